Context: an optimization exercise on an open-source flow, tuned for small area, a short achievable clock period and few clock cycles. The choices shown serve that exercise and are no tape-out recipe.
Where RTL was checked, it was by simulation tests only, not by an equivalence proof against the original.
Runs are listed by start time; runs that overlapped did not see each other's results, and the first one shown may already differ from the original design.
Not every run is shown, and edits may drop behaviour that the tests do not exercise.
The RTL of runs 5, 7 and 8 was laid out without a check of its function.
Power and IR drop assume default switching activity.

==> flow/design.v <==
module ellipse_generator
#(
parameter  int  BITS_RES            = 12,             
parameter  int  BITS_RAD            = BITS_RES - 1,   
parameter  bit  USE_ALTERA_IP       = 0               
)
(
  input logic                        clk,               
  input logic                        reset,             
  input logic                        enable,            
  input logic                        run,               
  input logic         [1:0]          quadrant,          
  input logic                        ellipse_filled,    
  input logic  signed [BITS_RES-1:0] Xc,                
  input logic  signed [BITS_RES-1:0] Yc,                
  input logic  signed [BITS_RES-1:0] Xr,                
  input logic  signed [BITS_RES-1:0] Yr,                
  input logic                        ena_pause,         
  output logic                       busy,              
  output logic signed [BITS_RES:0]   X_coord,           
  output logic signed [BITS_RES:0]   Y_coord,           
  output logic                       pixel_data_rdy,    
  output logic                       ellipse_complete   
);
logic               draw_line ;
logic        [1:0]  quadrant_latch ;     
logic        [3:0]  sub_function ;     
logic               inv ;     
logic               draw_flat ;     
logic               filled ;     
logic signed   [BITS_RES-1:0]   x ;     
logic signed   [BITS_RES-1:0]   y ;     
logic signed   [BITS_RES-1:0]   xcr ;     
logic signed   [BITS_RES-1:0]   ycr ;     
logic signed   [BITS_RES-1:0]   xrr ;     
logic signed   [BITS_RES-1:0]   yrr ;     
logic signed   [BITS_RAD*3+1:0] p ;     
logic signed   [BITS_RAD*3+1:0] px ;     
logic signed   [BITS_RAD*3+1:0] py ;     
logic unsigned [BITS_RAD*2-1:0] rx2 ;     
logic unsigned [BITS_RAD*2-1:0] ry2 ;     
logic unsigned [BITS_RAD*1-1:0] alu_mult_a ;  
logic unsigned [BITS_RAD*2-1:0] alu_mult_b ;  
logic unsigned [BITS_RAD*3-1:0] alu_mult_y     ;  
logic               pixel_data_rdy_int ;     
logic               busy_int ;     
logic               ena_process ;     
logic               freeze ;     
     always_ff @(posedge clk) if (ena_process) alu_mult_y <= alu_mult_a * alu_mult_b ;
always_comb begin
   pixel_data_rdy = pixel_data_rdy_int && !ena_pause ;  
   busy           = busy_int || run ;                   
   ena_process    = enable && !(ena_pause && pixel_data_rdy_int);
end
always_ff @( posedge clk or posedge reset ) begin
   if ( reset ) begin
      draw_line          <= 1'b0  ;
      pixel_data_rdy_int <= 1'b0  ;
      busy_int           <= 1'b0  ;
      ellipse_complete   <= 1'b0  ;
      quadrant_latch     <= 2'b0  ;
      sub_function       <= 4'd0  ;  
      x                  <= 0 ;
      y                  <= 0 ;
      xcr                <= 0 ;
      ycr                <= 0 ;
      xrr                <= 0 ;
      yrr                <= 0 ;
      p                  <= 0 ;
      rx2                <= 0 ;
      ry2                <= 0 ;
      px                 <= 0 ;
      py                 <= 0 ;
      inv                <= 1'b0 ;       
      draw_flat          <= 1'b0 ;
      filled             <= 1'b0 ;
      freeze             <= 1'b0 ;
      X_coord            <= (BITS_RES)'(0);
      Y_coord            <= (BITS_RES)'(0);
      alu_mult_a         <= (BITS_RAD*1)'(0);
      alu_mult_b         <= (BITS_RAD*2)'(0);
   end
   else if ( ena_process  ) begin 
if (!freeze) begin
  if (inv==0) begin
    case ( quadrant_latch )
      4'd0 : begin
             X_coord    <=  xcr + x;
             Y_coord    <=  ycr + y;
             end
      4'd1 : begin
             X_coord    <=  xcr - x;
             Y_coord    <=  ycr + y;
             end
      4'd2 : begin
             X_coord    <=  xcr + x;
             Y_coord    <=  ycr - y;
             end
      4'd3 : begin
             X_coord    <=  xcr - x;
             Y_coord    <=  ycr - y;
             end
      endcase
  end else begin
  case ( quadrant_latch )
      4'd0 : begin
             Y_coord    <=  xcr + x;
             X_coord    <=  ycr + y;
             end
      4'd1 : begin
             Y_coord    <=  xcr + x;
             X_coord    <=  ycr - y;
             end
      4'd2 : begin
             Y_coord    <=  xcr - x;
             X_coord    <=  ycr + y;
             end
      4'd3 : begin
             Y_coord    <=  xcr - x;
             X_coord    <=  ycr - y;
             end
      endcase
  end
end else begin   
  if (((X_coord==xcr)&& !inv) || ((X_coord==ycr)&& inv) )  freeze     <= 1'b0;            
  if (((X_coord>xcr)&& !inv)  || ((X_coord>ycr)&& inv)  )  X_coord    <= X_coord - 1'b1;  
  if (((X_coord<xcr)&& !inv)  || ((X_coord<ycr)&& inv)  )  X_coord    <= X_coord + 1'b1;  
end
casez ( sub_function )
    4'd0 : begin  
      if ( run ) begin   
         quadrant_latch <= quadrant ;  
         if ( ( Xr == 0 ) && ( Yr == 0 ) ) begin  
            x                  <= 0    ;  
            y                  <= 0    ;  
            pixel_data_rdy_int <= 1'b0  ;  
            ellipse_complete   <= 1'b0  ;  
            sub_function       <= 4'd9  ;  
            draw_line          <= 1'b1  ;  
            busy_int           <= 1'b1  ;  
            xcr       <= Xc ;  
            ycr       <= Yc ;
            xrr       <= 0 ;
            yrr       <= 0 ;
            inv       <= 1'b0 ;
            draw_flat <= 1'b0 ;
            freeze    <= 1'b0 ;
         end
         else begin  
            sub_function       <= sub_function + 1'd1  ;  
            draw_line          <= 1'b1  ;  
            busy_int           <= 1'b1  ;  
            pixel_data_rdy_int <= 1'b0  ;  
            ellipse_complete   <= 1'b0  ;  
            xcr       <= Xc ;  
            ycr       <= Yc ;
            xrr       <= Xr ;
            yrr       <= Yr ;
            inv       <= 1'b0 ;
            draw_flat <= 1'b0 ;
            filled    <= ellipse_filled ;
            freeze    <= 1'b0 ;
         end  
      end  
    end  
    4'd1 : begin  
     alu_mult_a[BITS_RAD*1-1:0]          <= xrr[BITS_RAD-1:0] ;
     alu_mult_b[BITS_RAD*1-1:0]          <= xrr[BITS_RAD-1:0] ;
     alu_mult_b[BITS_RAD*2-1:BITS_RAD*1] <= 0     ;
     x                                   <= 0     ;
     y                                   <= yrr   ;
     draw_flat                           <= 1'b0  ;
     p                                   <= 0     ;
     sub_function                        <= sub_function + 1'd1  ;  
    end
    4'd2 : begin  
     alu_mult_a[BITS_RAD*1-1:0]          <= yrr[BITS_RAD-1:0] ;
     alu_mult_b[BITS_RAD*1-1:0]          <= yrr[BITS_RAD-1:0] ;
     alu_mult_b[BITS_RAD*2-1:BITS_RAD*1] <= 0     ;
     sub_function                        <= sub_function + 1'd1  ;  
    end
    4'd3 : begin  
     rx2[BITS_RAD*2-1:0]                <= alu_mult_y[BITS_RAD*2-1:0] ;  
     alu_mult_a[BITS_RAD*1-1:0]          <= yrr[BITS_RAD-1:0] ;
     alu_mult_b[BITS_RAD*2-1:0]          <= alu_mult_y[BITS_RAD*2-1:0] ;
     ry2                                 <= (BITS_RAD*2)'((alu_mult_y[BITS_RAD*2-1:0] + 2) >> 2) ;  
     px                                  <= 0     ;                                  
     sub_function                        <= sub_function + 1'd1  ;                   
    end
    4'd4 : begin  
     px                                 <= px + ry2 ;  
     ry2[BITS_RAD*2-1:0]                <= alu_mult_y[BITS_RAD*2-1:0] ;  
     sub_function                       <= sub_function + 1'd1  ;  
    end
    4'd5 : begin  
     px                                 <= px + ry2 - alu_mult_y[BITS_RAD*3-1:0] ;  
     py                                 <= (alu_mult_y[((BITS_RAD)*3-1):0]) << 1 ;  
     sub_function                       <= sub_function + 1'd1  ;  
    end
    4'd6 : begin  
     p                                  <= px  ;  
     px                                 <= 0;
              if (xrr<2) sub_function   <= sub_function + 2'd2  ;  
              else       sub_function   <= sub_function + 1'd1  ;  
    end
    4'd7 : begin  
  if (!freeze) begin
       if (px <= py) begin   
                     pixel_data_rdy_int <= 1'b1  ;  
		             x                  <= x + 1'd1 ;
		             px                 <= px + (ry2<<1);
                     if (inv && filled) freeze <= 1'b1;    
		             if (p <= 0) begin
	                             p  <= p + ry2 + (px + (ry2<<1)) ;
		                         end else begin
		                         if (!inv && filled)  freeze <= 1'b1;      
                                 y  <= y - 1'd1;
                                 py <= py - (rx2<<1);
                                 p  <= p + ry2 + (px + (ry2<<1)) - (py - (rx2<<1)) ;
                                 end
       end else begin  
          pixel_data_rdy_int <= 1'b0  ;                 
          sub_function       <= sub_function + 1'd1  ;  
       end
   end  
    end  
    4'd8 : begin  
if (!freeze) begin
if (((y<2) || draw_flat) && x <= xrr ) begin  
    draw_flat          <= 1'b1 ;       
    y                  <= 0        ;   
              if (draw_flat) begin               
              pixel_data_rdy_int <= 1'b1  ;      
              x                  <= x + 1'd1 ;   
              end
    end else begin
          if (inv) begin
                   pixel_data_rdy_int <= 1'b0  ;  
                   sub_function       <= 4'd0  ;  
                   inv                <= 1'b0  ;  
                   draw_line          <= 1'b0  ;  
                   ellipse_complete   <= 1'b1  ;
                   busy_int           <= 1'b0  ;  
          end else begin
                   pixel_data_rdy_int <= 1'b0  ;  
                   sub_function       <= 4'd1  ;  
                   inv                <= 1'b1  ;  
                   xcr                <= ycr   ;  
                   ycr                <= xcr   ;
                   xrr                <= yrr   ;  
                   yrr                <= xrr   ;
          end
     end  
    end  
    end  
    4'd9 : begin  
            pixel_data_rdy_int <= 1'b1                 ;  
            sub_function       <= sub_function + 1'd1  ;  
    end
    default : begin                 
    sub_function       <= 4'd0  ;   
    draw_line          <= 1'b0  ;   
    pixel_data_rdy_int <= 1'b0  ;  
    sub_function       <= 4'd0  ;  
    ellipse_complete   <= 1'b1  ;
    busy_int           <= 1'b0  ;  
    end
  endcase  
      if (!draw_line && !run ) begin
         pixel_data_rdy_int <= 1'b0 ;  
         ellipse_complete   <= 1'b0 ;  
         busy_int           <= 1'b0 ;  
      end
   end  
end
endmodule
==> flow/run.sh <==
#!/bin/bash
# synth_recipe.tcl (not shown) runs the flow's synth.tcl, then flattens the netlist and writes it again
# the make line also repeats each setting of config.mk as NAME=value (left out here)
make -C /OpenROAD-flow-scripts/flow DESIGN_CONFIG=/design/flow/config.mk WORK_HOME=/design/flow/orfs CLKGATE_MAP_FILE= SYNTH_SCRIPT=/design/flow/synth_recipe.tcl finish
==> flow/config.mk <==
export PLATFORM = sky130hd
export DESIGN_NAME = ellipse_generator
export DESIGN_NICKNAME = ellipse_generator
export VERILOG_FILES = /design/flow/design.v
export SDC_FILE = /design/flow/constraint.sdc
export NUM_CORES = 4
export LEC_CHECK = 0
export CAP_MARGIN = 20
export CORE_MARGIN = 2
export CORE_UTILIZATION = 40
export SLEW_MARGIN = 20
==> flow/constraint.sdc <==
create_clock -name core_clock -period 7.5 [get_ports {clk}]
set_input_delay 1.5000 -clock core_clock [delete_from_list [all_inputs] [get_ports {clk}]]
set_output_delay 1.5000 -clock core_clock [all_outputs]
set_load 0.01 [all_outputs]
==> results.cfg, run 1 <==
[timing]
max_clock_freq_mhz = 140
timing.setup.tns_ns = 0
rsz_0062_raised_after_global_routing = no
skew_ns = 0.0527
worstMarginPinSlew_ns = 1.00
finalSetupViolations = 0
timing.max_slew.rel_slack = 0.327
min_period_over_period = 0.955
finalCriticalPeriod_ns = 7.17
slew_violations = 0
final-hold-violation-count = 0

[synth]
seq_area_frac_synth = 0.226
simple_gate_share_of_the_synthesized_area = 0.171
post_synth_xor_area_fraction = 0.0640
number_of_enable_flip_flop_cells_after_synthesis = 33
syn-mean-instance-area_sq_um = 8.27
ys_warn_count = 1
postSynth.asyncResetShare = 0.899
yosys-mux-area-fraction = 0.0151
synth_compound_area_frac = 0.214
synth_area_sq_um = 36900
synth.ff_latch_count = 326
postSynthCellCount = 4462
ys_dominant_reg_cell = dfrtp_1
synth_cell_types = 109
synth_top_family_by_area = adder cells
fraction_of_the_mapped_netlist_area_in_adder_cells = 0.246
mappedNetlistNets = 5117

[cts]
cts_tree = done
numClockSinks = 326
cts-htree-levels = 2
cts_root_buf = clkbuf_16
clkSlewWorstSetupHoldPaths_ns = 0.06
worstSkewPairLatency_ns = 0.64
cts_inserted_buffers = 44
clock_path_buffers = 3

[final_layout]
post_layout_net_count = 5089
area_overhead_of_the_layout_relative_to_synthesis_pct = 9.67
drive_above_1_share = 0.0524
count_of_placed_standard_cells_in_the_final_layout_fillers_left_out = 5656
final_core_utilization = 0.442

[global_routing]
grt_first_pass_wirelength_mm = 176
antenna_found_initial = 0
grt_start_max_net_pins = 161
first_global_vias = 30800
grt_usage = 0.234
globalRoute.totalOverflow = 0

[floorplanning]
placement_rows = 111
floorplan.die.height_um = 308
die-width_um = 308
floorplan.initialDensity = 0.403
ioPinCount = 85
design.core.area_sq_um = 91500
dieArea_sq_um = 94700

[setup_path]
max_fanout_on_critical_path = 6
required_ns = 7.99
type_of_the_setup_path_with_the_least_slack = register to register
critical_path.slowest_cell = fa_1
cp-start-kind = register
r2r_setup_slack_ns = 0.33
crit_arrival_ns = 7.66
worst-path-buf-inv = 1
cpPeakStageDelay_ns = 0.48
critPathCaptureType = register
critical_path_s_top_delay_family = compound AO/OA/AOI/OAI gates

[routing]
routed-via-count = 31900
initial_drc_count = 2501
drt_wl_total_mm = 111
antenna_left = 0
drt_pre_antenna_iters = 6
post_drt_wl_per_cell_um = 19.6
drc = 0
route.detailed.vias_per_inst = 5.63

[min_path]
min-delay-path-class = register to register

[place]
placedCellCount = 5572
globalplace.congestion = 0.932
dpl.hpwl_mm = 86.8
port_buffers = 84

[flow_run]
drv.max_cap_violation_count = 0

[status]
status = finished clean
layer usage:
metal  vias up  global-route usage  wire, um
met4         0              0.0469      1780
met3       110              0.0308      6940
li1      15400                   -         -
met2       874               0.360     48200
met5         -                   0         0
met1     15500               0.351     54100
cells in the mapped netlist (33+ instances only):
cell / count / area (sq um)
a211oi_1: 34 / 255
a21o_1: 105 / 788
a21oi_1: 303 / 1520
a22oi_1: 38 / 285
a31oi_1: 85 / 532
and2_1: 113 / 707
clkbuf_1: 184 / 691
dfrtp_1: 293 / 7330
edfxtp_1: 33 / 991
fa_1: 211 / 4220
ha_1: 388 / 4850
inv_1: 413 / 1550
nand2_1: 603 / 2260
nand2b_1: 51 / 319
nand3_1: 66 / 330
nand4_1: 41 / 257
nor2_1: 314 / 1180
nor2b_1: 40 / 250
nor3_1: 49 / 245
o21a_1: 48 / 360
o21ai_0: 331 / 1660
xnor2_1: 181 / 1590
xor2_1: 86 / 753
final timing paths:
kind                                               end  cells after the start                    from
worst max-delay path                 p[31]$_DFFE_PP0P_                     30       px[4]$_DFFE_PP0P_
worst min-delay path            Y_coord[7]$_DFFE_PP0P_                      2  Y_coord[7]$_DFFE_PP0P_
worst max register to register       p[31]$_DFFE_PP0P_                     30       px[4]$_DFFE_PP0P_
worst min register to register  Y_coord[7]$_DFFE_PP0P_                      2  Y_coord[7]$_DFFE_PP0P_
max in group asynchronous            p[34]$_DFFE_PP0P_                      3                   reset
min in group asynchronous            px[0]$_DFFE_PP0P_                      2                   reset
flip-flops by register name (all words and copies together), names as in the netlist, 13 cells and up:
register	flops
ry2	22
px	35
Y_coord	13
py	34
p	35
alu_mult_b	22
alu_mult_y	33
X_coord	13
rx2	22
cells by family (layout without fill, tap and decap cells):
family,after synthesis,in the layout
multiplexers,38,38
buffers and inverters,626,633
XOR/XNOR,268,268
AO/OA/AOI/OAI,1224,1224
adder cells (fa/ha/maj),599,599
flip-flops,326,326
AND/OR/NAND/NOR,1381,1381
other,0,1
through the flow:
stage	hold slack, ns	instance area [sq um]	setup slack [ns]
4_1_cts	0.488	40300	0.136
3_3_place_gp	0.463	38800	0.252
3_5_place_dp	0.474	38800	0.224
6_report	0.481	40500	0.335
5_1_grt	0.521	40500	0.00796
2_1_floorplan	0.448	36900	0.900
layout make-up:
cell class / instances / area, sq um
antenna: 1 / 2.50
clock buffer: 58 / 1190
clock inverter: 23 / 307
fill: 8971 / 51100
inverter: 415 / 1560
multi-input combinational: 3510 / 26300
sequential: 326 / 8320
tap: 1186 / 1480
timing repair buffer: 137 / 1270
cells in the final DEF (no fill, tap or decap), types with 33 or more instances in the layout:
cell,instances
inv_1,412
clkdlybuf4s50_1,84
nand4_1,41
xor2_1,84
o21a_1,47
fa_1,211
nor3_1,49
clkbuf_16,45
a22oi_1,38
nand3_1,66
and2_1,110
nand2b_1,51
edfxtp_1,33
buf_4,51
dfrtp_1,292
xnor2_1,179
a31oi_1,84
a21o_1,105
ha_1,386
o21ai_0,328
nor2_1,313
nand2_1,601
a21oi_1,299
nor2b_1,40
a211oi_1,34
timing repair:
item | CTS | global route
hold buffers | 0 | 0
resized for setup | 0 | 21
buffers inserted | 0 | 1
setup endpoints to repair | 0 | 8
worst reg2reg max path, delay by kind of cell (launching register included):
family,cells,cell delay [ns]
xor gates and xnor gates,3,0.48
AOI/OAI and AO/OA,19,3.79
adders and majority gates,4,1.44
DFF,1,0.46
and+or+nand+nor,3,0.70
buffers and inverters,1,0.16
Testbench counts, summed over its fixed seeds: cycles 332,522.
Power of run 1 is left out: the tool's default activity adds up to more than one toggle a clock period on the data nets, which glitch-free logic cannot reach.
==> inputs of run 2 (changes only) <==
==> flow/design.v (replaced) <==
module ellipse_generator
#(
parameter  int  BITS_RES            = 12,
parameter  int  BITS_RAD            = BITS_RES - 1,
parameter  bit  USE_ALTERA_IP       = 0
)
(
  input logic                        clk,
  input logic                        reset,
  input logic                        enable,
  input logic                        run,
  input logic         [1:0]          quadrant,
  input logic                        ellipse_filled,
  input logic  signed [BITS_RES-1:0] Xc,
  input logic  signed [BITS_RES-1:0] Yc,
  input logic  signed [BITS_RES-1:0] Xr,
  input logic  signed [BITS_RES-1:0] Yr,
  input logic                        ena_pause,
  output logic                       busy,
  output logic signed [BITS_RES:0]   X_coord,
  output logic signed [BITS_RES:0]   Y_coord,
  output logic                       pixel_data_rdy,
  output logic                       ellipse_complete
);
localparam logic [2:0] S_IDLE  = 3'd0,
                       S_SQ    = 3'd1,    
                       S_L1    = 3'd2,    
                       S_L2    = 3'd3,    
                       S_MUL   = 3'd4,    
                       S_INIT  = 3'd5,    
                       S_ARC   = 3'd6,    
                       S_FLAT  = 3'd7;    
logic [2:0]         st;
logic               inv, filled, fill, point;
logic [1:0]         q;
logic [3:0]         cnt;
logic signed [11:0] x, y, w;
logic signed [11:0] xc, yc;
logic [10:0]        a, b;
logic [32:0]        qx;
logic signed [33:0] d;
logic signed [34:0] pm;
logic [21:0]        ry2;
logic [22:0]        s2;
logic step, arc_go, arc_end, flat_ok, flat_last, half_end, last_pix, rdy_int, ena, accept;
logic do_step, fill_start, fill_end, start_cmd, start_half2;
assign step      = !pm[34];                    
assign arc_go    = !d[33];                     
logic signed [11:0] a_s, b_s;
assign a_s = {1'b0, a};
assign b_s = {1'b0, b};
assign flat_ok   = (y < 2) && (a_s >= x);
assign flat_last = (x[10:0] == a);
assign arc_end   = (st == S_ARC && !fill && !arc_go) || (st == S_INIT && a < 2);
assign half_end  = (arc_end && !flat_ok) || (st == S_FLAT && flat_last);
assign rdy_int = point || (st == S_ARC && (fill || arc_go)) || (st == S_FLAT);
assign pixel_data_rdy = rdy_int && !ena_pause;
assign ena = enable && !(ena_pause && rdy_int);
assign last_pix = point || (st == S_FLAT && inv && flat_last);
assign ellipse_complete = (last_pix && enable && !ena_pause) ||
                          (arc_end && inv && !flat_ok);
assign accept = (st == S_IDLE && !point) || ellipse_complete;
assign busy   = !accept || run;
assign start_cmd   = accept && run;
assign start_half2 = half_end && !inv;
assign do_step     = st == S_ARC && !fill && arc_go;
assign fill_start  = do_step && filled && (inv || step);
assign fill_end    = st == S_ARC && fill && w[11];
logic signed [11:0] dx, dy;
always_comb begin
  dx = fill ? (w[11] ? 12'sd0 : w) : (inv ? y : x);
  dy = inv ? x : y;
  X_coord = 13'(xc) + 13'(q[0] ? ~dx : dx) + 13'(q[0]);
  Y_coord = 13'(yc) + 13'(q[1] ? ~dy : dy) + 13'(q[1]);
end
logic ak, bk;
assign ak = a[cnt];
assign bk = b[cnt];
logic [32:0] qx_a, qx_b, qx_n;
always_comb begin
  qx_a = 33'd0; qx_b = 33'd0;
  case (st)
    S_SQ:  begin qx_a = {qx[31:0], 1'b0}; qx_b = ak ? 33'(a) : 33'd0; end
    S_MUL, S_L1, S_L2: qx_a = qx;
    S_ARC: begin qx_a = qx; qx_b = do_step ? 33'(ry2) : 33'd0; end
    default: ;
  endcase
  qx_n = qx_a + qx_b;
end
logic [33:0] d_a, d_b, d_n;
logic        d_c;
always_comb begin
  d_a = 34'd0; d_b = 34'd0; d_c = 1'b0;
  case (st)
    S_SQ:  begin d_a = {d[32:0], 1'b0}; d_b = bk ? 34'(b) : 34'd0; end
    S_L1:  begin d_a = d; d_b = 34'(qx); end
    S_MUL: begin d_a = {d[32:0], 1'b0}; d_b = bk ? 34'(qx) : 34'd0; end
    S_INIT: d_a = d;
    S_ARC: begin
      d_a = d;
      if (do_step) begin d_b = ~(34'(step ? s2 : {1'b0, ry2})); d_c = 1'b1; end
    end
    default: ;
  endcase
  d_n = d_a + d_b + 34'(d_c);
end
logic [34:0] p_a, p_b, p_c, p_d, p_n;
logic        p_cin;
always_comb begin
  p_a = pm; p_b = 35'd0; p_c = 35'd0; p_d = 35'd0; p_cin = 1'b0;
  case (st)
    S_MUL: begin
      p_a = {pm[33:0], 1'b1};
      p_b = bk ? ~(35'(qx)) : ~(35'd0);
      p_cin = 1'b1;
    end
    S_INIT: begin
      p_b = 35'(ry2);
      p_c = 35'(qx[32:2]);
      p_cin = qx[1];
    end
    S_ARC: if (do_step) begin
      p_b = 35'(ry2);
      p_c = 35'({(step ? s2 : {1'b0, ry2}), 1'b0});
      p_d = step ? {~d, 1'b1} : 35'({qx, 1'b0});
      p_cin = step;
    end
    default: ;
  endcase
  p_n = p_a + p_b + p_c + p_d + 35'(p_cin);
end
logic signed [11:0] x_n, y_n, w_n;
logic x_inc, y_dec;
assign x_inc = (do_step && !(fill_start && inv)) || (fill_end && inv) ||
               (st == S_FLAT);
assign y_dec = (do_step && step && !(fill_start && !inv)) || (fill_end && !inv);
assign x_n = x + 12'(x_inc);
assign y_n = y - 12'(y_dec);
assign w_n = (fill ? w : (inv ? y : x)) - 1'd1;
always_ff @(posedge clk or posedge reset) begin
  if (reset) begin
    st    <= S_IDLE;
    point <= 1'b0;
    fill  <= 1'b0;
  end else if (ena) begin
    if (accept) begin
      point <= 1'b0;
      st    <= S_IDLE;
      fill  <= 1'b0;
      if (run) begin
        if (Xr == 0 && Yr == 0) point <= 1'b1;
        else                    st    <= S_SQ;
      end
    end else begin
      case (st)
        S_SQ:   if (cnt == 0) st <= S_L1;
        S_L1:   st <= S_L2;
        S_L2:   st <= S_MUL;
        S_MUL:  if (cnt == 0) st <= S_INIT;
        S_INIT: if (a >= 2) st <= S_ARC;
        default: ;
      endcase
      if (fill_start) fill <= 1'b1;
      if (fill_end)   fill <= 1'b0;
      if (arc_end && flat_ok) st <= S_FLAT;
      if (half_end) st <= inv ? S_IDLE : S_SQ;
    end
  end
end
always_ff @(posedge clk) begin
  if (ena) begin
    if (start_cmd) begin
      xc     <= Xc;
      yc     <= Yc;
      q      <= quadrant;
      a      <= Xr[10:0];
      b      <= Yr[10:0];
      filled <= ellipse_filled;
    end
    if (start_half2) begin
      a <= b;
      b <= a;
    end
    if (start_cmd || start_half2)
      inv <= start_half2;
    if (start_cmd || start_half2 || st == S_L2) cnt <= 4'd10;
    else if (st == S_SQ || st == S_MUL)         cnt <= cnt - 1'd1;
    if (start_cmd || start_half2 || st == S_INIT) qx <= 0;
    else                                          qx <= qx_n;
    if (start_cmd || start_half2 || st == S_L2) d <= 0;
    else                                        d <= d_n;
    if (st == S_L2) pm <= -35'sd1;
    else            pm <= p_n;
    if (st == S_L1) ry2 <= d[21:0];
    if (st == S_L2) s2  <= d[22:0];
    if (start_cmd || st == S_L2) x <= 0;
    else                         x <= x_n;
    if (start_cmd)                            y <= 0;
    else if (st == S_L2)                      y <= b_s;
    else if (arc_end && flat_ok)              y <= 0;
    else                                      y <= y_n;
    if (fill_start || fill) w <= w_n;
  end
end
endmodule
==> run 2 against run 1 <==
Compared with the run above:
- first-iteration DRC count decreased by 38%
- cell area decreased by 43%
- clock skew decreased by 0.020 ns
- non-clock buffer count decreased by 25
- largest cell class unchanged
- critical endpoint is now X_coord[12]
- flip-flop and latch count decreased by 84
- synthesized area decreased by 44%
- worst hold slack improved by 0.048 ns
==> results.cfg, run 2 <==
[synth]
syn-mean-instance-area_sq_um = 9.14
synth.ff_latch_count = 242
synth_largest_type_area_fraction = 0.346
seq_area_frac_synth = 0.352
yosys.area.top_type = edfxtp_1
synth_area_sq_um = 20600
mappedNetlistNets = 2508
synth_cell_types = 75
synthMostInstantiatedCell = nand2_1
synth.top_cells.by_area = edfxtp_1 (35%), ha_1 (8.0%), fa_1 (6.8%)
number_of_enable_flip_flop_cells_after_synthesis = 237
ys_dominant_reg_cell = edfxtp_1
postSynthCellCount = 2251
postSynth.asyncResetShare = 0.0207
ys_warn_count = 1
netlist_top_cells_count = nand2_1 (355), edfxtp_1 (237), nor2_1 (180)

[timing]
timing.setup.tns_ns = 0
rsz_0062_raised_after_global_routing = no
finalSetupViolations = 0
skew_ns = 0.0328
slew_violations = 0
timing.max_slew.rel_slack = 0.254
max_clock_freq_mhz = 152
finalCriticalPeriod_ns = 6.57
min_period_over_period = 0.877
worstMarginPinSlew_ns = 1.12
final-hold-violation-count = 0

[final_layout]
mostFrequentLayoutCells = nand2_1 (354), edfxtp_1 (237), nor2_1 (176), a21oi_1 (151), inv_1 (132)
drive_above_1_share = 0.0522
count_of_placed_standard_cells_in_the_final_layout_fillers_left_out = 3000
post_layout_net_count = 2552
top_regs = pm (35), d (34), qx (33)
largest_register_ff_count = 35
regMostFlops = pm
antenna_cells_inserted = 0
area_overhead_of_the_layout_relative_to_synthesis_pct = 12.8
final_common_cell = nand2_1
filler_cells = 4903

[cts]
numClockSinks = 242
worstSkewPairLatency_ns = 0.61
cts-htree-levels = 1
cts_root_buf = clkbuf_16
post_cts.repair.setup_buffers = 0
cts_hold_repair.buffers = 0
cts_inserted_buffers = 31
clkSlewWorstSetupHoldPaths_ns = 0.07
post_cts.resized_instances = 0
clock_path_buffers = 3
cts_tree = done

[floorplanning]
placement_rows = 83
dieArea_sq_um = 53300
floorplan.die.height_um = 231
ioPinCount = 85
die-width_um = 231
floorplan.initialDensity = 0.403
design.core.area_sq_um = 51100

[setup_path]
required_ns = 6.00
cp-start-kind = register
critPathCaptureType = output port
max_fanout_on_critical_path = 16
crit_arrival_ns = 5.07
type_of_the_setup_path_with_the_least_slack = register to output port

[global_routing]
first_global_vias = 17100
grt_start_max_net_pins = 60
grt_usage = 0.228
grt_first_pass_wirelength_mm = 96.3
antenna_found_initial = 2
globalRoute.totalOverflow = 0

[place]
port_buffers = 84
globalplace.congestion = 0.921
placedCellCount = 2941
dpl.hpwl_mm = 44.8

[routing]
drt_pre_antenna_iters = 7
antenna_left = 0
route.detailed.vias_per_inst = 5.76
initial_drc_count = 1552
drt_wl_total_mm = 61.2
drc = 0
post_drt_wl_per_cell_um = 20.4
routed-via-count = 17300

[pwr]
leakagePower_uw = 0.0100
ir_worst_vdd_mv = 0.166
totalPowerFinal_uw = 8850
cell_pwr_density_nw_per_um2 = 381

[status]
status = finished clean

[min_path]
min-delay-path-class = register to register

[flow_run]
drv.max_cap_violation_count = 0
run 2: cell count changes in the layout (fill, tap and decap cells not counted), moves of 72 or more:
cell,previous run,this run
a22o_1,2,77
nand2_1,601,354
ha_1,386,131
dfrtp_1,292,5
a31oi_1,84,12
a21oi_1,299,151
edfxtp_1,33,237
nor2_1,313,176
fa_1,211,70
and2_1,110,26
inv_1,412,132
o21ai_0,328,122
xnor2_1,179,102
run 2: cell type report:
cell class                 instances  area, sq um  area share
multi-input combinational       1772        12500       0.536
sequential                       242         7240       0.312
timing repair buffer             112         1050      0.0454
tap                              680          851      0.0366
clock buffer                      38          802      0.0345
inverter                         136          513      0.0221
clock inverter                    20          300      0.0129
run 2: path summary, 6_finish.rpt:
kind	startpoint	to	slack, ns	depth (start not counted)
max	fill$_DFFE_PP0P_	X_coord[12]	0.93	14
min in group asynchronous	reset	fill$_DFFE_PP0P_	1.17	2
max reg2reg	st[0]$_DFFE_PP0P_	pm[31]$_SDFFCE_PP1P_	1.15	21
min reg2reg	d[22]$_SDFFCE_PP0P_	s2[22]$_DFFE_PP_	0.53	0
min	d[22]$_SDFFCE_PP0P_	s2[22]$_DFFE_PP_	0.53	0
max in group asynchronous	reset	st[1]$_DFFE_PP0P_	6.08	2
run 2: per-stage QoR:
step | util | hold slack (ns) | area [sq um] | setup WS [ns]
floorplan | - | 0.476 | 20600 | 1.90
finish | 0.454 | 0.529 | 23200 | 0.925
CTS | 0.454 | 0.530 | 23200 | 0.891
global placement | 0.433 | 0.518 | 22100 | 1.35
detailed placement | 0.433 | 0.510 | 22100 | 1.22
global route | 0.454 | 0.558 | 23200 | 0.583
run 2: worst max-delay path: stages (launching register included):
cell,delay [ns]
dfrtp_1,0.65
nor2b_1,0.60
a2bb2oi_1,0.28
mux2_2,0.35
fa_1,0.42
a21o_1,0.17
a21oi_1,0.22
o21bai_1,0.09
a21oi_1,0.22
nor2b_1,0.08
o21a_1,0.19
o31a_1,0.26
o21ai_0,0.22
a31o_2,0.19
clkdlybuf4s50_1,0.52
run 2: kinds of logic after synthesis:
kind of cell | after synthesis | share of synthesized area
buffers and inverters | 237 | 0.0446
adders and majority gates | 202 | 0.148
DFF | 242 | 0.352
xor gates and xnor gates | 154 | 0.0655
and+or+nand+nor | 767 | 0.167
AOI/OAI and AO/OA | 584 | 0.189
muxes | 65 | 0.0331
run 2: layer usage:
layer | part of all wire | vias up | global-route usage
met5 | 0.00021 | - | 0
met4 | 0.039 | 2 | 0.0843
met3 | 0.067 | 126 | 0.0317
met2 | 0.46 | 632 | 0.376
met1 | 0.43 | 8373 | 0.306
li1 | - | 8150 | -
run 2: report_power, final:
| group | leakage (uW) | switching, uW | total (uW) | internal, uW |
|---|---|---|---|---|
| clock | 0.000533 | 644 | 1650 | 1000 |
| sequential | 0.00235 | 503 | 2590 | 2090 |
| combinational | 0.00712 | 2660 | 4610 | 1950 |
Testbench counts for the RTL of run 2, summed over its fixed seeds: cycles 341,438.
==> inputs of run 3 (changes only) <==
--- a/flow/design.v
+++ b/flow/design.v
@@ -81,7 +81,8 @@
   qx_a = 33'd0; qx_b = 33'd0;
   case (st)
     S_SQ:  begin qx_a = {qx[31:0], 1'b0}; qx_b = ak ? 33'(a) : 33'd0; end
-    S_MUL, S_L1, S_L2: qx_a = qx;
+    S_L1:  if (inv) qx_b = 33'(ry2); else qx_a = qx;
+    S_MUL, S_L2: qx_a = qx;
     S_ARC: begin qx_a = qx; qx_b = do_step ? 33'(ry2) : 33'd0; end
     default: ;
   endcase
@@ -93,7 +94,8 @@
   d_a = 34'd0; d_b = 34'd0; d_c = 1'b0;
   case (st)
     S_SQ:  begin d_a = {d[32:0], 1'b0}; d_b = bk ? 34'(b) : 34'd0; end
-    S_L1:  begin d_a = d; d_b = 34'(qx); end
+    S_L1:  if (inv) begin d_a = 34'(s2); d_b = ~(34'(ry2)); d_c = 1'b1; end
+           else     begin d_a = d; d_b = 34'(qx); end
     S_MUL: begin d_a = {d[32:0], 1'b0}; d_b = bk ? 34'(qx) : 34'd0; end
     S_INIT: d_a = d;
     S_ARC: begin
@@ -109,14 +111,11 @@
 always_comb begin
   p_a = pm; p_b = 35'd0; p_c = 35'd0; p_d = 35'd0; p_cin = 1'b0;
   case (st)
-    S_MUL: begin
-      p_a = {pm[33:0], 1'b1};
-      p_b = bk ? ~(35'(qx)) : ~(35'd0);
-      p_cin = 1'b1;
-    end
     S_INIT: begin
+      p_a = 35'd0;
       p_b = 35'(ry2);
       p_c = 35'(qx[32:2]);
+      p_d = ~(35'(d));
       p_cin = qx[1];
     end
     S_ARC: if (do_step) begin
@@ -163,7 +162,7 @@
       if (fill_start) fill <= 1'b1;
       if (fill_end)   fill <= 1'b0;
       if (arc_end && flat_ok) st <= S_FLAT;
-      if (half_end) st <= inv ? S_IDLE : S_SQ;
+      if (half_end) st <= inv ? S_IDLE : S_L1;
     end
   end
 end
@@ -183,16 +182,15 @@
     end
     if (start_cmd || start_half2)
       inv <= start_half2;
-    if (start_cmd || start_half2 || st == S_L2) cnt <= 4'd10;
+    if (start_cmd || st == S_L2) cnt <= 4'd10;
     else if (st == S_SQ || st == S_MUL)         cnt <= cnt - 1'd1;
-    if (start_cmd || start_half2 || st == S_INIT) qx <= 0;
+    if (start_cmd || st == S_INIT) qx <= 0;
     else                                          qx <= qx_n;
-    if (start_cmd || start_half2 || st == S_L2) d <= 0;
+    if (start_cmd || st == S_L2) d <= 0;
     else                                        d <= d_n;
-    if (st == S_L2) pm <= -35'sd1;
-    else            pm <= p_n;
-    if (st == S_L1) ry2 <= d[21:0];
-    if (st == S_L2) s2  <= d[22:0];
+    pm <= p_n;
+    if ((st == S_L1 && !inv) || (st == S_L2 && inv)) ry2 <= d[21:0];
+    if (st == S_L2 && !inv)                          s2  <= d[22:0];
     if (start_cmd || st == S_L2) x <= 0;
     else                         x <= x_n;
     if (start_cmd)                            y <= 0;
==> run 3 against run 2 <==
Compared with the run above:
- combinational power down 15%
- sequential power down 3%
- sequential share of layout area up 0.31 points
- clock skew up 0.013 ns
- synthesized area down 0.75%
- global-route usage down 0.90 points
- first-iteration DRC count down 7.0%
- critical endpoint is now X_coord[10]
==> results.cfg, run 3 <==
[synth]
seq_area_frac_synth = 0.355
synthMostInstantiatedCell = edfxtp_1
synth.ff_latch_count = 242
yosys.area.top_type = edfxtp_1
postSynthCellCount = 2161
mappedNetlistNets = 2418
synth_area_sq_um = 20400
synth_cell_types = 94
synth_largest_type_area_fraction = 0.348
number_of_enable_flip_flop_cells_after_synthesis = 237
ys_warn_count = 1
ys_dominant_reg_cell = edfxtp_1
netlist_top_cells_count = edfxtp_1 (237), nor2_1 (194), nand2_1 (172)
synth.top_cells.by_area = edfxtp_1 (35%), ha_1 (8.7%), fa_1 (5.8%)
postSynth.asyncResetShare = 0.0207
syn-mean-instance-area_sq_um = 9.45

[setup_path]
required_ns = 6.00
worst-path-buf-inv = 2
cell_with_the_most_instances_on_the_worst_path = a21oi_1
cp-start-kind = register
path_cells = nor2b_1 > o2bb2ai_1 > mux2i_1 > inv_1 > fa_1 > a21o_1 > a21oi_1 > o21bai_1 > a21oi_1 > o21bai_1 > a21oi_1 > o21bai_1 > a21oi_1 > xnor2_1 > clkdlybuf4s50_1
crit_arrival_ns = 5.10
max_fanout_on_critical_path = 18
type_of_the_setup_path_with_the_least_slack = register to output port
critical_path_s_top_delay_family = compound AO/OA/AOI/OAI gates
rr_startpoint = st[1]$_DFFE_PP0P_
critical_path.startpoint = fill$_DFFE_PP0P_
critPathCaptureType = output port
critical_path.slowest_cell = dfrtp_1
cpPeakStageDelay_ns = 0.76

[global_routing]
globalRoute.totalOverflow = 0
grt_usage = 0.219
global_route.usage.met2 = 0.359
global_route.peak_usage_layer = met2
grt_first_pass_wirelength_mm = 92.8
first_global_vias = 16600
grt_use_met1 = 0.301
antenna_found_initial = 0
grt_start_max_net_pins = 108
grt_util_met3 = 0.0316

[timing]
skew_ns = 0.0460
worstMarginPinSlew_ns = 1.04
timing.max_slew.rel_slack = 0.306
rsz_0062_raised_after_global_routing = no
max_clock_freq_mhz = 151
finalSetupViolations = 0
timing.setup.tns_ns = 0
min_period_over_period = 0.880
setup_slack_ns = 0.898
finalCriticalPeriod_ns = 6.60
slew_violations = 0
final-hold-violation-count = 0

[routing]
antenna_left = 0
drt_pre_antenna_iters = 8
route.detailed.vias_per_inst = 5.73
routed-via-count = 16600
drt_wl_total_mm = 58.9
initial_drc_count = 1444
drc = 0
post_drt_wl_per_cell_um = 20.3

[pwr]
seq_power_share = 0.317
ir_worst_vdd_mv = 0.178
leakagePower_uw = 0.00948
power_frac_clock = 0.188
netSwitchingFraction = 0.416
cell_internal_pwr_uw = 4600
cell_pwr_density_nw_per_um2 = 343
switching_power_uw = 3280
comb_power_share = 0.495

[cts]
cts_root_buf = clkbuf_16
numClockSinks = 242
cts_tree = done
worstSkewPairLatency_ns = 0.61
clkSlewWorstSetupHoldPaths_ns = 0.06
cts-htree-levels = 1
clock_path_buffers = 3
post_cts.repair.setup_buffers = 0
cts_inserted_buffers = 30
cts_hold_repair.buffers = 0
post_cts.resized_instances = 0

[floorplanning]
die-width_um = 230
dieArea_sq_um = 52900
floorplan.die.height_um = 230
design.core.area_sq_um = 50300
floorplan.initialDensity = 0.406
ioPinCount = 85
placement_rows = 82

[final_layout]
drive_above_1_share = 0.0651
largest_register_ff_count = 35
area_overhead_of_the_layout_relative_to_synthesis_pct = 12.5
finalInstanceArea_sq_um = 23000
top_regs = pm (35), d (34), qx (33)
post_layout_net_count = 2464
final_common_cell = edfxtp_1
regMostFlops = pm
mostFrequentLayoutCells = edfxtp_1 (237), nor2_1 (192), nand2_1 (171), inv_1 (154), a21oi_1 (148)

[status]
status = finished clean

[place]
port_buffers = 84
dpl_cell_area_sq_um = 22000
preCtsSetupSlack_ns = 1.12
dpl.hpwl_mm = 43.5
globalplace.congestion = 0.927

[flow_run]
drv.max_cap_violation_count = 0

[min_path]
min-delay-path-class = register to register
worst_hold_startpoint = point$_DFFE_PP0P_
==> run 3: logic make-up (layout without fill, tap and decap cells) <==
logic type	count (synthesis)	after routing	synth area share
and+or+nand+nor	651	651	0.154
AOI/OAI and AO/OA	585	585	0.192
buffers and inverters	256	323	0.0488
DFF	242	242	0.355
adders and majority gates	201	201	0.145
xor gates and xnor gates	149	149	0.0639
muxes	77	77	0.0417
other	0	1	0
==> run 3: power groups by stage <==
stage                     Clock (uW)  Combinational (uW)  Sequential [uW]
after floorplan                    0                2880             2260
after global placement             0                3800             2500
after detailed placement           0                3870             2500
after CTS                       1510                3890             2480
after global routing            1560                4320             2540
final                           1480                3900             2500
==> run 3: metrics by stage <==
step           utilization  hold WS, ns  std cells  total power (uW)
6_report             0.457        0.546       2901              7880
5_1_grt              0.457        0.574       2900              8420
4_1_cts              0.457        0.545       2900              7890
3_5_place_dp         0.437        0.521       2847              6370
3_3_place_gp         0.437        0.526       2847              6300
2_1_floorplan            -        0.489       2161              5140
==> run 3: final cells by class <==
class                      instances  area [sq um]
tap                              672           841
multi-input combinational       1663         12300
antenna                            1          2.50
fill                            4821         27300
timing repair buffer             113          1070
sequential                       242          7240
clock inverter                    11           134
clock buffer                      42           846
inverter                         157           592
==> run 3: worst paths after layout <==
check	to	slack, ns	depth (start not counted)
worst max-delay path	X_coord[10]	0.90	15
worst min-delay path	point$_DFFE_PP0P_	0.55	1
worst max register to register	pm[33]$_DFFE_PP_	1.26	18
worst min register to register	point$_DFFE_PP0P_	0.55	1
max in group asynchronous	st[2]$_DFFE_PP0P_	6.09	2
min in group asynchronous	point$_DFFE_PP0P_	1.18	2
==> run 3: worst register-to-register path: cells and delay by family (launching register included) <==
| kind | cells | cell delay, ns |
|---|---|---|
| adder cells (fa/ha/maj) | 4 | 1.58 |
| AO/OA/AOI/OAI | 7 | 1.70 |
| XOR/XNOR | 1 | 0.16 |
| buffers and inverters | 1 | 0.05 |
| AND/OR/NAND/NOR | 5 | 1.76 |
| flip-flops | 1 | 0.73 |
==> run 3: metal layers <==
| metal | wire length (um) | part of all wire |
|---|---|---|
| met1 | 26400 | 0.45 |
| met2 | 27000 | 0.46 |
| met3 | 3980 | 0.068 |
| met4 | 1570 | 0.027 |
| met5 | 0 | 0 |
Testbench counts for the RTL of run 3, summed over its fixed seeds: cycles 338,622.
==> inputs of run 4 (changes only) <==
--- a/flow/config.mk
+++ b/flow/config.mk
@@ -5,7 +5,9 @@
 export SDC_FILE = /design/flow/constraint.sdc
 export NUM_CORES = 4
 export LEC_CHECK = 0
+export ABC_CLOCK_PERIOD_IN_PS = 4500
 export CAP_MARGIN = 20
 export CORE_MARGIN = 2
 export CORE_UTILIZATION = 40
+export SETUP_SLACK_MARGIN = 2.5
 export SLEW_MARGIN = 20
==> run 4 against run 3 <==
Compared with the run above:
- final cell count grew 3.4%
- cell area grew 7.5%
- clock-buffer cell count shrank 8
- synthesized cell count is the same
- still clean on timing, DRC and antenna
- setup slack gained 1.3 ns
==> results.cfg, run 4 <==
[status]
status = finished clean

[timing]
rsz_0062_raised_after_global_routing = yes
worstMarginPinSlew_ns = 0.950
finalSetupViolations = 0
min_period_over_period = 0.701
setup_slack_ns = 2.24
timing.setup.tns_ns = 0
timing.max_slew.rel_slack = 0.365
max_clock_freq_mhz = 190
slew_violations = 0
skew_ns = 0.0343
final-hold-violation-count = 0
finalCriticalPeriod_ns = 5.26

[synth]
number_of_enable_flip_flop_cells_after_synthesis = 237
synth.ff_latch_count = 242
yosys.area.top_type = edfxtp_1
seq_area_frac_synth = 0.355
synth.top_cells.by_area = edfxtp_1 (35%), ha_1 (8.7%), fa_1 (5.8%)
postSynthCellCount = 2161
synth_area_sq_um = 20400
ys_dominant_reg_cell = edfxtp_1
syn-mean-instance-area_sq_um = 9.45
synth_cell_types = 94
netlist_top_cells_count = edfxtp_1 (237), nor2_1 (194), nand2_1 (172)
ys_warn_count = 1
synth_largest_type_area_fraction = 0.348
synthMostInstantiatedCell = edfxtp_1
mappedNetlistNets = 2418
postSynth.asyncResetShare = 0.0207

[setup_path]
worst-path-buf-inv = 3
critical_path_s_top_delay_family = compound AO/OA/AOI/OAI gates
cell_with_the_most_instances_on_the_worst_path = a21oi_2
crit_arrival_ns = 3.76
rr_startpoint = st[0]$_DFFE_PP0P_
critical_path.startpoint = inv$_DFFE_PP_
path_cells = buf_6 > buf_12 > mux2i_4 > mux2_4 > fa_2 > a21o_1 > a21oi_2 > o21bai_1 > a21oi_2 > o21bai_1 > a21oi_2 > o21ai_2 > o21a_1 > o41ai_2 > buf_2
cp-start-kind = register
required_ns = 6.00
critPathCaptureType = output port
cpPeakStageDelay_ns = 0.42
type_of_the_setup_path_with_the_least_slack = register to output port
critical_path.slowest_cell = edfxtp_1
max_fanout_on_critical_path = 3

[routing]
drt_wl_total_mm = 62.7
routed-via-count = 17500
antenna_left = 0
initial_drc_count = 1766
route.detailed.vias_per_inst = 5.84
post_drt_wl_per_cell_um = 20.9
drc = 0
drt_pre_antenna_iters = 7

[pwr]
totalPowerFinal_uw = 8350
leakagePower_uw = 0.0103
ir_worst_vdd_mv = 0.209
cell_pwr_density_nw_per_um2 = 338

[final_layout]
regMostFlops = pm
top_regs = pm (35), d (34), qx (33)
area_overhead_of_the_layout_relative_to_synthesis_pct = 21.0
antenna_cells_inserted = 0
largest_register_ff_count = 35
mostFrequentLayoutCells = edfxtp_1 (237), nor2_1 (188), nand2_1 (170), inv_1 (147), a21oi_1 (130)
post_layout_net_count = 2561
final_common_cell = edfxtp_1
filler_cells = 4598
drive_above_1_share = 0.166

[cts]
cts_inserted_buffers = 31
worstSkewPairLatency_ns = 0.61
clock_path_buffers = 3
cts_tree = done
cts-htree-levels = 1
cts_root_buf = clkbuf_16
cts_hold_repair.buffers = 0
clkSlewWorstSetupHoldPaths_ns = 0.06
numClockSinks = 242

[floorplanning]
dieArea_sq_um = 52900
floorplan.initialDensity = 0.406
floorplan.die.height_um = 230
die-width_um = 230
ioPinCount = 85
placement_rows = 82
design.core.area_sq_um = 50300

[global_routing]
grt_usage = 0.228
antenna_found_initial = 0
grt_start_max_net_pins = 131
globalRoute.totalOverflow = 0
first_global_vias = 17100
grt_first_pass_wirelength_mm = 96.3

[place]
port_buffers = 84
globalplace.congestion = 0.868
preCtsSetupSlack_ns = 1.49
dpl.hpwl_mm = 43.4

[min_path]
min-delay-path-class = register to register
worst_hold_startpoint = point$_DFFE_PP0P_

[flow_run]
drv.max_cap_violation_count = 0
run 4: cell counts after synthesis:
No cell type changed its count.
run 4: metal layers:
layer,up-vias,routed length (um),global-route usage
li1,8157,-,-
met1,8548,26800,0.305
met2,691,29700,0.387
met3,121,4280,0.0288
met4,0,1910,0.0629
met5,-,0,0
run 4: logic make-up after synthesis:
logic type      Yosys count  share of synthesized area
mux                      77                     0.0417
flops                   242                      0.355
fa+ha+maj               201                      0.145
buf+inv                 256                     0.0488
xor+xnor                149                     0.0639
simple gates            651                      0.154
compound gates          585                      0.192
run 4: repair_timing:
item / 4_1_cts / 5_1_grt
resized for setup: 121 / 154
setup buffers: 52 / 42
cloned: 2 / 1
endpoints found under the setup margin: 84 / 58
pin swaps: 28 / 64
run 4: layout make-up:
| cell class | instances | area [sq um] | area share |
|---|---|---|---|
| clock inverter | 23 | 221 | 0.00896 |
| clock buffer | 34 | 787 | 0.0318 |
| sequential | 242 | 7250 | 0.293 |
| multi-input combinational | 1663 | 13000 | 0.528 |
| timing repair buffer | 209 | 1970 | 0.0797 |
| inverter | 157 | 602 | 0.0243 |
| tap | 672 | 841 | 0.0340 |
run 4: power breakdown:
| group | switching, uW | internal (uW) |
|---|---|---|
| combinational | 2430 | 1910 |
| sequential | 478 | 2020 |
| clock | 621 | 890 |
| total | 3530 | 4830 |
run 4: final timing paths:
| kind | to | slack [ns] | cells past startpoint |
|---|---|---|---|
| min | point$_DFFE_PP0P_ | 0.54 | 1 |
| max reg2reg | pm[32]$_DFFE_PP_ | 2.52 | 21 |
| max in group asynchronous | st[1]$_DFFE_PP0P_ | 6.16 | 2 |
| min in group asynchronous | st[0]$_DFFE_PP0P_ | 1.12 | 2 |
| min reg2reg | point$_DFFE_PP0P_ | 0.54 | 1 |
| max | Y_coord[12] | 2.24 | 15 |
run 4: metrics by stage:
step	cells	util	cell area [sq um]	hold WS (ns)
after floorplan	2161	-	20500	0.489
after global routing	3000	0.492	24700	0.546
after global placement	2846	0.438	22000	0.524
after CTS	2957	0.473	23800	0.532
after detailed placement	2846	0.438	22000	0.515
final	3000	0.492	24700	0.543
==> inputs of run 5 (changes only) <==
==> flow/design.v (replaced) <==
module ellipse_generator
#(
parameter  int  BITS_RES            = 12,
parameter  int  BITS_RAD            = BITS_RES - 1,
parameter  bit  USE_ALTERA_IP       = 0
)
(
  input logic                        clk,
  input logic                        reset,
  input logic                        enable,
  input logic                        run,
  input logic         [1:0]          quadrant,
  input logic                        ellipse_filled,
  input logic  signed [BITS_RES-1:0] Xc,
  input logic  signed [BITS_RES-1:0] Yc,
  input logic  signed [BITS_RES-1:0] Xr,
  input logic  signed [BITS_RES-1:0] Yr,
  input logic                        ena_pause,
  output logic                       busy,
  output logic signed [BITS_RES:0]   X_coord,
  output logic signed [BITS_RES:0]   Y_coord,
  output logic                       pixel_data_rdy,
  output logic                       ellipse_complete
);
localparam logic [3:0] S_IDLE  = 4'd0,
                       S_SQ    = 4'd1,    
                       S_S1    = 4'd2,    
                       S_S2    = 4'd3,    
                       S_MUL   = 4'd4,    
                       S_T1    = 4'd5,    
                       S_T2    = 4'd6,    
                       S_T3    = 4'd7,    
                       S_ARC   = 4'd8,    
                       S_FLAT  = 4'd9,    
                       S_POINT = 4'd10,   
                       S_END   = 4'd11;   
logic [3:0]         st;
logic               inv, filled, freeze, rdy, busy_int;
logic [1:0]         q;
logic [3:0]         cnt;
logic signed [11:0] x, y;
logic signed [11:0] xc, yc;
logic [10:0]        a, b;
logic [34:0]        A;
logic [34:0]        C;
logic [34:0]        pm;
logic [21:0]        ry2;
logic [22:0]        s2;
logic ena, step, go, ak, bk;
assign pixel_data_rdy = rdy && !ena_pause;
assign busy           = busy_int || run;
assign ena            = enable && !(ena_pause && rdy);
assign step = !pm[34];                  
assign ak   = a[cnt];
assign bk   = b[cnt];
logic [35:0] g1, g2, g3, gs;
always_comb begin
  g1 = {13'd0, ry2};
  g2 = {12'd0, s2, 1'b0};
  g3 = ~{C[34], C};
  gs = (g1 ^ g2 ^ g3) + {((g1 & g2) | (g1 & g3) | (g2 & g3)), 1'b1};
end
assign go = !gs[35];
logic signed [11:0] a_s;
assign a_s = {1'b0, a};
logic flat_ok, flat_last, arc_exit, half_end, draw;
assign draw      = (st == S_ARC) && !freeze;
assign flat_ok   = (y < 2) && (a_s >= x);
assign flat_last = (x[10:0] == a);
assign arc_exit  = (draw && !go) || (st == S_T3 && a < 2);
assign half_end  = (arc_exit && !flat_ok) || (st == S_FLAT && flat_last);
logic do_step, emit;
assign do_step = draw && go;
assign emit    = do_step || (st == S_FLAT);
logic [34:0] a_in, a_op, a_n;
logic        a_c;
always_comb begin
  a_in = A; a_op = 35'd0; a_c = 1'b0;
  case (st)
    S_SQ:  begin a_in = {A[33:0], 1'b0}; a_op = ak ? 35'(a) : 35'd0; end
    S_T1:  begin a_in = {2'b00, A[34:2]}; a_op = 35'(ry2); a_c = A[1]; end
    S_T2:  begin a_in = 35'd0; a_op = 35'(ry2); end
    S_T3:  a_op = {12'd0, ry2, 1'b0};
    S_ARC: if (do_step) a_op = {12'd0, ry2, 1'b0};
    default: ;
  endcase
  a_n = a_in + a_op + 35'(a_c);
end
logic [34:0] c_in, c_op, c_n;
logic        c_c;
always_comb begin
  c_in = C; c_op = 35'd0; c_c = 1'b0;
  case (st)
    S_SQ:  begin c_in = {C[33:0], 1'b0}; c_op = bk ? 35'(b) : 35'd0; end
    S_S1:  c_op = A;
    S_MUL: begin c_in = {C[33:0], 1'b1}; c_op = bk ? ~A : 35'd0; c_c = bk; end
    S_T1:  begin c_in = {C[33:0], 1'b1}; c_op = {11'd0, s2, 1'b0}; end
    S_T2:  begin c_op = 35'(ry2); c_c = 1'b1; end
    S_ARC: if (do_step) c_op = step ? {11'd0, s2, 1'b0} : {12'd0, ry2, 1'b0};
    default: ;
  endcase
  c_n = c_in + c_op + 35'(c_c);
end
logic [34:0] p_in, p_op, p_n;
always_comb begin
  p_in = pm; p_op = 35'd0;
  case (st)
    S_T1:  begin p_in = 35'd0; p_op = C; end
    S_T2:  p_op = A;
    S_ARC: if (do_step) p_op = step ? C : A;
    default: ;
  endcase
  p_n = p_in + p_op;
end
logic signed [11:0] dx, dy;
logic signed [12:0] xc13, mx, my;
always_comb begin
  dx = inv ? y : x;
  dy = inv ? x : y;
  mx = 13'(xc) + 13'(q[0] ? ~dx : dx) + 13'(q[0]);
  my = 13'(yc) + 13'(q[1] ? ~dy : dy) + 13'(q[1]);
  xc13 = 13'(xc);
end
always_ff @(posedge clk or posedge reset) begin
  if (reset) begin
    st               <= S_IDLE;
    rdy              <= 1'b0;
    busy_int         <= 1'b0;
    ellipse_complete <= 1'b0;
    freeze           <= 1'b0;
  end else if (ena) begin
    case (st)
      S_IDLE: begin
        ellipse_complete <= 1'b0;
        busy_int         <= run;
        if (run) st <= (Xr == 0 && Yr == 0) ? S_POINT : S_SQ;
      end
      S_SQ:    if (cnt == 0) st <= S_S1;
      S_S1:    st <= S_S2;
      S_S2:    st <= S_MUL;
      S_MUL:   if (cnt == 0) st <= S_T1;
      S_T1:    st <= S_T2;
      S_T2:    st <= S_T3;
      S_T3:    if (a >= 2) st <= S_ARC;
      S_POINT: st <= S_END;
      S_END: begin
        ellipse_complete <= 1'b1;
        busy_int         <= 1'b0;
        st               <= S_IDLE;
      end
      default: ;
    endcase
    if (st == S_ARC) begin
      if (freeze) begin
        if (X_coord == xc13) freeze <= 1'b0;
      end else if (go) begin
        if (filled && (inv || step)) freeze <= 1'b1;
      end
    end
    rdy <= emit || (st == S_POINT) || (st == S_ARC && freeze);
    if (arc_exit && flat_ok) st <= S_FLAT;
    if (half_end) begin
      if (!inv) st <= S_SQ;
      else begin
        ellipse_complete <= !(st == S_FLAT);
        st               <= (st == S_FLAT) ? S_END : S_IDLE;
        busy_int         <= (st == S_FLAT);
      end
    end
  end
end
always_ff @(posedge clk) begin
  if (ena) begin
    if (st == S_IDLE && run) begin
      xc     <= Xc;
      yc     <= Yc;
      q      <= quadrant;
      a      <= Xr[10:0];
      b      <= Yr[10:0];
      filled <= ellipse_filled;
      inv    <= 1'b0;
    end
    if (half_end && !inv) begin
      inv <= 1'b1;
      a   <= b;
      b   <= a;
    end
    if ((st == S_IDLE) || (half_end && !inv) || st == S_S2) cnt <= 4'd10;
    else if (st == S_SQ || st == S_MUL)                     cnt <= cnt - 1'd1;
    if ((st == S_IDLE) || (half_end && !inv)) A <= 35'd0;
    else                                      A <= a_n;
    if ((st == S_IDLE) || (half_end && !inv)) C <= 35'd0;
    else if (st == S_S2)                      C <= '1;
    else                                      C <= c_n;
    pm <= p_n;
    if (st == S_S1) ry2 <= C[21:0];
    if (st == S_S2) s2  <= C[22:0];
    if (st == S_S2) begin
      x <= 0;
      y <= {1'b0, b};
    end else begin
      if (do_step || st == S_FLAT) x <= x + 1'd1;
      if (do_step && step)         y <= y - 1'd1;
      if (arc_exit && flat_ok)     y <= 0;
    end
    if (st == S_POINT) begin
      X_coord <= xc13;
      Y_coord <= 13'(yc);
    end else if (st == S_ARC && freeze) begin
      if (X_coord > xc13) X_coord <= X_coord - 1'd1;
      if (X_coord < xc13) X_coord <= X_coord + 1'd1;
    end else if (emit) begin
      X_coord <= mx;
      Y_coord <= my;
    end
  end
end
endmodule
--- a/flow/config.mk
+++ b/flow/config.mk
@@ -5,9 +5,8 @@
 export SDC_FILE = /design/flow/constraint.sdc
 export NUM_CORES = 4
 export LEC_CHECK = 0
-export ABC_CLOCK_PERIOD_IN_PS = 4500
 export CAP_MARGIN = 20
 export CORE_MARGIN = 2
 export CORE_UTILIZATION = 40
-export SETUP_SLACK_MARGIN = 2.5
+export SETUP_SLACK_MARGIN = 3.5
 export SLEW_MARGIN = 20
==> run 5 against run 4 <==
Compared with the run above:
- still clean
- critical endpoint is now C[31]$_SDFFCE_PP0P_
- via count up 11%
- clock skew is 0.010 ns higher
- maximum frequency down 9.2%
- critical path type is now register to register
- worst hold slack worse by 0.027 ns
- die area rose by 5.4%
- flip-flop and latch count increased by 20
- first-iteration DRC count rose by 1.0%
- register-to-register slack worse by 0.80 ns
- synthesized area increased by 5.5%
- critical path depth up 9
- synthesized cell count up 5.2%
- wire length rose by 18%
==> results.cfg, run 5 <==
[timing]
slew_violations = 0
final-hold-violation-count = 0
max_clock_freq_mhz = 173
worstMarginPinSlew_ns = 1.19
finalCriticalPeriod_ns = 5.78
timing.max_slew.rel_slack = 0.204
timing.setup.tns_ns = 0
skew_ns = 0.0446
finalSetupViolations = 0
rsz_0062_raised_after_global_routing = yes
tightest_hold_margin_ns = 0.516
min_period_over_period = 0.771

[setup_path]
max_fanout_on_critical_path = 11
critPathCaptureType = register
cp-start-kind = register
required_ns = 7.81
type_of_the_setup_path_with_the_least_slack = register to register
critical_path.endpoint = C[31]$_SDFFCE_PP0P_
rr_startpoint = C[14]$_SDFFCE_PP0P_
crit_arrival_ns = 6.10
r2r_setup_slack_ns = 1.72
reg2reg_depth = 24
critical_path.startpoint = C[14]$_SDFFCE_PP0P_
crit-reg2reg-capture = C[31]$_SDFFCE_PP0P_

[flow_run]
drv.max_cap_violation_count = 0

[synth]
ys_dominant_reg_cell = edfxtp_1
mappedNetlistNets = 2534
netlist_top_cells_count = edfxtp_1 (254), a21oi_1 (185), o21ai_0 (183)
synthMostInstantiatedCell = edfxtp_1
synth_cell_types = 75
synth.top_cells.by_area = edfxtp_1 (35%), ha_1 (10%), a21oi_1 (4.3%)
postSynth.asyncResetShare = 0.0305
seq_area_frac_synth = 0.363
postSynthCellCount = 2273
number_of_enable_flip_flop_cells_after_synthesis = 254
synth_area_sq_um = 21500
yosys.area.top_type = edfxtp_1
synth_largest_type_area_fraction = 0.354
ys_warn_count = 1
syn-mean-instance-area_sq_um = 9.48
synth.ff_latch_count = 262

[status]
status = finished clean

[final_layout]
mostFrequentLayoutCells = edfxtp_1 (254), nand2_1 (155), inv_1 (152), a21oi_1 (145), buf_4 (139)
drive_above_1_share = 0.232
top_regs = A (35), C (35), pm (35)
final_core_utilization = 0.519
area_overhead_of_the_layout_relative_to_synthesis_pct = 28.8
final_common_cell = edfxtp_1
post_layout_net_count = 2758
antenna_cells_inserted = 0

[cts]
clock_path_buffers = 3
cts_tree = done
numClockSinks = 262
cts_root_buf = clkbuf_16
cts_inserted_buffers = 36
clkSlewWorstSetupHoldPaths_ns = 0.06
cts-htree-levels = 2
cts_hold_repair.buffers = 0
worstSkewPairLatency_ns = 0.59

[routing]
antenna_left = 0
routed-via-count = 19400
drt_pre_antenna_iters = 8
drc = 0
route.detailed.vias_per_inst = 6.04
drt_wl_total_mm = 73.7
post_drt_wl_per_cell_um = 22.9
initial_drc_count = 1784

[global_routing]
grt_usage = 0.253
antenna_found_initial = 1
globalRoute.totalOverflow = 0
grt_start_max_net_pins = 64
first_global_vias = 19000
grt_first_pass_wirelength_mm = 110

[floorplanning]
ioPinCount = 85
design.core.area_sq_um = 53500
die-width_um = 236
floorplan.die.height_um = 236
placement_rows = 85
dieArea_sq_um = 55700
floorplan.initialDensity = 0.403

[place]
dpl.hpwl_mm = 49.7
globalplace.congestion = 0.920
port_buffers = 84

[min_path]
min-delay-path-class = register to register
-- run 5: cell count changes after synthesis, moves of 17 or more --
cell,change
a21oi_1,+32
fa_1,-30
mux2_2,+22
o21ai_0,+75
edfxtp_1,+17
a222oi_1,+18
o22ai_1,-29
ha_1,+34
nor2_1,-57
-- run 5: timing repair --
action / CTS / global route
cloned: 7 / 2
pin swaps: 98 / 105
setup buffers: 97 / 56
setup endpoints to repair: 174 / 191
hold endpoints to repair: 0 / 0
resized for setup: 190 / 169
-- run 5: worst min-delay path by stage --
stage	start	to	slack (ns)	cells after the start
after CTS	C[22]$_SDFFCE_PP0P_	s2[22]$_DFFE_PP_	0.52	0
final	ellipse_complete$_DFFE_PP0P_	ellipse_complete$_DFFE_PP0P_	0.52	2
after global placement	C[22]$_SDFFCE_PP0P_	s2[22]$_DFFE_PP_	0.50	0
after detailed placement	C[22]$_SDFFCE_PP0P_	s2[22]$_DFFE_PP_	0.50	0
after global routing	C[22]$_SDFFCE_PP0P_	s2[22]$_DFFE_PP_	0.54	0
after floorplan	C[22]$_SDFFCE_PP0P_	s2[22]$_DFFE_PP_	0.47	0
-- run 5: cell type report --
| cell class | instances | area (sq um) |
|---|---|---|
| inverters | 163 | 614 |
| multi-input cells | 1762 | 14700 |
| clock buffers | 38 | 908 |
| clock inverters | 26 | 272 |
| well taps | 696 | 871 |
| flip-flops and latches | 262 | 7830 |
| fillers | 4735 | 25800 |
| repair buffers | 272 | 2540 |
-- run 5: logic make-up (layout without fill, tap and decap cells) --
kind of cell,Yosys count,in the layout,synth area share
fa+ha+maj,205,205,0.129
compound gates,705,708,0.213
mux,107,107,0.0548
flops,262,262,0.363
buf+inv,254,499,0.0452
simple gates,606,608,0.140
xor+xnor,134,134,0.0551
-- run 5: worst max-delay path, stage by stage (launching register included) --
cell and delay [ns]:
edfxtp_1 0.40, inv_1 0.13, fa_1 0.41, ha_1 0.31
nand4_1 0.12, or2_4 0.28, or2_4 0.22, o2111a_2 0.16
a2111oi_4 0.39, o21ai_4 0.18, buf_4 0.20, buf_6 0.10
buf_6 0.14, o21ai_1 0.16, ha_1 0.27, a211oi_1 0.23
o21ai_0 0.15, o211ai_1 0.24, a31oi_4 0.20, buf_4 0.18
o2111ai_2 0.22, a21boi_2 0.10, or3_1 0.40, mux2i_1 0.13
and3_1 0.16
-- run 5: routing by layer --
layer  GRT usage  share of wire  vias up
met1       0.308           0.40     9423
li1            -              -     9002
met2       0.427           0.48      805
met3      0.0345          0.064      204
met4       0.154          0.060        0
met5           0              0        -
-- run 5: metrics by stage --
| step | cell area (sq um) | cells | worst slack, ns |
|---|---|---|---|
| 2_1_floorplan | 22000 | 2273 | 2.11 |
| 5_1_grt | 27700 | 3219 | 1.58 |
| 3_5_place_dp | 23600 | 2992 | 1.14 |
| 3_3_place_gp | 23600 | 2992 | 1.26 |
| 6_report | 27700 | 3219 | 1.72 |
| 4_1_cts | 26500 | 3160 | 1.84 |
Power of run 5 is not shown: the default activity estimate is doubtful for this run.
==> inputs of run 6 (changes only) <==
==> flow/design.v: back to that of run 3 <==
==> run 6 against run 5 <==
Compared with the run above:
- still clean on timing, DRC and antenna
- wire length decreased by 3.8%
- via count decreased by 4.1%
- maximum frequency increased by 11%
- first-iteration DRC count decreased by 3.3%
- non-clock buffer count increased by 105
- global-route usage increased by 0.49 points
- critical path type is now register to output port
- critical endpoint is now X_coord[10]
- largest cell class unchanged
- highest routed layer unchanged
==> results.cfg, run 6 <==
[status]
status = finished clean

[timing]
finalSetupViolations = 0
timing.setup.tns_ns = 0
worstMarginPinSlew_ns = 0.841
min_period_over_period = 0.693
setup_slack_ns = 2.31
max_clock_freq_mhz = 192
rsz_0062_raised_after_global_routing = yes
timing.max_slew.rel_slack = 0.438
skew_ns = 0.0243
slew_violations = 0
finalCriticalPeriod_ns = 5.19
final-hold-violation-count = 0

[setup_path]
cpPeakStageDelay_ns = 0.46
rr_startpoint = st[0]$_DFFE_PP0P_
type_of_the_setup_path_with_the_least_slack = register to output port
path_cells = buf_6 > mux2i_4 > o2bb2ai_4 > mux2i_2 > inv_1 > fa_2 > a21o_1 > a21oi_2 > o21bai_1 > a21oi_2 > o21bai_1 > a21oi_2 > o21bai_2 > a21oi_2 > xnor2_1 > buf_2
cell_with_the_most_instances_on_the_worst_path = a21oi_2
max_fanout_on_critical_path = 7
reg2reg_depth = 19
crit_arrival_ns = 3.69
r2r_setup_slack_ns = 2.60
critical_path.slowest_cell = edfxtp_1
required_ns = 6.00
cp-start-kind = register
crit-reg2reg-capture = pm[34]$_DFFE_PP_
critPathCaptureType = output port

[final_layout]
regMostFlops = pm
area_overhead_of_the_layout_relative_to_synthesis_pct = 36.8
post_layout_net_count = 2733
drive_above_1_share = 0.317
final_core_utilization = 0.556
final_common_cell = edfxtp_1
largest_register_ff_count = 35
top_regs = pm (35), d (34), qx (33)
filler_cells = 4180
mostFrequentLayoutCells = edfxtp_1 (237), buf_4 (190), nor2_1 (173), nand2_1 (156), inv_1 (144)
antenna_cells_inserted = 0

[synth]
synth_cell_types = 94
number_of_enable_flip_flop_cells_after_synthesis = 237
mappedNetlistNets = 2418
ys_dominant_reg_cell = edfxtp_1
ys_warn_count = 1
synth_largest_type_area_fraction = 0.348
synth.top_cells.by_area = edfxtp_1 (35%), ha_1 (8.7%), fa_1 (5.8%)
postSynth.asyncResetShare = 0.0207
syn-mean-instance-area_sq_um = 9.45
yosys.area.top_type = edfxtp_1
synth.ff_latch_count = 242
netlist_top_cells_count = edfxtp_1 (237), nor2_1 (194), nand2_1 (172)
synthMostInstantiatedCell = edfxtp_1
synth_area_sq_um = 20400
postSynthCellCount = 2161
seq_area_frac_synth = 0.355

[min_path]
min_delay_worst_endpoint = point$_DFFE_PP0P_
min_path_cells = 1
min-delay-path-class = register to register
worst_hold_startpoint = point$_DFFE_PP0P_

[floorplanning]
floorplan.initialDensity = 0.406
die-width_um = 230
dieArea_sq_um = 52900
placement_rows = 82
ioPinCount = 85
design.core.area_sq_um = 50300
floorplan.die.height_um = 230

[pwr]
ir_worst_vdd_mv = 0.215
netSwitchingFraction = 0.436
switching_power_uw = 4080
seq_power_share = 0.266
cell_internal_pwr_uw = 5280
power_frac_clock = 0.153
comb_power_share = 0.580
cell_pwr_density_nw_per_um2 = 335
leakagePower_uw = 0.0115

[cts]
cts_tree = done
clkSlewWorstSetupHoldPaths_ns = 0.06
cts-htree-levels = 1
cts_hold_repair.buffers = 0
cts_inserted_buffers = 31
clock_path_buffers = 3
cts_root_buf = clkbuf_16
numClockSinks = 242
worstSkewPairLatency_ns = 0.61

[global_routing]
antenna_found_initial = 0
grt_first_pass_wirelength_mm = 108
grt_usage = 0.258
globalRoute.totalOverflow = 0
first_global_vias = 19000
grt_start_max_net_pins = 101

[routing]
route.detailed.vias_per_inst = 5.88
drt_pre_antenna_iters = 8
initial_drc_count = 1726
antenna_left = 0
drc = 0
post_drt_wl_per_cell_um = 22.4
drt_wl_total_mm = 70.9
routed-via-count = 18600

[place]
globalplace.congestion = 0.896
preCtsSetupSlack_ns = 1.37
port_buffers = 84
dpl.hpwl_mm = 44.8

[flow_run]
drv.max_cap_violation_count = 0
[run 6: power by group through the flow]
stage | Sequential (uW) | Clock, uW | Combinational [uW]
detailed placement | 2530 | 0 | 3970
floorplan | 2250 | 0 | 2970
global route | 2520 | 1500 | 5870
CTS | 2460 | 1450 | 4860
finish | 2490 | 1430 | 5430
global placement | 2520 | 0 | 3900
[run 6: kinds of logic after synthesis]
kind of cell,count (synthesis),synth area share
xor gates and xnor gates,149,0.0639
AOI/OAI and AO/OA,585,0.192
buffers and inverters,256,0.0488
and+or+nand+nor,651,0.154
DFF,242,0.355
muxes,77,0.0417
adders and majority gates,201,0.145
[run 6: stage by stage]
stage                     hold slack (ns)  instance area, sq um  total power [uW]  cells
after CTS                           0.538                 26500              8780   3102
after global placement              0.529                 22200              6420   2844
after detailed placement            0.521                 22200              6490   2844
final                               0.536                 27900              9360   3171
after floorplan                     0.489                 20800              5220   2161
after global routing                0.573                 27900              9900   3171
[run 6: cell type report]
class,count,area [sq um],share of cell area
clock inverters,16,120,0.00430
well taps,672,841,0.0301
inverters,157,611,0.0219
flip-flops and latches,242,7250,0.259
multi-input cells,1667,14800,0.530
clock buffers,40,820,0.0293
repair buffers,377,3490,0.125
[run 6: worst max-delay path: cells and delay by family (launching register included)]
kind | cells | cell delay [ns]
AO/OA/AOI/OAI | 9 | 1.29
flip-flops | 1 | 0.46
multiplexers | 2 | 0.43
buffers and inverters | 3 | 0.42
adder cells (fa/ha/maj) | 1 | 0.36
XOR/XNOR | 1 | 0.13
[run 6: layer usage]
metal / track usage / part of all wire / vias to the layer above
met2: 0.423 / 0.47 / 828
met1: 0.333 / 0.40 / 9089
met4: 0.135 / 0.053 / 0
met3: 0.0340 / 0.078 / 224
met5: 0 / 0 / -
li1: - / - / 8498
[run 6: worst max path at each step]
stage                           start          endpoint  slack [ns]
detailed placement  st[2]$_DFFE_PP0P_  pm[32]$_DFFE_PP_        1.37
global placement    st[2]$_DFFE_PP0P_  pm[34]$_DFFE_PP_        1.41
global route            inv$_DFFE_PP_       X_coord[10]        2.12
finish                  inv$_DFFE_PP_       X_coord[10]        2.31
CTS                     inv$_DFFE_PP_       Y_coord[12]        2.29
floorplan           st[0]$_DFFE_PP0P_  pm[31]$_DFFE_PP_        2.93
[run 6: repair_timing]
action	4_1_cts	5_1_grt
cloned	7	2
buffers inserted	195	66
pin swaps	209	143
resized for setup	520	188
setup endpoints to repair	123	110
Testbench counts for the RTL of run 6, summed over its fixed seeds: cycles 338,622.
==> inputs of run 7 (changes only) <==
==> flow/design.v (replaced) <==
module ellipse_generator
#(
parameter  int  BITS_RES            = 12,
parameter  int  BITS_RAD            = BITS_RES - 1,
parameter  bit  USE_ALTERA_IP       = 0
)
(
  input logic                        clk,
  input logic                        reset,
  input logic                        enable,
  input logic                        run,
  input logic         [1:0]          quadrant,
  input logic                        ellipse_filled,
  input logic  signed [BITS_RES-1:0] Xc,
  input logic  signed [BITS_RES-1:0] Yc,
  input logic  signed [BITS_RES-1:0] Xr,
  input logic  signed [BITS_RES-1:0] Yr,
  input logic                        ena_pause,
  output logic                       busy,
  output logic signed [BITS_RES:0]   X_coord,
  output logic signed [BITS_RES:0]   Y_coord,
  output logic                       pixel_data_rdy,
  output logic                       ellipse_complete
);
localparam logic [3:0] S_IDLE  = 4'd0,
                       S_SQ    = 4'd1,    
                       S_S1    = 4'd2,    
                       S_S2    = 4'd3,    
                       S_MUL   = 4'd4,    
                       S_T1    = 4'd5,    
                       S_T2    = 4'd6,    
                       S_T3    = 4'd7,    
                       S_ARC   = 4'd8,    
                       S_FLAT  = 4'd9,    
                       S_POINT = 4'd10,   
                       S_END   = 4'd11;   
logic [3:0]         st;
logic               inv, filled, freeze, rdy, busy_int;
logic [1:0]         q;
logic [3:0]         cnt;
logic signed [11:0] x, y;
logic signed [11:0] xc, yc;
logic [10:0]        a, b;
logic [34:0]        A;
logic [34:0]        C;
logic [34:0]        pm;
logic [21:0]        ry2;
logic [22:0]        s2;
logic ena, step, go, ak, bk;
assign pixel_data_rdy = rdy && !ena_pause;
assign busy           = busy_int || run;
assign ena            = enable && !(ena_pause && rdy);
assign step = !pm[34];                  
assign ak   = a[cnt];
assign bk   = b[cnt];
logic [35:0] g1, g2, g3, gs;
always_comb begin
  g1 = {13'd0, ry2};
  g2 = {12'd0, s2, 1'b0};
  g3 = ~{C[34], C};
  gs = (g1 ^ g2 ^ g3) + {((g1 & g2) | (g1 & g3) | (g2 & g3)), 1'b1};
end
assign go = !gs[35];
logic signed [11:0] a_s;
assign a_s = {1'b0, a};
logic flat_ok, flat_last, arc_exit, half_end, draw;
assign draw      = (st == S_ARC) && !freeze;
assign flat_ok   = (y < 2) && (a_s >= x);
assign flat_last = (x[10:0] == a);
assign arc_exit  = (draw && !go) || (st == S_T3 && a < 2);
assign half_end  = (arc_exit && !flat_ok) || (st == S_FLAT && flat_last);
logic do_step, emit, arc_hold;
assign do_step  = draw && go;
assign arc_hold = (st == S_ARC) && (freeze || !go);
assign emit    = do_step || (st == S_FLAT);
logic [34:0] a_in, a_op, a_n;
logic        a_c;
always_comb begin
  a_in = A; a_op = 35'd0; a_c = 1'b0;
  case (st)
    S_SQ:  begin a_in = {A[33:0], 1'b0}; a_op = ak ? 35'(a) : 35'd0; end
    S_T1:  begin a_in = {2'b00, A[34:2]}; a_op = 35'(ry2); a_c = A[1]; end
    S_T2:  begin a_in = 35'd0; a_op = 35'(ry2); end
    S_T3:  a_op = {12'd0, ry2, 1'b0};
    S_ARC: a_op = {12'd0, ry2, 1'b0};
    default: ;
  endcase
  a_n = a_in + a_op + 35'(a_c);
end
logic [34:0] c_in, c_op, c_n;
logic        c_c;
always_comb begin
  c_in = C; c_op = 35'd0; c_c = 1'b0;
  case (st)
    S_SQ:  begin c_in = {C[33:0], 1'b0}; c_op = bk ? 35'(b) : 35'd0; end
    S_S1:  c_op = A;
    S_MUL: begin c_in = {C[33:0], 1'b1}; c_op = bk ? ~A : 35'd0; c_c = bk; end
    S_T1:  begin c_in = {C[33:0], 1'b1}; c_op = {11'd0, s2, 1'b0}; end
    S_T2:  begin c_op = 35'(ry2); c_c = 1'b1; end
    S_ARC: c_op = step ? {11'd0, s2, 1'b0} : {12'd0, ry2, 1'b0};
    default: ;
  endcase
  c_n = c_in + c_op + 35'(c_c);
end
logic [34:0] p_in, p_op, p_n;
always_comb begin
  p_in = pm; p_op = 35'd0;
  case (st)
    S_T1:  begin p_in = 35'd0; p_op = C; end
    S_T2:  p_op = A;
    S_ARC: p_op = step ? C : A;
    default: ;
  endcase
  p_n = p_in + p_op;
end
logic signed [11:0] dx, dy;
logic signed [12:0] xc13, mx, my;
always_comb begin
  dx = inv ? y : x;
  dy = inv ? x : y;
  mx = 13'(xc) + 13'(q[0] ? ~dx : dx) + 13'(q[0]);
  my = 13'(yc) + 13'(q[1] ? ~dy : dy) + 13'(q[1]);
  xc13 = 13'(xc);
end
always_ff @(posedge clk or posedge reset) begin
  if (reset) begin
    st               <= S_IDLE;
    rdy              <= 1'b0;
    busy_int         <= 1'b0;
    ellipse_complete <= 1'b0;
    freeze           <= 1'b0;
  end else if (ena) begin
    case (st)
      S_IDLE: begin
        ellipse_complete <= 1'b0;
        busy_int         <= run;
        if (run) st <= (Xr == 0 && Yr == 0) ? S_POINT : S_SQ;
      end
      S_SQ:    if (cnt == 0) st <= S_S1;
      S_S1:    st <= S_S2;
      S_S2:    st <= S_MUL;
      S_MUL:   if (cnt == 0) st <= S_T1;
      S_T1:    st <= S_T2;
      S_T2:    st <= S_T3;
      S_T3:    if (a >= 2) st <= S_ARC;
      S_POINT: st <= S_END;
      S_END: begin
        ellipse_complete <= 1'b1;
        busy_int         <= 1'b0;
        st               <= S_IDLE;
      end
      default: ;
    endcase
    if (st == S_ARC) begin
      if (freeze) begin
        if (X_coord == xc13) freeze <= 1'b0;
      end else if (go) begin
        if (filled && (inv || step)) freeze <= 1'b1;
      end
    end
    rdy <= emit || (st == S_POINT) || (st == S_ARC && freeze);
    if (arc_exit && flat_ok) st <= S_FLAT;
    if (half_end) begin
      if (!inv) st <= S_SQ;
      else begin
        ellipse_complete <= !(st == S_FLAT);
        st               <= (st == S_FLAT) ? S_END : S_IDLE;
        busy_int         <= (st == S_FLAT);
      end
    end
  end
end
always_ff @(posedge clk) begin
  if (ena) begin
    if (st == S_IDLE && run) begin
      xc     <= Xc;
      yc     <= Yc;
      q      <= quadrant;
      a      <= Xr[10:0];
      b      <= Yr[10:0];
      filled <= ellipse_filled;
      inv    <= 1'b0;
    end
    if (half_end && !inv) begin
      inv <= 1'b1;
      a   <= b;
      b   <= a;
    end
    if ((st == S_IDLE) || (half_end && !inv) || st == S_S2) cnt <= 4'd10;
    else if (st == S_SQ || st == S_MUL)                     cnt <= cnt - 1'd1;
    if ((st == S_IDLE) || (half_end && !inv)) A <= 35'd0;
    else if (!arc_hold)                       A <= a_n;
    if ((st == S_IDLE) || (half_end && !inv)) C <= 35'd0;
    else if (st == S_S2)                      C <= '1;
    else if (!arc_hold)                       C <= c_n;
    if (!arc_hold) pm <= p_n;
    if (st == S_S1) ry2 <= C[21:0];
    if (st == S_S2) s2  <= C[22:0];
    if (st == S_S2) begin
      x <= 0;
      y <= {1'b0, b};
    end else begin
      if (do_step || st == S_FLAT) x <= x + 1'd1;
      if (do_step && step)         y <= y - 1'd1;
      if (arc_exit && flat_ok)     y <= 0;
    end
    if (st == S_POINT) begin
      X_coord <= xc13;
      Y_coord <= 13'(yc);
    end else if (st == S_ARC && freeze) begin
      if (X_coord > xc13) X_coord <= X_coord - 1'd1;
      if (X_coord < xc13) X_coord <= X_coord + 1'd1;
    end else if (emit) begin
      X_coord <= mx;
      Y_coord <= my;
    end
  end
end
endmodule
--- a/flow/config.mk
+++ b/flow/config.mk
@@ -8,5 +8,5 @@
 export CAP_MARGIN = 20
 export CORE_MARGIN = 2
 export CORE_UTILIZATION = 40
-export SETUP_SLACK_MARGIN = 3.5
+export SETUP_SLACK_MARGIN = 2.5
 export SLEW_MARGIN = 20
==> run 7 against run 6 <==
Compared with the run above:
- final cell count shrank 3.2%
- synthesized area increased by 6.1%
- wire length down 6.5%
- flip-flop and latch count rose by 20
- global-route usage is 2.8 points lower
- setup slack improved by 0.27 ns
- register-to-register slack got worse by 0.02 ns
- clock skew is 0.0064 ns lower
- clock-buffer cell count is 5 higher
- first-iteration DRC count is 5.9% higher
- critical path depth rose by 2
==> results.cfg, run 7 <==
[global_routing]
grt_usage = 0.231
globalRoute.totalOverflow = 0
first_global_vias = 18000
antenna_found_initial = 0
grt_first_pass_wirelength_mm = 102
grt_start_max_net_pins = 64

[setup_path]
path_cells = buf_4 > mux4_2 > nor2_1 > a211oi_1 > a31oi_1 > nor2_4 > a222oi_1 > inv_1 > ha_1 > a21o_1 > a41o_1 > a21oi_1 > o211ai_1 > and2_1 > a31o_2 > a311oi_1 > xor2_1 > nor2_1
cell_with_the_most_instances_on_the_worst_path = nor2_1
cp-start-kind = register
crit_arrival_ns = 5.22
type_of_the_setup_path_with_the_least_slack = register to register
critical_path.slowest_cell = mux4_2
required_ns = 7.79
max_fanout_on_critical_path = 11
cpPeakStageDelay_ns = 0.50
critPathCaptureType = register
reg2reg_depth = 18

[synth]
ys_warn_count = 1
number_of_enable_flip_flop_cells_after_synthesis = 254
yosys.area.top_type = edfxtp_1
mappedNetlistNets = 2529
synth.top_cells.by_area = edfxtp_1 (35%), ha_1 (10%), a21oi_1 (4.0%)
synth_area_sq_um = 21700
postSynthCellCount = 2268
synth_largest_type_area_fraction = 0.352
synthMostInstantiatedCell = edfxtp_1
seq_area_frac_synth = 0.361
syn-mean-instance-area_sq_um = 9.55
ys_dominant_reg_cell = edfxtp_1
synth_cell_types = 93
postSynth.asyncResetShare = 0.0305
netlist_top_cells_count = edfxtp_1 (254), nand2_1 (200), ha_1 (176)
synth.ff_latch_count = 262

[place]
globalplace.congestion = 0.892
port_buffers = 84
dpl_cell_area_sq_um = 23200
dpl.hpwl_mm = 47.3

[cts]
numClockSinks = 262
cts_hold_repair.buffers = 0
clkSlewWorstSetupHoldPaths_ns = 0.06
cts-htree-levels = 2
cts_inserted_buffers = 35
cts_root_buf = clkbuf_16
cts_tree = done
worstSkewPairLatency_ns = 0.56
clock_path_buffers = 3

[timing]
finalCriticalPeriod_ns = 4.92
skew_ns = 0.0179
finalSetupViolations = 0
rsz_0062_raised_after_global_routing = no
min_period_over_period = 0.656
timing.setup.tns_ns = 0
max_clock_freq_mhz = 203
worstMarginPinSlew_ns = 1.07
timing.max_slew.rel_slack = 0.289
slew_violations = 0
final-hold-violation-count = 0

[final_layout]
top_regs = A (35), C (35), pm (35)
finalInstanceArea_sq_um = 24800
antenna_cells_inserted = 0
final_common_cell = edfxtp_1
post_layout_net_count = 2610
drive_above_1_share = 0.0994
mostFrequentLayoutCells = edfxtp_1 (254), nand2_1 (199), ha_1 (176), a21oi_1 (173), inv_1 (149)
area_overhead_of_the_layout_relative_to_synthesis_pct = 14.6

[floorplanning]
ioPinCount = 85
design.core.area_sq_um = 53700
floorplan.die.height_um = 237
floorplan.initialDensity = 0.403
dieArea_sq_um = 56000
placement_rows = 85
die-width_um = 237

[routing]
drc = 0
drt_wl_total_mm = 66.3
post_drt_wl_per_cell_um = 21.6
routed-via-count = 18500
drt_pre_antenna_iters = 8
antenna_left = 0
route.detailed.vias_per_inst = 6.03
initial_drc_count = 1828

[status]
status = finished clean

[flow_run]
drv.max_cap_violation_count = 0

[min_path]
min_path_cells = 0
min-delay-path-class = register to register
==> run 7: changes by cell type in the layout (fill, tap and decap cells not counted), sizes merged, moves of 22 or more <==
cell and delta:
nand2 +28, o22ai -34, o21ai +22, fa -30, clkdlybuf4s50 +30, buf -264, nor2 -69, ha +34
==> run 7: worst max-delay path, delay by kind of cell, from the launching register on <==
kind            cells  cell delay, ns
fa+ha+maj           1            0.29
simple gates        4            0.55
buf+inv             2            0.27
xor+xnor            1            0.19
mux                 1            0.50
flops               1            0.45
compound gates      9            2.41
==> run 7: cell families after synthesis <==
family / Yosys count / synth area share
AOI/OAI and AO/OA: 692 / 0.218
and+or+nand+nor: 639 / 0.147
DFF: 262 / 0.361
buffers and inverters: 246 / 0.0441
adders and majority gates: 205 / 0.128
xor gates and xnor gates: 140 / 0.0566
muxes: 84 / 0.0438
==> run 7: cell type report <==
type | count | area (sq um)
clock buffers | 45 | 935
clock inverters | 17 | 150
fillers | 4965 | 28900
inverters | 150 | 567
multi-input cells | 1764 | 13200
flip-flops and latches | 262 | 7840
well taps | 696 | 871
repair buffers | 136 | 1270
==> run 7: metrics by stage <==
step | hold slack (ns) | utilization | cells | setup slack, ns
finish | 0.530 | 0.462 | 3070 | 2.58
global route | 0.564 | 0.462 | 3070 | 2.46
CTS | 0.530 | 0.457 | 3051 | 2.45
detailed placement | 0.516 | 0.433 | 2977 | 1.61
global placement | 0.516 | 0.433 | 2977 | 1.68
floorplan | 0.474 | - | 2268 | 2.53
==> run 7: final timing paths <==
kind / to / start / slack [ns]
min in group asynchronous: freeze$_DFFE_PP0P_ / reset / 1.22
max reg2reg: A[19]$_SDFFCE_PP0P_ / cnt[0]$_SDFFCE_PP0P_ / 2.58
min: s2[22]$_DFFE_PP_ / C[22]$_SDFFCE_PP0P_ / 0.53
max in group asynchronous: st[2]$_DFFE_PP0P_ / reset / 5.98
max: A[19]$_SDFFCE_PP0P_ / cnt[0]$_SDFFCE_PP0P_ / 2.58
min reg2reg: s2[22]$_DFFE_PP_ / C[22]$_SDFFCE_PP0P_ / 0.53
==> run 7: metal layers <==
metal,vias up,share of wire,track usage,routed length (um)
met1,8879,0.41,0.292,27300
met2,751,0.47,0.386,31300
met4,0,0.054,0.121,3600
li1,8697,-,-,-
met5,-,0,0,0
met3,183,0.061,0.0289,4010
==> run 7: timing repair <==
| action | CTS | global route |
|---|---|---|
| setup buffers | 9 | 18 |
| endpoints found under the setup margin | 132 | 101 |
| pin swaps | 4 | 12 |
| cloned | 3 | 1 |
| gates resized for setup | 24 | 34 |
Power of run 7 is not shown: the default activity estimate is doubtful for this run.
==> inputs of run 8 (changes only) <==
--- a/flow/config.mk
+++ b/flow/config.mk
@@ -8,5 +8,5 @@
 export CAP_MARGIN = 20
 export CORE_MARGIN = 2
 export CORE_UTILIZATION = 40
-export SETUP_SLACK_MARGIN = 2.5
+export SETUP_SLACK_MARGIN = 3.0
 export SLEW_MARGIN = 20
==> run 8 against run 7 <==
Compared with the run above:
- largest cell class unchanged
- critical endpoint is now C[34]$_SDFFCE_PP0P_
- first-iteration DRC count grew 3.6%
- cell area grew 4.8%
- synthesized area is the same
- setup slack gained 0.24 ns
- still clean on timing, DRC and antenna
- final cell count grew 1.8%
- sequential share of layout area shrank 1.5 points
- clock skew is essentially flat
- critical path type unchanged
- non-clock buffer count grew 51
- worst hold slack lost 0.0014 ns
==> results.cfg, run 8 <==
[final_layout]
post_layout_net_count = 2661
antenna_cells_inserted = 0
area_overhead_of_the_layout_relative_to_synthesis_pct = 20.2
top_regs = A (35), C (35), pm (35)
drive_above_1_share = 0.152
final_common_cell = edfxtp_1
mostFrequentLayoutCells = edfxtp_1 (254), nand2_1 (197), ha_1 (166), a21oi_1 (153), inv_1 (148)
final_core_utilization = 0.485

[timing]
finalSetupViolations = 0
max_clock_freq_mhz = 214
finalCriticalPeriod_ns = 4.68
worstMarginPinSlew_ns = 1.19
skew_ns = 0.0183
min_period_over_period = 0.624
slew_violations = 0
timing.setup.tns_ns = 0
timing.max_slew.rel_slack = 0.210
rsz_0062_raised_after_global_routing = yes
setup_slack_ns = 2.82
final-hold-violation-count = 0

[place]
port_buffers = 84
globalplace.congestion = 0.879
preCtsSetupSlack_ns = 1.84
dpl.hpwl_mm = 47.3

[global_routing]
grt_usage = 0.239
grt_first_pass_wirelength_mm = 106
globalRoute.totalOverflow = 0
grt_start_max_net_pins = 48
first_global_vias = 18300
antenna_found_initial = 0

[cts]
cts_tree = done
clkSlewWorstSetupHoldPaths_ns = 0.06
cts_inserted_buffers = 36
clock_path_buffers = 3
numClockSinks = 262
cts_root_buf = clkbuf_16
cts-htree-levels = 2
worstSkewPairLatency_ns = 0.57
cts_hold_repair.buffers = 0

[setup_path]
critical_path.startpoint = cnt[0]$_SDFFCE_PP0P_
required_ns = 7.81
cp-start-kind = register
crit_arrival_ns = 4.99
rr_startpoint = cnt[0]$_SDFFCE_PP0P_
critPathCaptureType = register
max_fanout_on_critical_path = 4
type_of_the_setup_path_with_the_least_slack = register to register

[flow_run]
drv.max_cap_violation_count = 0

[synth]
synth.ff_latch_count = 262
ys_warn_count = 1
synth.top_cells.by_area = edfxtp_1 (35%), ha_1 (10%), a21oi_1 (4.0%)
synth_largest_type_area_fraction = 0.352
number_of_enable_flip_flop_cells_after_synthesis = 254
ys_dominant_reg_cell = edfxtp_1
postSynth.asyncResetShare = 0.0305
yosys.area.top_type = edfxtp_1
syn-mean-instance-area_sq_um = 9.55
netlist_top_cells_count = edfxtp_1 (254), nand2_1 (200), ha_1 (176)
seq_area_frac_synth = 0.361
postSynthCellCount = 2268
mappedNetlistNets = 2529
synthMostInstantiatedCell = edfxtp_1
synth_area_sq_um = 21700
synth_cell_types = 93

[routing]
route.detailed.vias_per_inst = 6.03
drt_pre_antenna_iters = 10
antenna_left = 0
initial_drc_count = 1894
routed-via-count = 18800
post_drt_wl_per_cell_um = 22.2
drc = 0
drt_wl_total_mm = 69.3

[floorplanning]
floorplan.die.height_um = 237
die-width_um = 237
design.core.area_sq_um = 53700
dieArea_sq_um = 56000
ioPinCount = 85
placement_rows = 85
floorplan.initialDensity = 0.403

[min_path]
min-delay-path-class = register to register
worst_hold_startpoint = C[22]$_SDFFCE_PP0P_

[status]
status = finished clean
run 8: final timing paths:
| kind | to | slack (ns) | depth (start not counted) |
|---|---|---|---|
| max in group asynchronous | st[2]$_DFFE_PP0P_ | 5.98 | 2 |
| min | s2[22]$_DFFE_PP_ | 0.53 | 0 |
| min reg2reg | s2[22]$_DFFE_PP_ | 0.53 | 0 |
| min in group asynchronous | rdy$_DFFE_PP0P_ | 1.21 | 2 |
| max | C[34]$_SDFFCE_PP0P_ | 2.82 | 20 |
| max reg2reg | C[34]$_SDFFCE_PP0P_ | 2.82 | 20 |
run 8: kinds of logic after synthesis:
group,synth area share
buf+inv,0.0441
xor+xnor,0.0566
compound gates,0.218
mux,0.0438
fa+ha+maj,0.128
flops,0.361
simple gates,0.147
run 8: stage by stage:
step	instances	area, sq um	hold WS (ns)
floorplan	2268	21700	0.474
global placement	2979	23300	0.511
detailed placement	2979	23300	0.513
CTS	3095	25500	0.527
global route	3124	26000	0.554
finish	3124	26000	0.529
run 8: repair_timing:
item / 4_1_cts / 5_1_grt
pin swaps: 42 / 71
gates cloned: 4 / 1
resized for setup: 110 / 72
setup buffers: 46 / 28
hold endpoints to repair: 0 / 0
endpoints found under the setup margin: 222 / 186
run 8: routing by layer:
layer  vias up  part of all wire  GRT usage
met5         -                 0          0
met4         0             0.048      0.115
met3       169             0.066     0.0308
met2       769              0.48      0.407
met1      9092              0.41      0.301
li1       8798                 -          -
run 8: final cells by class:
| type | instances | area, sq um |
|---|---|---|
| sequential | 262 | 7840 |
| tap | 696 | 871 |
| clock inverter | 28 | 350 |
| timing repair buffer | 187 | 1820 |
| inverter | 150 | 563 |
| clock buffer | 38 | 908 |
| multi-input combinational | 1763 | 13700 |
| fill | 4899 | 27700 |
run 8: critical path, stage by stage (launching register included):
cell and delay (ns):
edfxtp_1 0.48, mux4_2 0.57, nor2_4 0.12, o31ai_4 0.09
nand4_2 0.13, buf_12 0.12, o21ai_2 0.04, a221o_1 0.29
fa_2 0.41, inv_2 0.08, fa_2 0.21, nor2b_2 0.05
o31a_1 0.35, o31ai_4 0.35, a21oi_2 0.11, o41ai_2 0.20
buf_4 0.18, o21ai_4 0.08, a2111oi_4 0.33, o21a_1 0.19
nor3_2 0.04
Power of run 8 is not shown: the default activity estimate is doubtful for this run.
==> inputs of run 9 (changes only) <==
--- a/flow/design.v
+++ b/flow/design.v
@@ -46,13 +46,12 @@
 logic [34:0]        pm;
 logic [21:0]        ry2;
 logic [22:0]        s2;
-logic ena, step, go, ak, bk;
+logic ena, step, go;
+logic ak, bk;
 assign pixel_data_rdy = rdy && !ena_pause;
 assign busy           = busy_int || run;
 assign ena            = enable && !(ena_pause && rdy);
 assign step = !pm[34];                  
-assign ak   = a[cnt];
-assign bk   = b[cnt];
 logic [35:0] g1, g2, g3, gs;
 always_comb begin
   g1 = {13'd0, ry2};
@@ -188,6 +187,18 @@
     end
     if ((st == S_IDLE) || (half_end && !inv) || st == S_S2) cnt <= 4'd10;
     else if (st == S_SQ || st == S_MUL)                     cnt <= cnt - 1'd1;
+    if (st == S_IDLE) begin
+      ak <= Xr[10];
+      bk <= Yr[10];
+    end else if (half_end && !inv) begin
+      ak <= b[10];
+      bk <= a[10];
+    end else if (st == S_S2) begin
+      bk <= b[10];
+    end else if ((st == S_SQ || st == S_MUL) && cnt != 0) begin
+      ak <= a[cnt - 1'd1];
+      bk <= b[cnt - 1'd1];
+    end
     if ((st == S_IDLE) || (half_end && !inv)) A <= 35'd0;
     else if (!arc_hold)                       A <= a_n;
     if ((st == S_IDLE) || (half_end && !inv)) C <= 35'd0;
==> run 9 against run 8 <==
Compared with the run above:
- die area fell by 1.4%
- synthesized area fell by 1.4%
- still clean on timing, DRC and antenna
- clock skew rose by 0.015 ns
==> results.cfg, run 9 <==
[cts]
worstSkewPairLatency_ns = 0.56
cts_tree = done
clock_path_buffers = 3
cts-htree-levels = 2
cts_hold_repair.buffers = 0
clkSlewWorstSetupHoldPaths_ns = 0.06
cts_inserted_buffers = 36
numClockSinks = 264
cts_root_buf = clkbuf_16

[synth]
number_of_enable_flip_flop_cells_after_synthesis = 256
netlist_top_cells_count = edfxtp_1 (256), ha_1 (176), a21oi_1 (175)
postSynth.asyncResetShare = 0.0303
synthMostInstantiatedCell = edfxtp_1
seq_area_frac_synth = 0.369
synth_cell_types = 82
ys_warn_count = 1
postSynthCellCount = 2210
synth_largest_type_area_fraction = 0.360
synth.top_cells.by_area = edfxtp_1 (36%), ha_1 (10%), xnor2_1 (4.2%)
yosys.area.top_type = edfxtp_1
syn-mean-instance-area_sq_um = 9.66
mappedNetlistNets = 2471
synth_area_sq_um = 21400
synth.ff_latch_count = 264
ys_dominant_reg_cell = edfxtp_1

[global_routing]
first_global_vias = 17800
grt_first_pass_wirelength_mm = 102
grt_usage = 0.232
grt_start_max_net_pins = 66
antenna_found_initial = 0
globalRoute.totalOverflow = 0

[final_layout]
final_common_cell = edfxtp_1
finalInstanceArea_sq_um = 25000
antenna_cells_inserted = 0
mostFrequentLayoutCells = edfxtp_1 (256), ha_1 (176), a21oi_1 (166), inv_1 (157), nand2_1 (155)
final_core_utilization = 0.476
drive_above_1_share = 0.120
filler_cells = 4850
top_regs = A (35), C (35), pm (35)
area_overhead_of_the_layout_relative_to_synthesis_pct = 17.2
post_layout_net_count = 2588

[routing]
drc = 0
antenna_left = 0
routed-via-count = 18400
initial_drc_count = 2147
drt_pre_antenna_iters = 8
drt_wl_total_mm = 67.5
route.detailed.vias_per_inst = 6.05
post_drt_wl_per_cell_um = 22.2

[floorplanning]
dieArea_sq_um = 55300
ioPinCount = 85
die-width_um = 235
floorplan.die.height_um = 235
placement_rows = 84
design.core.area_sq_um = 52700
floorplan.initialDensity = 0.406

[pwr]
cell_pwr_density_nw_per_um2 = 452
leakagePower_uw = 0.00999
ir_worst_vdd_mv = 0.286
totalPowerFinal_uw = 11300

[setup_path]
critPathCaptureType = register
crit_arrival_ns = 4.74
reg2reg_depth = 17
max_fanout_on_critical_path = 11
cell_with_the_most_instances_on_the_worst_path = fa_1
r2r_setup_slack_ns = 3.03
critical_path.slowest_cell = dfrtp_4
path_cells = buf_4 > nor2_2 > nand3_4 > o21ai_0 > a221o_1 > fa_1 > inv_1 > fa_1 > nor2b_2 > o31ai_4 > a21oi_4 > a31oi_2 > and3_1 > o31ai_2 > a31oi_1 > xor2_1 > a21oi_1
type_of_the_setup_path_with_the_least_slack = register to register
critical_path.endpoint = C[24]$_SDFFCE_PP0P_
crit-reg2reg-capture = C[24]$_SDFFCE_PP0P_
crit_cells = 17
worst-path-buf-inv = 2
required_ns = 7.77
cp-start-kind = register
critical_path_s_top_delay_family = compound AO/OA/AOI/OAI gates
rr_startpoint = st[3]$_DFFE_PP0P_
cpPeakStageDelay_ns = 0.54
critical_path.startpoint = st[3]$_DFFE_PP0P_

[place]
dpl_cell_area_sq_um = 23000
dpl.hpwl_mm = 46.9
port_buffers = 84
globalplace.congestion = 0.902

[timing]
final-hold-violation-count = 0
timing.setup.tns_ns = 0
finalCriticalPeriod_ns = 4.47
max_clock_freq_mhz = 224
skew_ns = 0.0337
worstMarginPinSlew_ns = 1.12
timing.max_slew.rel_slack = 0.252
rsz_0062_raised_after_global_routing = yes
slew_violations = 0
min_period_over_period = 0.596
finalSetupViolations = 0

[flow_run]
drv.max_cap_violation_count = 0

[status]
status = finished clean

[min_path]
min-delay-path-class = register to register
run 9: cell count changes after synthesis, sizes merged, moves of 9 or more:
cell,delta
nand2,-43
nor2,+39
and2,-36
nor2b,+35
o21ai,-31
a222oi,+19
a22oi,-18
a21o,-12
nor3,-12
a211oi,-11
xor2,+10
inv,+9
run 9: what timing repair did:
item / in CTS / in global routing
setup buffers: 29 / 24
gates cloned: 2 / 5
gates resized for setup: 47 / 62
setup endpoints to repair: 139 / 63
pin swaps: 15 / 19
run 9: cells by family after synthesis:
kind of cell               synth area share
AOI/OAI and AO/OA                     0.205
and+or+nand+nor                       0.143
DFF                                   0.369
buffers and inverters                0.0455
adders and majority gates             0.130
xor gates and xnor gates             0.0631
muxes                                0.0439
run 9: worst min-delay path by stage:
stage / from / cells after the start / endpoint / slack [ns]
4_1_cts: ellipse_complete$_DFFE_PP0P_ / 1 / ellipse_complete$_DFFE_PP0P_ / 0.51
2_1_floorplan: C[22]$_SDFFCE_PP0P_ / 0 / s2[22]$_DFFE_PP_ / 0.47
6_report: ellipse_complete$_DFFE_PP0P_ / 1 / ellipse_complete$_DFFE_PP0P_ / 0.50
3_5_place_dp: ellipse_complete$_DFFE_PP0P_ / 1 / ellipse_complete$_DFFE_PP0P_ / 0.49
3_3_place_gp: ellipse_complete$_DFFE_PP0P_ / 1 / ellipse_complete$_DFFE_PP0P_ / 0.49
5_1_grt: ellipse_complete$_DFFE_PP0P_ / 1 / ellipse_complete$_DFFE_PP0P_ / 0.54
run 9: metrics by stage:
| stage | std cells | setup WS, ns | hold WS [ns] |
|---|---|---|---|
| after floorplan | 2210 | 2.57 | 0.474 |
| after global placement | 2917 | 1.82 | 0.487 |
| after detailed placement | 2917 | 1.65 | 0.491 |
| after CTS | 3010 | 2.92 | 0.514 |
| after global routing | 3039 | 2.92 | 0.539 |
| final | 3039 | 3.03 | 0.502 |
run 9: metal layers:
layer | global-route usage | up-vias | part of all wire
li1 | - | 8554 | -
met1 | 0.304 | 8926 | 0.42
met2 | 0.392 | 747 | 0.47
met3 | 0.0370 | 165 | 0.076
met4 | 0.0738 | 0 | 0.035
met5 | 0 | - | 0
run 9: report_power, final:
| part | total (uW) | switching (uW) | internal (uW) | leakage (uW) |
|---|---|---|---|---|
| sequential | 2910 | 510 | 2400 | 0.00247 |
| combinational | 6730 | 3850 | 2880 | 0.00698 |
| clock | 1690 | 705 | 981 | 0.000542 |
run 9: cell type report:
cell class                 instances  area [sq um]  area share
multi-input combinational       1699         13000       0.520
timing repair buffer             167          1550      0.0618
clock inverter                    22           194     0.00775
inverter                         159           599      0.0239
clock buffer                      40           916      0.0366
sequential                       264          7900       0.316
tap                              688           861      0.0344
Testbench counts for the RTL of run 9, summed over its fixed seeds: cycles 342,742.
==> inputs of run 10 (changes only) <==
--- a/flow/config.mk
+++ b/flow/config.mk
@@ -7,6 +7,6 @@
 export LEC_CHECK = 0
 export CAP_MARGIN = 20
 export CORE_MARGIN = 2
-export CORE_UTILIZATION = 40
+export CORE_UTILIZATION = 55
 export SETUP_SLACK_MARGIN = 3.0
 export SLEW_MARGIN = 20
==> run 10 against run 9 <==
Compared with the run above:
- via count down 0.55%
- still clean on timing, DRC and antenna
- wire length down 3.2%
- setup slack better by 0.049 ns
- first-iteration DRC count down 20%
- core utilization up 17 points
- sequential power about the same
- power down 0.51%
- synthesized area unchanged
- combinational power down 1%
- clock-buffer cell count up 7
- register-to-register slack better by 0.09 ns
- worst hold slack better by 0.034 ns
==> results.cfg, run 10 <==
[status]
status = finished clean

[cts]
clkSlewWorstSetupHoldPaths_ns = 0.06
cts_tree = done
clock_path_buffers = 3
cts_root_buf = clkbuf_16
cts-htree-levels = 2
cts_inserted_buffers = 35
numClockSinks = 264
worstSkewPairLatency_ns = 0.55
cts_hold_repair.buffers = 0

[synth]
mappedNetlistNets = 2471
synth.top_cells.by_area = edfxtp_1 (36%), ha_1 (10%), xnor2_1 (4.2%)
synth_largest_type_area_fraction = 0.360
number_of_enable_flip_flop_cells_after_synthesis = 256
synth_cell_types = 82
postSynthCellCount = 2210
ys_warn_count = 1
seq_area_frac_synth = 0.369
synth_area_sq_um = 21400
synth.ff_latch_count = 264
yosys.area.top_type = edfxtp_1
netlist_top_cells_count = edfxtp_1 (256), ha_1 (176), a21oi_1 (175)
synthMostInstantiatedCell = edfxtp_1
syn-mean-instance-area_sq_um = 9.66
postSynth.asyncResetShare = 0.0303
ys_dominant_reg_cell = edfxtp_1

[timing]
worstMarginPinSlew_ns = 0.978
finalCriticalPeriod_ns = 4.42
slew_violations = 0
skew_ns = 0.0144
tightest_hold_margin_ns = 0.536
final-hold-violation-count = 0
min_period_over_period = 0.589
rsz_0062_raised_after_global_routing = no
finalSetupViolations = 0
timing.max_slew.rel_slack = 0.347
max_clock_freq_mhz = 226
setup_slack_ns = 3.08
timing.setup.tns_ns = 0

[setup_path]
critical_path.endpoint = busy
reg2reg_depth = 20
crit_arrival_ns = 2.92
r2r_setup_slack_ns = 3.12
crit_cells = 3
max_fanout_on_critical_path = 5
type_of_the_setup_path_with_the_least_slack = input port to output port
rr_startpoint = st[2]$_DFFE_PP0P_
cp-start-kind = input port
critical_path.slowest_cell = clkdlybuf4s50_1
cell_with_the_most_instances_on_the_worst_path = clkdlybuf4s50_1
critical_path_s_top_delay_family = buffers and inverters
crit-reg2reg-capture = C[23]$_SDFFCE_PP0P_
cpPeakStageDelay_ns = 0.55
path_cells = clkdlybuf4s50_1 > or2_2 > clkdlybuf4s50_1
worst-path-buf-inv = 2
required_ns = 6.00
critical_path.startpoint = run
critPathCaptureType = output port

[floorplanning]
dieArea_sq_um = 40400
design.core.area_sq_um = 38500
floorplan.initialDensity = 0.555
die-width_um = 201
placement_rows = 72
ioPinCount = 85
floorplan.die.height_um = 201

[pwr]
cell_pwr_density_nw_per_um2 = 455
ir_worst_vdd_mv = 0.316
leakagePower_uw = 0.00992

[global_routing]
antenna_found_initial = 0
globalRoute.totalOverflow = 0
first_global_vias = 17600
grt_first_pass_wirelength_mm = 99.1
grt_start_max_net_pins = 66
grt_usage = 0.313

[flow_run]
drv.max_cap_violation_count = 0

[final_layout]
finalInstanceArea_sq_um = 24800
area_overhead_of_the_layout_relative_to_synthesis_pct = 16.0
final_core_utilization = 0.644
top_regs = A (35), C (35), pm (35)
antenna_cells_inserted = 0
final_common_cell = edfxtp_1
mostFrequentLayoutCells = edfxtp_1 (256), ha_1 (171), a21oi_1 (170), inv_1 (157), nor2_1 (156)
drive_above_1_share = 0.111
filler_cells = 3210
post_layout_net_count = 2569

[routing]
route.detailed.vias_per_inst = 6.42
antenna_left = 0
routed-via-count = 18300
initial_drc_count = 1728
drt_pre_antenna_iters = 8
post_drt_wl_per_cell_um = 22.9
drc = 0
drt_wl_total_mm = 65.3

[place]
globalplace.congestion = 0.920
port_buffers = 84
preCtsSetupSlack_ns = 1.51
dpl_cell_area_sq_um = 22800
dpl.hpwl_mm = 45.8

[min_path]
min-delay-path-class = register to register
[run 10: final cells by class]
| class | instances | area [sq um] | share of cell area |
|---|---|---|---|
| flip-flops and latches | 264 | 7900 | 0.319 |
| well taps | 518 | 648 | 0.0262 |
| repair buffers | 149 | 1520 | 0.0613 |
| clock buffers | 47 | 973 | 0.0393 |
| clock inverters | 14 | 173 | 0.00697 |
| multi-input cells | 1699 | 13000 | 0.523 |
| inverters | 159 | 599 | 0.0242 |
[run 10: tightest hold or removal path, stage by stage (launching register included)]
cell	delay, ns
dfrtp_1	0.38
nand2_1	0.06
o21ai_0	0.06
[run 10: layer usage]
| layer | wire length, um | global-route usage | part of all wire |
|---|---|---|---|
| met5 | 0 | 0 | 0 |
| met4 | 3040 | 0.152 | 0.047 |
| met3 | 4560 | 0.0416 | 0.070 |
| met2 | 30700 | 0.517 | 0.47 |
| met1 | 26900 | 0.406 | 0.41 |
[run 10: kinds of logic after synthesis]
group / count (synthesis) / share of synthesized area
AOI/OAI and AO/OA: 639 / 0.205
and+or+nand+nor: 613 / 0.143
DFF: 264 / 0.369
buffers and inverters: 252 / 0.0455
adders and majority gates: 205 / 0.130
xor gates and xnor gates: 154 / 0.0631
muxes: 83 / 0.0439
[run 10: repair_timing]
action,4_1_cts,5_1_grt
setup endpoints to repair,199,150
cloned,2,5
resized for setup,55,64
pin swaps,8,21
buffers inserted,5,29
[run 10: worst min-delay path by stage]
stage                              start                   end  slack [ns]  cells after the start
floorplan            C[22]$_SDFFCE_PP0P_      s2[22]$_DFFE_PP_        0.47                      0
global placement    busy_int$_DFFE_PP0P_  busy_int$_DFFE_PP0P_        0.51                      2
detailed placement  busy_int$_DFFE_PP0P_  busy_int$_DFFE_PP0P_        0.52                      2
CTS                 busy_int$_DFFE_PP0P_  busy_int$_DFFE_PP0P_        0.54                      2
global route         C[18]$_SDFFCE_PP0P_     ry2[18]$_DFFE_PP_        0.57                      0
finish              busy_int$_DFFE_PP0P_  busy_int$_DFFE_PP0P_        0.54                      2
[run 10: through the flow]
step                power, uW  cells
floorplan                7440   2210
finish                  11300   2850
global route            12100   2850
detailed placement       8950   2747
global placement         8860   2747
CTS                     10900   2815
[run 10: where the power goes]
part           leakage (uW)  total [uW]  internal [uW]  switching [uW]
Clock              0.000551        1710           1050             667
Sequential          0.00247        2920           2400             521
Combinational       0.00689        6630           2840            3800

==> static timing again, ports no longer ideal <==
The flow's constraints put no driver on any port. The routed layouts listed below were extracted and timed again, unchanged, in two steps. Step 1 assumes that a clkbuf_16 drives the clock port and a buf_2 every other input. Step 2 moves the port delays by t, midway between the first and last clock arrival at a register: inputs arrive t later, outputs are due t later. That takes back most of the time a late clock gives input paths. Slacks: ideal ports / drivers / drivers and shift; pairs: ideal ports / drivers.
run | t, ns | setup WS [ns] | pins driven straight from the clock port
run 1 | 0.679 | 0.335 / 0.335 / 0.335 | 1
run 2 | 0.651 | 0.925 / 0.865 / 1.151 | 1
run 3 | 0.633 | 0.898 / 0.846 / 1.264 | 1
run 4 | 0.641 | 2.245 / 2.193 / 2.524 | 1
run 5 | 0.625 | 1.715 / 1.715 / 1.715 | 1
run 6 | 0.654 | 2.305 / 2.251 / 2.597 | 1
run 7 | 0.609 | 2.577 / 2.577 / 2.577 | 1
run 8 | 0.624 | 2.819 / 2.819 / 2.819 | 1
run 9 | 0.601 | 3.031 / 3.031 / 3.031 | 1
run 10 | 0.599 | 3.080 / 3.058 / 3.058 | 1
After both steps every run listed still meets setup and hold. The setup slack of run 10, which loses most, moves by -0.022 ns with the drivers and by -0.022 ns with both steps.
